Source: an optimization exercise on an open RTL-to-GDS flow (aim: small area). Production flows keep margins and buffers that such runs may drop. The RTL was checked by simulation tests, not by an equivalence proof against the original design. Runs are listed by start time; runs that overlapped did not see each other's results, and the first one shown may already differ from the original design. Some runs may be left out. An edit can pass the tests and still lose a function that they never use.

<file path="flow/config.mk">
export PLATFORM = sky130hd
export DESIGN_NAME = processor
export DESIGN_NICKNAME = processor
export VERILOG_FILES = /design/flow/design.v
export SDC_FILE = /design/flow/constraint.sdc
export NUM_CORES = 4
export LEC_CHECK = 0
export CAP_MARGIN = 20
export CORE_MARGIN = 2
export CORE_UTILIZATION = 40
export SETUP_SLACK_MARGIN = 0.5
export SLEW_MARGIN = 20
</file>
<file path="flow/constraint.sdc">
create_clock -name core_clock -period 14.0 [get_ports {clk}]
set_input_delay 2.8000 -clock core_clock [delete_from_list [all_inputs] [get_ports {clk}]]
set_output_delay 2.8000 -clock core_clock [all_outputs]
set_load 0.01 [all_outputs]
</file>
<file path="flow/run.sh">
#!/bin/bash
# synth_recipe.tcl (not shown) runs the flow's synth.tcl, then flattens the netlist and writes it again
# the make line also repeats each setting of config.mk as NAME=value (left out here)
make -C /OpenROAD-flow-scripts/flow DESIGN_CONFIG=/design/flow/config.mk WORK_HOME=/design/flow/orfs CLKGATE_MAP_FILE= SYNTH_SCRIPT=/design/flow/synth_recipe.tcl finish
</file>
<file path="flow/design.v">
module processor( input         clk, reset,
                  output [31:0] PC,
                  input  [31:0] instruction,
                  output        WE,
                  output [31:0] address_to_mem,
                  output [31:0] data_to_mem,
                  input  [31:0] data_from_mem
                );
	wire reg_write, alu_src_a, alu_src_b, mem_to_reg, branch_beq, branch_jal, branch_jalr, zero;
	wire [2:0] alu_control, imm_control;
	wire [31:0]	rs1, rs2, imm_out, mux0_out, mux1_out, mux2_out, mux3_out, alu0_out, alu1_out, alu2_out, mux_2_0_out, mux_2_1_out;
	wire xxx1, xxx2; 
	wire [1:0] mux_2_1_control;
	reg [31:0] my_PC;
			controller ctr(	instruction[6:0], 
						instruction[14:12],
						instruction[31:25],
						reg_write,
						alu_control,
						WE,
						imm_control,
						alu_src_a,
						alu_src_b,
						mem_to_reg,
						branch_beq,
						branch_jal,
						branch_jalr,
						mux_2_1_control);
		gpr_set gpr(	instruction[19:15],
						instruction[24:20],
						instruction[11:7],
						reg_write,
						mux1_out,
						clk,
						rs1, 
						rs2,
						reset);
		imm_decoder imm(instruction[31:7],
						imm_control,
						imm_out);
		mux mux0(mux_2_1_out, alu2_out, branch_jal | branch_jalr, mux0_out);
		mux mux1(mux0_out, data_from_mem, mem_to_reg, mux1_out);
		mux mux2(rs1, my_PC, alu_src_a, mux2_out);
		mux mux3(rs2, imm_out, alu_src_b, mux3_out);
		alu alu0(	mux2_out,
					mux3_out,
					alu_control,
					alu0_out,
					zero);
		alu alu1(	imm_out,
					my_PC,
					3'b000,
					alu1_out,
					xxx1);
		alu alu2(	{{29{1'b0}},3'b100},
					my_PC,
					3'b000,
					alu2_out,
					xxx2);
		mux2 mux_2_0(	alu2_out,
						alu0_out,
						alu1_out,
						my_PC,
						{(zero & branch_beq) | branch_jal, branch_jalr},
						mux_2_0_out);
		mux2 mux_2_1(	alu0_out,
						imm_out,
						alu1_out,
						{32{1'b0}},
						mux_2_1_control,
						mux_2_1_out);				
	always @(posedge clk)
	begin
		if (reset)
		begin
			my_PC <= 0;
		end
		else
		begin
			my_PC <= mux_2_0_out;
		end
	end
	assign PC = my_PC;
	assign address_to_mem = mux_2_1_out;
	assign data_to_mem = rs2;
endmodule
module alu(	input	signed	[31:0]	src_a,
			input	signed	[31:0]	src_b,
			input			[2:0]	alu_control,
			output	reg		[31:0]	alu_out,
			output	reg				zero); 
	always @(*)
	begin
		case (alu_control)
			3'b000:  
				alu_out <= src_a + src_b;
			3'b001:  
				alu_out <= src_a & src_b;
			3'b010:  
				alu_out <= src_a - src_b;
			3'b011:  
				alu_out <= src_a < src_b;
			3'b100:  
				alu_out <= {src_a[31:24] + src_b[31:24], src_a[23:16] + src_b[23:16], src_a[15:8] + src_b[15:8], src_a[7:0] + src_b[7:0]};
			3'b101:  
				alu_out <= src_a << src_b;
			3'b110:  
				alu_out <= src_a >> src_b;
			3'b111:  
				alu_out <= src_a >>> src_b;
		endcase
		zero <= alu_out == {32{1'b0}} ? 1 : 0;
	end
endmodule
module mux(	input		[31:0]	in1,
			input		[31:0]	in2,
			input				control,
			output	reg	[31:0]	out);
	always @(*)
		if (control)
			out <= in2;
		else
			out <= in1;
endmodule
module mux2(input		[31:0]	in1,
			input		[31:0]	in2,
			input		[31:0]	in3,
			input		[31:0]	in4,
			input		[1:0]	control,
			output	reg	[31:0]	out);
	always @(*)
		case (control)
			0: out <= in1;
			1: out <= in2;
			2: out <= in3;
			3: out <= in4;
			default: out <= in1;
		endcase
endmodule
module gpr_set(	input		[4:0]	a1,
				input		[4:0]	a2,
				input		[4:0]	a3,
				input				we3,
				input		[31:0]	wd3,
				input				clk,
				output		[31:0]	rd1,
				output		[31:0]	rd2,
				input				reset);
	reg[31:0] regs [31:0];
	always @(posedge clk)
	begin
		if (reset)
		begin
			regs[0] <= {32{1'b0}};
			regs[1] <= {32{1'b0}};
			regs[2] <= {32{1'b0}};
			regs[3] <= {32{1'b0}};
			regs[4] <= {32{1'b0}};
			regs[5] <= {32{1'b0}};
			regs[6] <= {32{1'b0}};
			regs[7] <= {32{1'b0}};
			regs[8] <= {32{1'b0}};
			regs[9] <= {32{1'b0}};
			regs[10] <= {32{1'b0}};
			regs[11] <= {32{1'b0}};
			regs[12] <= {32{1'b0}};
			regs[13] <= {32{1'b0}};
			regs[14] <= {32{1'b0}};
			regs[15] <= {32{1'b0}};
			regs[16] <= {32{1'b0}};
			regs[17] <= {32{1'b0}};
			regs[18] <= {32{1'b0}};
			regs[19] <= {32{1'b0}};
			regs[20] <= {32{1'b0}};
			regs[21] <= {32{1'b0}};
			regs[22] <= {32{1'b0}};
			regs[23] <= {32{1'b0}};
			regs[24] <= {32{1'b0}};
			regs[25] <= {32{1'b0}};
			regs[26] <= {32{1'b0}};
			regs[27] <= {32{1'b0}};
			regs[28] <= {32{1'b0}};
			regs[29] <= {32{1'b0}};
			regs[30] <= {32{1'b0}};
			regs[31] <= {32{1'b0}};
		end
		else
		begin
			if (a3 != 5'b00000)
			begin
				if (we3)
				begin
					regs[a3] <= wd3;
				end
			end
		end
	end
	assign rd1 = regs[a1];
	assign rd2 = regs[a2];
endmodule
module imm_decoder(	input		[24:0]	imm_in,
					input		[2:0]	imm_control,
					output	reg	[31:0]	imm_out);
	always @(*)
		case (imm_control)
			3'b000:  
				imm_out <= {{21{imm_in[24]}}, imm_in[23:18], imm_in[17:14], imm_in[13]};
			3'b001:  
				imm_out <= {{21{imm_in[24]}}, imm_in[23:18], imm_in[4:1], imm_in[0]};
			3'b010:  
				imm_out <= {32{1'b0}};
			3'b011:  
				imm_out <= {{20{imm_in[24]}}, imm_in[0], imm_in[23:18], imm_in[4:1], 1'b0};
			3'b100:  
				imm_out <= {{12{imm_in[24]}}, imm_in[12:5], imm_in[13], imm_in[23:18], imm_in[17:14], 1'b0};
			3'b101:  
				imm_out <= {imm_in[24], imm_in[23:13], imm_in[12:5], {12{1'b0}}};
			default:
				imm_out <= {32{1'b0}};
		endcase
endmodule
module controller(	input 		[6:0] 	opcode, 
					input		[2:0]	funct3,
					input		[6:0]	funct7,
					output reg			reg_write,
					output reg	[2:0]	alu_control,
					output reg			mem_write,
					output reg	[2:0]	imm_control,
					output reg			alu_src_a,
					output reg			alu_src_b,
					output reg			mem_to_reg,
					output reg			branch_beq,
					output reg			branch_jal,
					output reg			branch_jalr,
					output reg	[1:0]	mux_2_1_control);
	always @(*)
		case (opcode)
			7'b0110011:	 
			begin
				case (funct7)
					7'b0000000:  
					begin
						case (funct3)
							3'b000:  
								alu_control <= 000;
							3'b111:  
								alu_control <= 001;
							3'b010:  
								alu_control <= 011;
							3'b001:  
								alu_control <= 101;
							3'b101:  
								alu_control <= 110;
							default:  
								alu_control <= 000;
						endcase
					end
					7'b0100000:  
					begin
						case (funct3)
							3'b000:  
								alu_control <= 010;
							3'b101:  
								alu_control <= 111;
							default:  
								alu_control <= 010;
						endcase
					end
					default:  
						alu_control <= 000;
				endcase
				{reg_write, mem_write, imm_control, alu_src_a, alu_src_b, mem_to_reg, branch_beq, branch_jal, branch_jalr, mux_2_1_control} <= {1'b1, 1'b0, 3'b000, 1'b0, 1'b0, 1'b0, 1'b0, 1'b0, 1'b0, 2'b00};
			end
			7'b0010011:  
				{reg_write, alu_control, mem_write, imm_control, alu_src_a, alu_src_b, mem_to_reg, branch_beq, branch_jal, branch_jalr, mux_2_1_control} <= {1'b1, 3'b000, 1'b0, 3'b000, 1'b0, 1'b1, 1'b0, 1'b0, 1'b0, 1'b0, 2'b00};
			7'b0001011:  
				{reg_write, alu_control, mem_write, imm_control, alu_src_a, alu_src_b, mem_to_reg, branch_beq, branch_jal, branch_jalr, mux_2_1_control} <= {1'b1, 3'b100, 1'b0, 3'b010, 1'b0, 1'b0, 1'b0, 1'b0, 1'b0, 1'b0, 2'b00};
			7'b0000011:  
				{reg_write, alu_control, mem_write, imm_control, alu_src_a, alu_src_b, mem_to_reg, branch_beq, branch_jal, branch_jalr, mux_2_1_control} <= {1'b1, 3'b000, 1'b0, 3'b000, 1'b0, 1'b1, 1'b1, 1'b0, 1'b0, 1'b0, 2'b00};
			7'b0100011:  
				{reg_write, alu_control, mem_write, imm_control, alu_src_a, alu_src_b, mem_to_reg, branch_beq, branch_jal, branch_jalr, mux_2_1_control} <= {1'b0, 3'b000, 1'b1, 3'b001, 1'b0, 1'b1, 1'b1, 1'b0, 1'b0, 1'b0, 2'b00};
			7'b1100011:  
				{reg_write, alu_control, mem_write, imm_control, alu_src_a, alu_src_b, mem_to_reg, branch_beq, branch_jal, branch_jalr, mux_2_1_control} <= {1'b0, 3'b010, 1'b0, 3'b011, 1'b0, 1'b0, 1'b0, 1'b1, 1'b0, 1'b0, 2'b00};
			7'b1101111:  
				{reg_write, alu_control, mem_write, imm_control, alu_src_a, alu_src_b, mem_to_reg, branch_beq, branch_jal, branch_jalr, mux_2_1_control} <= {1'b1, 3'b000, 1'b0, 3'b100, 1'b0, 1'b0, 1'b0, 1'b0, 1'b1, 1'b0, 2'b00};
			7'b1100111:  
				{reg_write, alu_control, mem_write, imm_control, alu_src_a, alu_src_b, mem_to_reg, branch_beq, branch_jal, branch_jalr, mux_2_1_control} <= {1'b1, 3'b000, 1'b0, 3'b000, 1'b0, 1'b1, 1'b0, 1'b0, 1'b0, 1'b1, 2'b00};
			7'b0010111:  
				{reg_write, alu_control, mem_write, imm_control, alu_src_a, alu_src_b, mem_to_reg, branch_beq, branch_jal, branch_jalr, mux_2_1_control} <= {1'b1, 3'b000, 1'b0, 3'b101, 1'b1, 1'b1, 1'b0, 1'b0, 1'b0, 1'b0, 2'b10};
			7'b0110111:  
				{reg_write, alu_control, mem_write, imm_control, alu_src_a, alu_src_b, mem_to_reg, branch_beq, branch_jal, branch_jalr, mux_2_1_control} <= {1'b1, 3'b000, 1'b0, 3'b101, 1'b0, 1'b1, 1'b0, 1'b0, 1'b0, 1'b0, 2'b01};
			default:  
				{reg_write, alu_control, mem_write, imm_control, alu_src_a, alu_src_b, mem_to_reg, branch_beq, branch_jal, branch_jalr, mux_2_1_control} <= {1'b0, 3'b000, 1'b0, 3'b000, 1'b0, 1'b0, 1'b0, 1'b0, 1'b1, 1'b1, 2'b00};
		endcase			
endmodule
</file>
==> flow_metrics.py, run 1 <==
metrics = {
    "timing": {
        "fin_skew_ns": 0.0639,
        "fin_crit_sh_pct": 96.9,
        "worst_pin_slew_ns": 1.35,
        "setup_ws_ns": 0.438,
        "slew_violations": 0,
        "tns_ns": 0,
        "maxSlewHeadroom_pct": 9.38,
        "setup_viol": 0,
        "hold_viol_final": 0,
        "max_freq_ghz": 0.0737,
        "fin_crit_ns": 13.56,
        "rsz0062_at_grt": "no",
    },
    "logic_synthesis": {
        "synth_seq_cells": 1056,
        "ys_async_sr_fraction_pct": 0,
        "syn_inst": 6325,
        "synth-simple-area-share_pct": 14.0,
        "synth-edff-count": 1024,
        "synth_top_family_by_area": "multiplexers",
        "synth.cell_area_sq_um": 68000,
        "synth_mux_area_share_pct": 18.8,
        "synth_cell_type_count": 108,
        "synth_xor_xnor_area_share_pct": 1.15,
        "syn_area_per_cell_sq_um": 10.8,
        "synth_compound_area_share_pct": 13.5,
        "synthAdderAreaFrac_pct": 1.97,
        "yosys_most_used_dff": "edfxtp_1",
        "yosysWarnings": 7,
        "yosysSeqAreaShare_pct": 46.1,
    },
    "floorplanning": {
        "chipWidth_um": 416,
        "dieArea_sq_um": 173000,
        "placementRows": 151,
        "start_util_pct": 40.2,
        "die_h_um": 416,
        "fp.coreArea_sq_um": 169000,
        "io_pins": 163,
    },
    "global_routing": {
        "grt_max_degree": 60,
        "grt.total_usage_pct": 40.6,
        "grt_pass1_vias": 58100,
        "grt_overflow": 0,
        "antenna_found_initial": 26,
        "grt_first_pass_wirelength_mm": 488,
    },
    "detailed_routing": {
        "first_iter_violations": 9666,
        "ant_nets": 0,
        "post_drt_wl_per_cell_um": 40.9,
        "routed_wl_mm": 360,
        "drt-pass1-iter-count": 6,
        "drc": 0,
        "num_vias": 61100,
        "viasPerCell": 6.94,
    },
    "clock_tree": {
        "root_buffer": "clkbuf_16",
        "clkLatencyLatePin_ns": 0.79,
        "clock_sinks": 1056,
        "cts_max_path_buffers": 3,
        "cts_setup_buffers": 0,
        "cts_tree": "done",
        "clkTransAtPathRegs_ns": 0.07,
        "htree_levels": 3,
        "numCtsBuffers": 108,
    },
    "placed_design": {
        "port-buffer-count": 162,
        "pre_cts_ws_ns": 0.549,
        "hpwl_mm": 252,
        "gp_congestion": 1.07,
    },
    "setup_path": {
        "crit_family": "compound AO/OA/AOI/OAI gates",
        "crit_start": "instruction[17]",
        "cp.arrival_ns": 10.76,
        "worst_path_most_repeated_cell": "a21oi_1",
        "crit_buf_inv": 4,
        "required_ns": 11.20,
        "worstSetupPathType": "input pin to primary output",
        "path_max_fanout": 27,
        "max_stage_delay_ns": 0.88,
        "reg2reg_depth": 28,
        "crit_chain": "buf_4, inv_2, nor2_1, a221o_1, nor3_2, a21oi_1, ha_1, a21oi_1, nor2b_1, a21oi_1, o21ai_1, a41oi_1, a211oi_2, buf_4, o21ai_0, a22o_1, xnor2_1, a21oi_1, o22ai_1, buf_4",
        "slowest_stage": "a21oi_1",
        "rr_startpoint": "gpr.regs[31][14]",
        "end_kind": "primary output",
        "timing.rr.end": "my_PC[3]",
        "rrSetupSlack_ns": 4.21,
        "startpoint_type": "input pin",
    },
    "cells_and_area": {
        "area_growth_pct": 14.3,
        "drive_above_1_share_pct": 17.7,
        "fillers": 15600,
        "final_cell_mix": "nor2_1, edfxtp_1, mux2i_1, buf_4, mux4_2",
        "multi_input_area_sq_um": 34400,
        "mostFrequentLayoutCell": "nor2_1",
        "nets": 6647,
        "seq_area_sq_um": 31400,
    },
    "hold_path": {
        "hold_start": "my_PC[10]",
        "hold-path-cell-count": 2,
        "min_to": "my_PC[10]",
        "min_path_type": "register to register",
    },
    "status": {
        "status": "timing/DRC/antenna clean",
    },
    "run": {
        "cap_violations": 0,
    },
}
[routing by layer]
layer | global-route usage [%] | share of wire (%)
met3 | 10.4 | 12
met2 | 62.3 | 44
met5 | 0 | 0.029
met4 | 33.8 | 10
met1 | 48.1 | 33
[worst max path at each step]
stage / to / slack (ns) / depth (start not counted)
6_report: address_to_mem[25] / 0.44 / 20
5_1_grt: address_to_mem[31] / 0.51 / 26
4_1_cts: address_to_mem[28] / 0.51 / 23
3_5_place_dp: address_to_mem[28] / 0.55 / 23
3_3_place_gp: address_to_mem[31] / 0.49 / 26
2_1_floorplan: address_to_mem[31] / 1.80 / 33
[metrics by stage]
step	util, %	cell area (sq um)	std cells	hold slack, ns
global route	46.0	77700	8788	0.668
global placement	43.8	74000	8584	0.613
CTS	45.9	77600	8782	0.640
detailed placement	43.8	74100	8584	0.628
finish	46.0	77700	8801	0.662
floorplan	-	68100	6356	0.539
[worst min-delay path, stage by stage (launching register included)]
cell and delay [ns]:
dfxtp_1 0.42, o21ai_0 0.12, a21oi_1 0.07
[timing repair]
action / 4_1_cts / 5_1_grt
resized for setup: 0 / 8
hold buffers: 0 / 0
setup endpoints to repair: 0 / 8
[synth_stat cells, drive strengths merged (44+ instances only)]
cell | instances | share of area, %
nor2 | 1348 | 7.5
clkbuf | 326 | 1.8
edfxtp | 1024 | 45
nand2b | 60 | 0.55
a22oi | 212 | 2.3
a221oi | 52 | 0.68
and3 | 46 | 0.42
mux4 | 347 | 11
nor4 | 44 | 0.42
buf | 255 | 2.0
xnor2 | 71 | 0.91
o22ai | 68 | 0.63
nand2 | 319 | 1.8
a21oi | 304 | 2.3
o21ai | 199 | 1.5
nand3 | 119 | 0.88
mux2i | 471 | 6.9
a211oi | 51 | 0.57
nor3 | 70 | 0.53
a22o | 53 | 0.68
o211ai | 67 | 0.75
ha | 99 | 1.8
inv | 109 | 0.60
[sequential cells by signal, indices dropped and copies added, names as in the netlist]
| register | flops |
|---|---|
| gpr.regs | 1024 |
| my_PC | 32 |
[final cells by class]
type | instances | area share [%]
clock buffers | 125 | 3.61
repair buffers | 592 | 6.63
flip-flops and latches | 1056 | 40.4
inverters | 111 | 0.536
diodes | 18 | 0.0579
well taps | 2218 | 3.57
clock inverters | 73 | 0.995
multi-input cells | 4608 | 44.2
[cells by family (layout without fill, tap and decap cells)]
family / Yosys count / count (layout)
compound gates: 1342 / 1342
xor+xnor: 89 / 89
fa+ha+maj: 104 / 104
buf+inv: 692 / 901
flops: 1056 / 1056
mux: 842 / 842
other cells: 1 / 50
simple gates: 2199 / 2199
Power of run 1 is not shown: the default activity estimate is doubtful for this run.
==> inputs of run 2 (changes only) <==
==> flow/design.v (replaced) <==
module processor( input         clk, reset,
                  output [31:0] PC,
                  input  [31:0] instruction,
                  output        WE,
                  output [31:0] address_to_mem,
                  output [31:0] data_to_mem,
                  input  [31:0] data_from_mem
                );
    wire [6:0] opcode = instruction[6:0];
    wire [2:0] f3     = instruction[14:12];
    wire [6:0] f7     = instruction[31:25];
    wire [4:0] a1     = instruction[19:15];
    wire [4:0] a2     = instruction[24:20];
    wire [4:0] a3     = instruction[11:7];
    wire is_op    = opcode == 7'b0110011;
    wire is_addi  = opcode == 7'b0010011;
    wire is_qb    = opcode == 7'b0001011;
    wire is_lw    = opcode == 7'b0000011;
    wire is_sw    = opcode == 7'b0100011;
    wire is_beq   = opcode == 7'b1100011;
    wire is_jal   = opcode == 7'b1101111;
    wire is_jalr  = opcode == 7'b1100111;
    wire is_auipc = opcode == 7'b0010111;
    wire is_lui   = opcode == 7'b0110111;
    wire stop     = ~(is_op | is_addi | is_qb | is_lw | is_sw | is_beq |
                      is_jal | is_jalr | is_auipc | is_lui);
    wire f7_zero = f7 == 7'b0000000;
    wire f7_sub  = f7 == 7'b0100000;
    wire op_and  = is_op & f7_zero & (f3 == 3'b111);
    wire op_slt  = is_op & f7_zero & (f3 == 3'b010);
    wire op_sll  = is_op & f7_zero & (f3 == 3'b001);
    wire op_srl  = is_op & f7_zero & (f3 == 3'b101);
    wire op_sra  = is_op & f7_sub  & (f3 == 3'b101);
    wire op_sub  = is_op & f7_sub  & (f3 != 3'b101);
    wire op_shift = op_sll | op_srl | op_sra;
    wire reg_write = is_op | is_addi | is_qb | is_lw | is_jal | is_jalr |
                     is_auipc | is_lui;
    reg  [31:0] my_PC;
    wire [31:0] rs1, rs2, wd;
    reg  [31:1] valid;
    wire [31:0] r [0:31];
    assign r[0] = 32'b0;
    wire [31:1] sel1, sel2, wen;
    genvar gi;
    generate
        for (gi = 1; gi < 32; gi = gi + 1) begin : g_reg
            reg [31:0] q;
            always @(posedge clk)
                if (wen[gi]) q <= wd;
            assign r[gi]    = q;
            assign wen[gi]  = reg_write & (a3 == gi);
            assign sel1[gi] = valid[gi] & (a1 == gi);
            assign sel2[gi] = valid[gi] & (a2 == gi);
        end
    endgenerate
    always @(posedge clk)
        if (reset) valid <= 31'b0;
        else       valid <= valid | wen;
    wire [32*31-1:0] rflat;
    generate
        for (gi = 1; gi < 32; gi = gi + 1) begin : g_flat
            assign rflat[32*(gi-1) +: 32] = r[gi];
        end
    endgenerate
    rdport p1(.sel(sel1), .d(rflat), .y(rs1));
    rdport p2(.sel(sel2), .d(rflat), .y(rs2));
    wire [31:0] immI = {{21{instruction[31]}}, instruction[30:20]};
    wire [31:0] immS = {{21{instruction[31]}}, instruction[30:25], instruction[11:7]};
    wire [31:0] immB = {{20{instruction[31]}}, instruction[7], instruction[30:25], instruction[11:8], 1'b0};
    wire [31:0] immJ = {{12{instruction[31]}}, instruction[19:12], instruction[20], instruction[30:21], 1'b0};
    wire [31:0] immU = {instruction[31:12], 12'b0};
    wire use_pc  = is_auipc | is_jal | is_beq;
    wire negb    = op_sub | op_slt;
    wire [31:0] opa = is_lui ? 32'b0 : (use_pc ? my_PC : rs1);
    reg  [31:0] imm;
    always @(*) begin
        case (1'b1)
            is_sw:              imm = immS;
            is_beq:             imm = immB;
            is_jal:             imm = immJ;
            is_auipc | is_lui:  imm = immU;
            default:            imm = immI;
        endcase
    end
    wire [31:0] opb = (is_op | is_qb) ? (rs2 ^ {32{negb}}) : imm;
    wire [8:0] s0 = {1'b0, opa[7:0]}   + {1'b0, opb[7:0]}   + {8'b0, negb};
    wire [8:0] s1 = {1'b0, opa[15:8]}  + {1'b0, opb[15:8]}  + {8'b0, s0[8] & ~is_qb};
    wire [8:0] s2 = {1'b0, opa[23:16]} + {1'b0, opb[23:16]} + {8'b0, s1[8] & ~is_qb};
    wire [7:0] s3 = opa[31:24] + opb[31:24] + {7'b0, s2[8] & ~is_qb};
    wire [31:0] sum = {s3, s2[7:0], s1[7:0], s0[7:0]};
    wire slt = (rs1[31] ^ rs2[31]) ? rs1[31] : sum[31];
    function [31:0] rev32(input [31:0] x);
        integer k;
        for (k = 0; k < 32; k = k + 1) rev32[k] = x[31 - k];
    endfunction
    wire fill = op_sra & rs1[31];
    wire [31:0] sh_in  = op_sll ? rev32(rs1) : rs1;
    wire [31:0] st1 = rs2[0] ? {fill,        sh_in[31:1]} : sh_in;
    wire [31:0] st2 = rs2[1] ? {{2{fill}},   st1[31:2]}   : st1;
    wire [31:0] st3 = rs2[2] ? {{4{fill}},   st2[31:4]}   : st2;
    wire [31:0] st4 = rs2[3] ? {{8{fill}},   st3[31:8]}   : st3;
    wire [31:0] sh_r = rs2[4] ? {{16{fill}}, st4[31:16]}  : st4;
    wire big = |rs2[31:5];
    wire [31:0] sh_o   = big ? {32{fill}} : sh_r;
    wire [31:0] shres  = op_sll ? rev32(sh_o) : sh_o;
    wire [31:0] pc4 = my_PC + 32'd4;
    reg  [31:0] wdr;
    always @(*) begin
        if (is_lw)                 wdr = data_from_mem;
        else if (is_jal | is_jalr) wdr = pc4;
        else if (op_and)           wdr = rs1 & rs2;
        else if (op_slt)           wdr = {31'b0, slt};
        else if (op_shift)         wdr = shres;
        else                       wdr = sum;
    end
    assign wd = wdr;
    wire taken = is_jal | is_jalr | (is_beq & (rs1 == rs2));
    always @(posedge clk)
        if (reset)      my_PC <= 32'b0;
        else if (stop)  my_PC <= my_PC;
        else if (taken) my_PC <= sum;
        else            my_PC <= pc4;
    assign PC = my_PC;
    assign WE = is_sw;
    assign address_to_mem = sum;
    assign data_to_mem = rs2;
endmodule
module rdport(input [31:1] sel, input [32*31-1:0] d, output [31:0] y);
    genvar b;
    generate
        for (b = 0; b < 32; b = b + 1) begin : g_bit
            wire [31:1] t;
            wire [9:0]  g;
            genvar k;
            for (k = 1; k < 32; k = k + 1) begin : g_t
                assign t[k] = d[32*(k-1) + b];
            end
            for (k = 0; k < 10; k = k + 1) begin : g_g
                aoi222 u(.a1(sel[3*k+1]), .a2(t[3*k+1]), .b1(sel[3*k+2]), .b2(t[3*k+2]),
                         .c1(sel[3*k+3]), .c2(t[3*k+3]), .y(g[k]));
            end
            wire n31, o0, o1, o2;
            nand2g u31(.a(sel[31]), .b(t[31]), .y(n31));
            nand4g u0(.a(g[0]), .b(g[1]), .c(g[2]), .d(g[3]), .y(o0));
            nand4g u1(.a(g[4]), .b(g[5]), .c(g[6]), .d(g[7]), .y(o1));
            nand3g u2(.a(g[8]), .b(g[9]), .c(n31), .y(o2));
            or3g   uo(.a(o0), .b(o1), .c(o2), .y(y[b]));
        end
    endgenerate
endmodule
module aoi222(input a1, a2, b1, b2, c1, c2, output y);
    assign y = ~((a1 & a2) | (b1 & b2) | (c1 & c2));
endmodule
module nand2g(input a, b, output y);
    assign y = ~(a & b);
endmodule
module nand3g(input a, b, c, output y);
    assign y = ~(a & b & c);
endmodule
module nand4g(input a, b, c, d, output y);
    assign y = ~(a & b & c & d);
endmodule
module or3g(input a, b, c, output y);
    assign y = a | b | c;
endmodule
--- a/flow/config.mk
+++ b/flow/config.mk
@@ -11,2 +11,3 @@
 export SETUP_SLACK_MARGIN = 0.5
 export SLEW_MARGIN = 20
+export SYNTH_HIERARCHICAL = 1
==> run 2 against run 1 <==
The layout now fails its checks (setup timing); register-to-register slack better by 0.15 ns; critical path depth up 25; routed wire length down 37%; fmax down 3.6%; cell count down 32%; worst hold slack worse by 0.17 ns; synthesized cell count down 44%; global-route usage down 5.6 points; critical endpoint is now address_to_mem[30]; largest cell class is now sequential cells.
==> flow_metrics.py, run 2 <==
metrics = {
    "status": {
        "status": "failed layout checks",
        "so_faults": "setup timing",
    },
    "floorplanning": {
        "fp.coreArea_sq_um": 122000,
        "placementRows": 128,
        "chipWidth_um": 353,
        "io_pins": 163,
        "die_h_um": 353,
        "dieArea_sq_um": 125000,
        "start_util_pct": 40.2,
    },
    "timing": {
        "rsz0062_at_grt": "yes",
        "fin_skew_ns": 0.0686,
        "fin_crit_sh_pct": 100,
        "setup_viol": 2,
        "slew_violations": 0,
        "fin_crit_ns": 14.06,
        "maxSlewHeadroom_pct": 22.1,
        "hold_viol_final": 0,
        "worst_pin_slew_ns": 1.16,
        "setup_ws_ns": -0.0638,
        "max_freq_ghz": 0.0711,
    },
    "detailed_routing": {
        "num_vias": 42800,
        "drc": 0,
        "drt-pass1-iter-count": 14,
        "viasPerCell": 7.20,
        "first_iter_violations": 8905,
        "post_drt_wl_per_cell_um": 38.1,
        "ant_nets": 0,
        "routed_wl_mm": 227,
    },
    "global_routing": {
        "grt_first_pass_wirelength_mm": 312,
        "grt_overflow": 0,
        "use_met1_pct": 45.2,
        "antenna_found_initial": 11,
        "use_met3_pct": 9.51,
        "grt_max_degree": 64,
        "grt.total_usage_pct": 35.1,
        "grt.met2_usage_pct": 53.0,
        "grt_pass1_vias": 39800,
        "top_usage_layer": "met2",
    },
    "placed_design": {
        "gp_congestion": 1.02,
        "hpwl_mm": 158,
        "dp.cells": 5698,
        "port-buffer-count": 162,
    },
    "logic_synthesis": {
        "syn_inst": 3548,
        "synth-edff-count": 992,
        "synth_seq_cells": 1055,
        "synth_top_area_share_pct": 61.0,
        "yosys.area.top_type": "edfxtp_1",
        "synth.most_common_cell": "edfxtp_1",
        "yosysSeqAreaShare_pct": 63.6,
        "yosys_most_used_dff": "edfxtp_1",
        "synth.area.top_cells": "edfxtp_1, a222oi_1, dfxtp_1, nand2_1, nand4_1",
        "ys_async_sr_fraction_pct": 0,
        "yosysWarnings": 7,
        "ys_top_cells_by_count": "edfxtp_1, a222oi_1, nand2_1",
        "synth_cell_type_count": 82,
        "syn_area_per_cell_sq_um": 13.8,
        "synth.cell_area_sq_um": 48900,
    },
    "clock_tree": {
        "clkLatencyLatePin_ns": 0.78,
        "cts_hold_buf": 0,
        "clock_sinks": 1055,
        "cts_max_path_buffers": 3,
        "root_buffer": "clkbuf_16",
        "clkTransAtPathRegs_ns": 0.06,
        "cts_tree": "done",
        "htree_levels": 3,
        "numCtsBuffers": 109,
    },
    "cells_and_area": {
        "fin_cells": 5948,
        "fillers": 10400,
        "reg.largest.list": "g.q: 992 flops, my_PC: 32 flops, valid: 31 flops",
        "area_growth_pct": 24.3,
        "nets": 4357,
        "top_register": "g.q",
        "drive_above_1_share_pct": 21.3,
        "largest_reg_flops": 992,
        "mostFrequentLayoutCell": "edfxtp_1",
        "final_cell_mix": "edfxtp_1, a222oi_1, buf_4, nand2_1, nor2_1",
    },
    "setup_path": {
        "startpoint_type": "input pin",
        "end_kind": "primary output",
        "cp.arrival_ns": 11.26,
        "worst_path_most_repeated_cell": "a21oi_2",
        "slowest_stage": "or3_1",
        "worstSetupPathType": "input pin to primary output",
        "path_max_fanout": 8,
        "crit_family": "compound AO/OA/AOI/OAI gates",
        "crit_buf_inv": 5,
        "required_ns": 11.20,
        "max_stage_delay_ns": 0.55,
    },
    "hold_path": {
        "min_path_type": "register to register",
    },
    "run": {
        "cap_violations": 0,
    },
}
==> run 2: worst register-to-register path, delay by kind of cell, from the launching register on <==
kind,cells,cell delay [ns]
AND/OR/NAND/NOR,14,2.23
flip-flops,1,0.34
buffers and inverters,4,0.93
adder cells (fa/ha/maj),6,2.20
XOR/XNOR,2,0.40
AO/OA/AOI/OAI,20,3.27
==> run 2: worst paths after layout <==
path	start	end	slack, ns	depth (start not counted)
worst min register to register	valid[31]	valid[31]	0.49	2
worst max register to register	valid[22]	g_reg[8].q[31]	4.36	46
worst max-delay path	instruction[21]	address_to_mem[30]	-0.06	45
worst min-delay path	valid[31]	valid[31]	0.49	2
==> run 2: cell type report <==
cell class                 count  area, sq um  share of cell area (%)
multi-input combinational   2347        18200                    30.0
clock inverter                60          659                    1.09
timing repair buffer         679         5760                    9.48
tap                         1625         2030                    3.35
sequential                  1055        31000                    51.1
antenna                        8         20.0                  0.0330
inverter                      31          119                   0.196
clock buffer                 143         2900                    4.77
==> run 2: timing repair <==
action | 4_1_cts | 5_1_grt
endpoints found under the setup margin | 9 | 10
gates cloned | 1 | 0
endpoints found under the hold margin | 0 | 0
setup buffers | 29 | 7
resized for setup | 150 | 23
pin swaps | 49 | 15
==> run 2: per-layer routing <==
layer  routed length (um)  vias to the layer above
met5                   57                        -
met4                16500                        8
met3                30100                      648
met2                98400                     3568
met1                81700                    21300
li1                     -                    17300
==> run 2: cell families (layout without fill, tap and decap cells) <==
group / Yosys count / in the layout / share of synthesized area [%]
buf+inv: 146 / 913 / 1.19
simple gates: 989 / 989 / 10.4
mux: 51 / 51 / 1.39
xor+xnor: 80 / 80 / 1.43
fa+ha+maj: 68 / 68 / 1.86
other cells: 0 / 8 / 0
compound gates: 1159 / 1159 / 20.2
flops: 1055 / 1055 / 63.6
==> run 2: Yosys stat by module, one instance, submodules excluded, a selection <==
| module | flops+latches | cell area [sq um] | copies in the design |
|---|---|---|---|
| nand2g | 0 | 3.75 | 64 |
| aoi222 | 0 | 10.0 | 640 |
| processor | 1055 | 40700 | 1 |
| or3g | 0 | 6.26 | 64 |
| nand3g | 0 | 5.00 | 64 |
| nand4g | 0 | 6.26 | 128 |
==> run 2: per-stage QoR <==
step	instance area, sq um	TNS, ns	utilization (%)	hold slack (ns)	worst slack (ns)
global route	60700	-1.76	50.0	0.522	-0.453
CTS	60500	0	49.8	0.491	0.00102
global placement	56400	-4.59	46.4	0.465	-0.929
detailed placement	56400	-4.41	46.4	0.475	-0.923
finish	60700	-0.0712	50.0	0.489	-0.0638
floorplan	49200	0	-	0.446	0.485
Power of run 2 is not shown: the default activity estimate is doubtful for this run.
==> inputs of run 3 (changes only) <==
--- a/flow/design.v
+++ b/flow/design.v
@@ -70,50 +70,37 @@
     wire [31:0] immJ = {{12{instruction[31]}}, instruction[19:12], instruction[20], instruction[30:21], 1'b0};
     wire [31:0] immU = {instruction[31:12], 12'b0};
-    wire use_pc  = is_auipc | is_jal | is_beq;
-    wire negb    = op_sub | op_slt;
-    wire [31:0] opa = is_lui ? 32'b0 : (use_pc ? my_PC : rs1);
-    reg  [31:0] imm;
-    always @(*) begin
-        case (1'b1)
-            is_sw:              imm = immS;
-            is_beq:             imm = immB;
-            is_jal:             imm = immJ;
-            is_auipc | is_lui:  imm = immU;
-            default:            imm = immI;
-        endcase
-    end
-    wire [31:0] opb = (is_op | is_qb) ? (rs2 ^ {32{negb}}) : imm;
-    wire [8:0] s0 = {1'b0, opa[7:0]}   + {1'b0, opb[7:0]}   + {8'b0, negb};
-    wire [8:0] s1 = {1'b0, opa[15:8]}  + {1'b0, opb[15:8]}  + {8'b0, s0[8] & ~is_qb};
-    wire [8:0] s2 = {1'b0, opa[23:16]} + {1'b0, opb[23:16]} + {8'b0, s1[8] & ~is_qb};
-    wire [7:0] s3 = opa[31:24] + opb[31:24] + {7'b0, s2[8] & ~is_qb};
-    wire [31:0] sum = {s3, s2[7:0], s1[7:0], s0[7:0]};
+    wire use_pc = is_auipc | is_jal | is_beq;
+    wire negb   = op_sub | op_slt;
+    wire useR   = is_op | is_qb;
+    wire selA_r = ~(use_pc | is_lui);
+    wire selI   = is_addi | is_lw | is_jalr;
+    wire selS   = is_sw;
+    wire selB   = is_beq;
+    wire selJ   = is_jal;
+    wire selU   = is_auipc | is_lui;
+    wire [31:0] sum;
+    addsec u_add(.rs1(rs1), .rs2(rs2), .pc(my_PC), .ins(instruction[31:7]),
+                 .selA_r(selA_r), .selA_pc(use_pc), .useR(useR), .negb(negb), .qb(is_qb),
+                 .selI(selI), .selS(selS), .selB(selB), .selJ(selJ), .selU(selU),
+                 .sum(sum));
     wire slt = (rs1[31] ^ rs2[31]) ? rs1[31] : sum[31];
-    function [31:0] rev32(input [31:0] x);
-        integer k;
-        for (k = 0; k < 32; k = k + 1) rev32[k] = x[31 - k];
-    endfunction
+    wire [31:0] shr, shl;
+    wire big  = |rs2[31:5];
     wire fill = op_sra & rs1[31];
-    wire [31:0] sh_in  = op_sll ? rev32(rs1) : rs1;
-    wire [31:0] st1 = rs2[0] ? {fill,        sh_in[31:1]} : sh_in;
-    wire [31:0] st2 = rs2[1] ? {{2{fill}},   st1[31:2]}   : st1;
-    wire [31:0] st3 = rs2[2] ? {{4{fill}},   st2[31:4]}   : st2;
-    wire [31:0] st4 = rs2[3] ? {{8{fill}},   st3[31:8]}   : st3;
-    wire [31:0] sh_r = rs2[4] ? {{16{fill}}, st4[31:16]}  : st4;
-    wire big = |rs2[31:5];
-    wire [31:0] sh_o   = big ? {32{fill}} : sh_r;
-    wire [31:0] shres  = op_sll ? rev32(sh_o) : sh_o;
-    wire [31:0] pc4 = my_PC + 32'd4;
-    reg  [31:0] wdr;
-    always @(*) begin
-        if (is_lw)                 wdr = data_from_mem;
-        else if (is_jal | is_jalr) wdr = pc4;
-        else if (op_and)           wdr = rs1 & rs2;
-        else if (op_slt)           wdr = {31'b0, slt};
-        else if (op_shift)         wdr = shres;
-        else                       wdr = sum;
-    end
-    assign wd = wdr;
-    wire taken = is_jal | is_jalr | (is_beq & (rs1 == rs2));
+    shifter u_sh(.x(rs1), .amt(rs2[4:0]), .left(op_sll), .fill(fill), .r(shr), .l(shl));
+    wire [31:0] pc4;
+    inc30 u_inc(.pc(my_PC[31:2]), .y(pc4[31:2]));
+    assign pc4[1:0] = my_PC[1:0];
+    wire sh_r = (op_srl | op_sra) & ~big;
+    wire sh_l = op_sll & ~big;
+    wire sh_f = op_sra & big & rs1[31];
+    wire s_sum = ~(is_lw | is_jal | is_jalr | op_and | op_slt | op_shift);
+    wbmux u_wb(.s_mem(is_lw), .s_pc4(is_jal | is_jalr), .s_and(op_and), .s_slt(op_slt),
+               .s_shr(sh_r), .s_shl(sh_l), .s_sum(s_sum), .fillall(sh_f),
+               .mem(data_from_mem), .pc4(pc4), .rs1(rs1), .rs2(rs2), .slt(slt),
+               .shr(shr), .shl(shl), .sum(sum), .y(wd));
+    wire eqv;
+    eqm u_eq(.a(rs1), .b(rs2), .eq(eqv));
+    wire taken = is_jal | is_jalr | (is_beq & eqv);
     always @(posedge clk)
         if (reset)      my_PC <= 32'b0;
@@ -140,10 +127,10 @@
                          .c1(sel[3*k+3]), .c2(t[3*k+3]), .y(g[k]));
             end
-            wire n31, o0, o1, o2;
+            wire n31, o0, o1, z;
             nand2g u31(.a(sel[31]), .b(t[31]), .y(n31));
             nand4g u0(.a(g[0]), .b(g[1]), .c(g[2]), .d(g[3]), .y(o0));
             nand4g u1(.a(g[4]), .b(g[5]), .c(g[6]), .d(g[7]), .y(o1));
-            nand3g u2(.a(g[8]), .b(g[9]), .c(n31), .y(o2));
-            or3g   uo(.a(o0), .b(o1), .c(o2), .y(y[b]));
+            nor2g  u2(.a(o0), .b(o1), .y(z));
+            nand4g uo(.a(z), .b(g[8]), .c(g[9]), .d(n31), .y(y[b]));
         end
     endgenerate
@@ -164,2 +151,200 @@
     assign y = a | b | c;
 endmodule
+module mux2i(input a0, a1, s, output y);
+    assign y = ~(s ? a1 : a0);
+endmodule
+module shifter(input [31:0] x, input [4:0] amt, input left, input fill,
+               output [31:0] r, output [31:0] l);
+    wire [31:0] s0, s1, s2, s3, s4, s5;
+    wire nfill = ~fill;
+    genvar i;
+    generate
+        for (i = 0; i < 32; i = i + 1) begin : g_s
+            mux2i u0(.a0(x[i]),  .a1(x[31-i]), .s(left), .y(s0[i]));
+            mux2i u1(.a0(s0[i]), .a1(i + 1  < 32 ? s0[(i+1)  % 32] : nfill), .s(amt[0]), .y(s1[i]));
+            mux2i u2(.a0(s1[i]), .a1(i + 2  < 32 ? s1[(i+2)  % 32] :  fill), .s(amt[1]), .y(s2[i]));
+            mux2i u3(.a0(s2[i]), .a1(i + 4  < 32 ? s2[(i+4)  % 32] : nfill), .s(amt[2]), .y(s3[i]));
+            mux2i u4(.a0(s3[i]), .a1(i + 8  < 32 ? s3[(i+8)  % 32] :  fill), .s(amt[3]), .y(s4[i]));
+            mux2i u5(.a0(s4[i]), .a1(i + 16 < 32 ? s4[(i+16) % 32] : nfill), .s(amt[4]), .y(s5[i]));
+            assign r[i] = s5[i];
+            assign l[i] = s5[31-i];
+        end
+    endgenerate
+endmodule
+module wbmux(input s_mem, s_pc4, s_and, s_slt, s_shr, s_shl, s_sum, fillall,
+             input [31:0] mem, pc4, rs1, rs2, input slt,
+             input [31:0] shr, shl, sum, output [31:0] y);
+    genvar i;
+    generate
+        for (i = 0; i < 32; i = i + 1) begin : g_b
+            wire n1, n2, np;
+            a32oi  u1(.a1(rs1[i]), .a2(rs2[i]), .a3(s_and), .b1(s_mem), .b2(mem[i]), .y(n1));
+            nand2g up(.a(s_pc4), .b(pc4[i]), .y(np));
+            aoi222 u2(.a1(s_shr), .a2(shr[i]), .b1(s_shl), .b2(shl[i]), .c1(s_sum), .c2(sum[i]), .y(n2));
+            if (i == 0) begin : g_0
+                wire n3 = ~((s_slt & slt) | fillall);
+                nand4g u3(.a(n1), .b(n2), .c(n3), .d(np), .y(y[i]));
+            end else begin : g_n
+                wire nf = ~fillall;
+                nand4g u3(.a(n1), .b(n2), .c(nf), .d(np), .y(y[i]));
+            end
+        end
+    endgenerate
+endmodule
+module inc30(input [29:0] pc, output [29:0] y);
+    wire [30:0] c;
+    assign c[0] = 1'b1;
+    genvar i;
+    generate
+        for (i = 0; i < 30; i = i + 1) begin : g_i
+            hadd u(.a(pc[i]), .b(c[i]), .s(y[i]), .c(c[i+1]));
+        end
+    endgenerate
+endmodule
+module eqm(input [31:0] a, b, output eq);
+    assign eq = a == b;
+endmodule
+module addsec(input [31:0] rs1, rs2, pc, input [31:7] ins,
+              input selA_r, selA_pc, useR, negb, qb,
+              input selI, selS, selB, selJ, selU,
+              output [31:0] sum);
+    wire [31:0] na, nb, x, g, p, gq, pq;
+    wire selIJ   = selI | selJ;
+    wire selSB   = selS | selB;
+    wire selIS   = selI | selS;
+    wire selISB  = selI | selS | selB;
+    wire selJU   = selJ | selU;
+    wire selIm   = selISB | selJ;
+    wire selAll  = selIm | selU;
+    genvar i;
+    generate
+        for (i = 0; i < 32; i = i + 1) begin : g_op
+            a22oi ua(.a1(rs1[i]), .a2(selA_r), .b1(pc[i]), .b2(selA_pc), .y(na[i]));
+            xor2g ux(.a(rs2[i]), .b(negb), .y(x[i]));
+            if (i == 0) begin : b0
+                aoi222 ub(.a1(useR), .a2(x[i]), .b1(selI), .b2(ins[20]), .c1(selS), .c2(ins[7]), .y(nb[i]));
+            end else if (i < 5) begin : b4
+                aoi222 ub(.a1(useR), .a2(x[i]), .b1(selIJ), .b2(ins[20+i]), .c1(selSB), .c2(ins[7+i]), .y(nb[i]));
+            end else if (i < 11) begin : b10
+                a22oi  ub(.a1(useR), .a2(x[i]), .b1(selIm), .b2(ins[20+i]), .y(nb[i]));
+            end else if (i == 11) begin : b11
+                assign nb[i] = ~((useR & x[i]) | (selIS & ins[31]) | (selB & ins[7]) | (selJ & ins[20]));
+            end else if (i < 20) begin : b19
+                aoi222 ub(.a1(useR), .a2(x[i]), .b1(selISB), .b2(ins[31]), .c1(selJU), .c2(ins[i]), .y(nb[i]));
+            end else if (i < 31) begin : b30
+                aoi222 ub(.a1(useR), .a2(x[i]), .b1(selIm), .b2(ins[31]), .c1(selU), .c2(ins[i]), .y(nb[i]));
+            end else begin : b31
+                a22oi  ub(.a1(useR), .a2(x[i]), .b1(selAll), .b2(ins[31]), .y(nb[i]));
+            end
+            xor2g up(.a(na[i]), .b(nb[i]), .y(p[i]));
+            if (i % 8 == 7) begin : q
+                nor3g ug(.a(na[i]), .b(nb[i]), .c(qb), .y(g[i]));
+                nor2bg uq(.a(qb), .bn(p[i]), .y(pq[i]));
+            end else begin : nq
+                nor2g ug(.a(na[i]), .b(nb[i]), .y(g[i]));
+                assign pq[i] = p[i];
+            end
+        end
+    endgenerate
+    assign gq[0] = 1'b0;
+    wire g0c;
+    a21og u0(.a1(p[0]), .a2(negb), .b1(g[0]), .y(g0c));
+    wire [31:0] G0 = {g[31:1], g0c};
+    wire [31:0] P0 = pq;
+    wire [31:0] G1, P1, G2, P2, G3, P3, G4, P4, G5;
+    generate
+        for (i = 0; i < 32; i = i + 1) begin : g_up
+            if (i % 2 == 1) begin : l1
+                a21og ug(.a1(P0[i]), .a2(G0[i-1]), .b1(G0[i]), .y(G1[i]));
+                if (i >= 2) begin : pp and2g up(.a(P0[i]), .b(P0[i-1]), .y(P1[i])); end
+                else begin : np assign P1[i] = 1'b0; end
+            end else begin : k1
+                assign G1[i] = G0[i]; assign P1[i] = P0[i];
+            end
+            if (i % 4 == 3) begin : l2
+                a21og ug(.a1(P1[i]), .a2(G1[i-2]), .b1(G1[i]), .y(G2[i]));
+                if (i >= 4) begin : pp and2g up(.a(P1[i]), .b(P1[i-2]), .y(P2[i])); end
+                else begin : np assign P2[i] = 1'b0; end
+            end else begin : k2
+                assign G2[i] = G1[i]; assign P2[i] = P1[i];
+            end
+            if (i % 8 == 7) begin : l3
+                a21og ug(.a1(P2[i]), .a2(G2[i-4]), .b1(G2[i]), .y(G3[i]));
+                if (i >= 8) begin : pp and2g up(.a(P2[i]), .b(P2[i-4]), .y(P3[i])); end
+                else begin : np assign P3[i] = 1'b0; end
+            end else begin : k3
+                assign G3[i] = G2[i]; assign P3[i] = P2[i];
+            end
+            if (i % 16 == 15) begin : l4
+                a21og ug(.a1(P3[i]), .a2(G3[i-8]), .b1(G3[i]), .y(G4[i]));
+                if (i >= 16) begin : pp and2g up(.a(P3[i]), .b(P3[i-8]), .y(P4[i])); end
+                else begin : np assign P4[i] = 1'b0; end
+            end else begin : k4
+                assign G4[i] = G3[i]; assign P4[i] = P3[i];
+            end
+        end
+    endgenerate
+    assign G5 = G4;
+    wire [31:0] C3, C2, C1, C0;
+    generate
+        for (i = 0; i < 32; i = i + 1) begin : g_dn
+            if (i == 23) begin : d3
+                a21og u(.a1(P3[i]), .a2(G5[15]), .b1(G5[i]), .y(C3[i]));
+            end else begin : e3
+                assign C3[i] = G5[i];
+            end
+            if (i % 8 == 3 && i >= 8) begin : d2
+                a21og u(.a1(P2[i]), .a2(C3[i-4]), .b1(C3[i]), .y(C2[i]));
+            end else begin : e2
+                assign C2[i] = C3[i];
+            end
+            if (i % 4 == 1 && i >= 4) begin : d1
+                a21og u(.a1(P1[i]), .a2(C2[i-2]), .b1(C2[i]), .y(C1[i]));
+            end else begin : e1
+                assign C1[i] = C2[i];
+            end
+            if (i % 2 == 0 && i >= 2) begin : d0
+                a21og u(.a1(P0[i]), .a2(C1[i-1]), .b1(C1[i]), .y(C0[i]));
+            end else begin : e0
+                assign C0[i] = C1[i];
+            end
+        end
+    endgenerate
+    generate
+        for (i = 0; i < 32; i = i + 1) begin : g_s
+            if (i == 0) begin : s0
+                xor2g u(.a(p[i]), .b(negb), .y(sum[i]));
+            end else begin : sn
+                xor2g u(.a(p[i]), .b(C0[i-1]), .y(sum[i]));
+            end
+        end
+    endgenerate
+endmodule
+module hadd(input a, b, output s, c);
+    assign s = a ^ b;
+    assign c = a & b;
+endmodule
+module a22oi(input a1, a2, b1, b2, output y);
+    assign y = ~((a1 & a2) | (b1 & b2));
+endmodule
+module a21og(input a1, a2, b1, output y);
+    assign y = (a1 & a2) | b1;
+endmodule
+module and2g(input a, b, output y);
+    assign y = a & b;
+endmodule
+module xor2g(input a, b, output y);
+    assign y = a ^ b;
+endmodule
+module nor2g(input a, b, output y);
+    assign y = ~(a | b);
+endmodule
+module nor3g(input a, b, c, output y);
+    assign y = ~(a | b | c);
+endmodule
+module nor2bg(input a, bn, output y);
+    assign y = ~(a | ~bn);
+endmodule
+module a32oi(input a1, a2, a3, b1, b2, output y);
+    assign y = ~((a1 & a2 & a3) | (b1 & b2));
+endmodule
==> flow/flow/run.sh (new file) <==
#!/bin/bash
# Standard ORFS layout with two changes: ports are buffered with the smallest
# buffer, and clock tree synthesis inserts no dummy loads.
set -euo pipefail
export BUFFER_PORTS_ARGS="-buffer_cell sky130_fd_sc_hd__buf_1"
export CTS_ARGS="-sink_clustering_enable -repair_clock_nets -dont_use_dummy_load -buf_list sky130_fd_sc_hd__clkbuf_16 -sink_clustering_size 25 -sink_clustering_max_diameter 80"
bash standard.sh finish > standard_flow.log 2>&1
==> flow/standard.sh (new file) <==
#!/bin/bash
# synth_recipe.tcl (not shown) runs the flow's synth.tcl, then flattens the netlist and writes it again
# the make line also repeats each setting of config.mk as NAME=value (left out here)
make -C /OpenROAD-flow-scripts/flow DESIGN_CONFIG=/design/flow/config.mk WORK_HOME=/design/flow/orfs CLKGATE_MAP_FILE= SYNTH_SCRIPT=/design/flow/synth_recipe.tcl "${@:-finish}"
--- a/flow/config.mk
+++ b/flow/config.mk
@@ -6,8 +6,11 @@
 export NUM_CORES = 4
 export LEC_CHECK = 0
-export CAP_MARGIN = 20
+export CAP_MARGIN = 10
 export CORE_MARGIN = 2
-export CORE_UTILIZATION = 40
-export SETUP_SLACK_MARGIN = 0.5
-export SLEW_MARGIN = 20
+export CORE_UTILIZATION = 58
+export CTS_BUF_LIST = sky130_fd_sc_hd__clkbuf_16
+export CTS_CLUSTER_DIAMETER = 80
+export CTS_CLUSTER_SIZE = 25
+export SETUP_SLACK_MARGIN = 0
+export SLEW_MARGIN = 10
 export SYNTH_HIERARCHICAL = 1
removed: flow/run.sh
==> run 3 against run 2 <==
Area after synthesis shrank 2.0%; the run now finishes clean; count of clock-buffer cells in the layout shrank 91; worst hold slack gained 0.0031 ns; utilization grew 14 points; cell count shrank 24%; critical endpoint is now address_to_mem[31]; cell area shrank 14%; global-route usage grew 10 points.
==> flow_metrics.py, run 3 <==
metrics = {
    "logic_synthesis": {
        "yosysWarnings": 7,
        "synth_seq_cells": 1055,
        "synth.cell_area_sq_um": 47900,
        "synth.area.top_cells": "edfxtp_1, a222oi_1, mux2i_1, nand4_1, dfxtp_1",
        "synth_cell_type_count": 65,
        "ys_async_sr_fraction_pct": 0,
        "ys_top_cells_by_count": "edfxtp_1, a222oi_1, nand4_1",
        "yosys.area.top_type": "edfxtp_1",
        "synth_top_area_share_pct": 62.2,
        "yosys_most_used_dff": "edfxtp_1",
        "synth-edff-count": 992,
        "syn_inst": 3130,
        "syn_area_per_cell_sq_um": 15.3,
        "synth.most_common_cell": "edfxtp_1",
        "yosysSeqAreaShare_pct": 64.9,
    },
    "timing": {
        "hold_viol_final": 0,
        "worst_pin_slew_ns": 1.27,
        "rsz0062_at_grt": "no",
        "tns_ns": 0,
        "setup_viol": 0,
        "maxSlewHeadroom_pct": 14.9,
        "fin_crit_ns": 12.70,
        "fin_skew_ns": 0.110,
        "max_freq_ghz": 0.0788,
        "slew_violations": 0,
        "fin_crit_sh_pct": 90.7,
    },
    "setup_path": {
        "rr_startpoint": "my_PC[2]",
        "crit_family": "simple AND/OR/NAND/NOR gates",
        "crit_buf_inv": 3,
        "crit_start": "instruction[21]",
        "startpoint_type": "input pin",
        "worst_path_most_repeated_cell": "a21o_1",
        "timing.rr.end": "g_reg[29].q[31]",
        "worstSetupPathType": "input pin to primary output",
        "max_stage_delay_ns": 0.74,
        "required_ns": 11.20,
        "cp.arrival_ns": 9.90,
        "reg2reg_depth": 33,
        "crit_chain": "buf_1, nor3_1, and3_1, buf_4, a222oi_1, nand4_1, nor2_1, nand4_1, xor2_1, a222oi_1, xor2_1, and2_1, and2_1, and2_1, a21o_1, a21o_1, a21o_1, a21o_1, xor2_1, buf_1",
        "rrSetupSlack_ns": 6.29,
        "end_kind": "primary output",
        "slowest_stage": "nand4_1",
        "path_max_fanout": 17,
    },
    "cells_and_area": {
        "mostFrequentLayoutCell": "edfxtp_1",
        "top_register": "g.q",
        "drive_above_1_share_pct": 10.3,
        "area_growth_pct": 9.54,
        "utilization_pct": 64.1,
        "final_cell_mix": "edfxtp_1, a222oi_1, nand4_1, mux2i_1, buf_4",
        "largest_reg_flops": 992,
        "reg.largest.list": "g.q: 992 flops, my_PC: 32 flops, valid: 31 flops",
        "nets": 3562,
    },
    "hold_path": {
        "min_to": "valid[14]",
        "hold_start": "valid[14]",
        "min_path_type": "register to register",
        "hold-path-cell-count": 2,
    },
    "placed_design": {
        "hpwl_mm": 127,
        "port-buffer-count": 162,
        "gp_congestion": 1.05,
    },
    "clock_tree": {
        "cts_setup_buffers": 0,
        "htree_levels": 2,
        "cts_hold_buf": 0,
        "clkTransAtPathRegs_ns": 0.10,
        "ctsResizeCount": 0,
        "cts_max_path_buffers": 3,
        "root_buffer": "clkbuf_16",
        "clock_sinks": 1055,
        "cts_tree": "done",
        "clkLatencyLatePin_ns": 0.68,
        "numCtsBuffers": 52,
    },
    "floorplanning": {
        "dieArea_sq_um": 84800,
        "die_h_um": 291,
        "io_pins": 163,
        "chipWidth_um": 291,
        "fp.coreArea_sq_um": 81800,
        "start_util_pct": 58.5,
        "placementRows": 105,
    },
    "global_routing": {
        "grt_overflow": 0,
        "antenna_found_initial": 7,
        "grt_first_pass_wirelength_mm": 275,
        "grt_max_degree": 65,
        "grt.total_usage_pct": 45.4,
        "grt_pass1_vias": 36300,
    },
    "detailed_routing": {
        "num_vias": 39400,
        "ant_nets": 0,
        "routed_wl_mm": 198,
        "drc": 0,
        "post_drt_wl_per_cell_um": 43.8,
        "viasPerCell": 8.68,
        "first_iter_violations": 10800,
        "drt-pass1-iter-count": 21,
    },
    "run": {
        "cap_violations": 0,
    },
    "status": {
        "status": "timing/DRC/antenna clean",
    },
}
[run 3: cell types whose count changed after synthesis, sizes merged, moves of 68 or more]
| cell | previous run | this run |
|---|---|---|
| nand3 | 101 | 11 |
| mux2i | 33 | 224 |
| or3 | 74 | 3 |
| nand2 | 253 | 106 |
| nand4 | 144 | 228 |
| clkbuf | 89 | 21 |
| xor2 | 28 | 128 |
| o21ai | 84 | 4 |
| a21oi | 145 | 19 |
[run 3: worst reg2reg max path, delay by kind of cell, from the launching register on]
kind	cells	cell delay, ns
fa+ha+maj	30	6.50
simple gates	2	0.20
flops	1	0.40
buf+inv	1	0.39
[run 3: per-module statistics from Yosys (local to each module, per instance), excerpt]
module	area (sq um)	flops+latches	cells
inc30	3.75	0	1
nor2bg	13.8	0	1
addsec	63.8	0	9
nor3g	10.0	0	1
hadd	12.5	0	1
a32oi	8.76	0	1
a21og	7.51	0	1
and2g	6.26	0	1
processor	33600	1055	1464
wbmux	12.5	0	2
eqm	347	0	43
shifter	244	0	33
[run 3: layer usage]
metal / vias to the layer above / track usage, % / wire (um)
li1: 15100 / - / -
met5: - / 0 / 35
met3: 770 / 12.3 / 34200
met1: 19100 / 60.9 / 64800
met2: 4364 / 66.8 / 83200
met4: 6 / 26.8 / 16200
[run 3: worst max-delay path by stage]
stage,end,cells after the start
after floorplan,address_to_mem[31],18
after global placement,address_to_mem[31],20
after detailed placement,address_to_mem[31],20
after CTS,address_to_mem[31],21
after global routing,address_to_mem[31],20
final,address_to_mem[31],20
[run 3: area by class of cell]
type | count | area (sq um)
Multi-Input combinational cell | 2000 | 16700
Clock buffer | 52 | 1300
Antenna cell | 2 | 5.00
Inverter | 8 | 30.0
Fill cell | 5975 | 29400
Sequential cell | 1055 | 31000
Timing Repair Buffer | 349 | 2010
Tap cell | 1070 | 1340
[run 3: cells by family (layout without fill, tap and decap cells)]
kind of cell | count (synthesis) | count (layout) | synth area share [%]
muxes | 224 | 224 | 4.68
buffers and inverters | 75 | 409 | 0.931
and+or+nand+nor | 715 | 715 | 8.03
xor gates and xnor gates | 129 | 129 | 2.36
DFF | 1055 | 1055 | 64.9
AOI/OAI and AO/OA | 899 | 899 | 18.3
adders and majority gates | 32 | 32 | 0.826
other | 1 | 3 | 0.00783
[run 3: metrics by stage]
step | hold WS [ns] | area [sq um] | instances | setup WS (ns)
2_1_floorplan | 0.442 | 47900 | 3130 | 2.12
3_3_place_gp | 0.464 | 51100 | 4482 | 1.88
3_5_place_dp | 0.466 | 51100 | 4482 | 1.93
4_1_cts | 0.492 | 52400 | 4534 | 1.90
5_1_grt | 0.510 | 52400 | 4534 | 1.47
6_report | 0.492 | 52400 | 4536 | 1.30
Power of run 3 is not shown: the default activity estimate is doubtful for this run.
==> inputs of run 4 (changes only) <==
==> flow/flow/run.sh (replaced) <==
#!/bin/bash
# Standard ORFS layout with two changes: ports are buffered with the smallest
# buffer, and clock tree synthesis inserts no dummy loads.
set -euo pipefail
export BUFFER_PORTS_ARGS="-buffer_cell sky130_fd_sc_hd__buf_1"
export CTS_ARGS="-sink_clustering_enable -repair_clock_nets -dont_use_dummy_load -buf_list sky130_fd_sc_hd__clkbuf_16 -sink_clustering_size 30 -sink_clustering_max_diameter 80"
bash standard.sh finish > standard_flow.log 2>&1
--- a/flow/config.mk
+++ b/flow/config.mk
@@ -8,8 +8,8 @@
 export CAP_MARGIN = 10
 export CORE_MARGIN = 2
-export CORE_UTILIZATION = 58
+export CORE_UTILIZATION = 63
 export CTS_BUF_LIST = sky130_fd_sc_hd__clkbuf_16
 export CTS_CLUSTER_DIAMETER = 80
-export CTS_CLUSTER_SIZE = 25
+export CTS_CLUSTER_SIZE = 30
 export SETUP_SLACK_MARGIN = 0
 export SLEW_MARGIN = 10
==> run 4 against run 3 <==
Still clean; utilization up 4.8 points; non-clock buffer count fell by 19; cell count down 2.5%; die area fell by 7.8%; critical path type unchanged; largest cell class unchanged.
==> flow_metrics.py, run 4 <==
metrics = {
    "setup_path": {
        "end_kind": "primary output",
        "cp.arrival_ns": 9.72,
        "slowest_stage": "nand4_1",
        "worst_path_most_repeated_cell": "a21o_1",
        "crit_chain": "buf_1, nor2b_1, and3_1, buf_4, a222oi_1, nand4_1, nor2_1, nand4_1, a22oi_2, xor2_1, a21o_1, a21o_1, a21o_1, a21o_1, a21o_1, a21o_1, a21o_1, a21o_1, a21o_1, xor2_1, buf_1",
        "path_max_fanout": 17,
        "startpoint_type": "input pin",
        "rr_startpoint": "valid[6]",
        "max_stage_delay_ns": 0.77,
        "crit_start": "instruction[18]",
        "worstSetupPathType": "input pin to primary output",
        "rrSetupSlack_ns": 6.44,
        "timing.rr.end": "g_reg[27].q[0]",
        "reg2reg_depth": 22,
        "required_ns": 11.20,
    },
    "placed_design": {
        "hpwl_mm": 122,
        "port-buffer-count": 162,
        "gp_congestion": 1.06,
    },
    "logic_synthesis": {
        "synth-edff-count": 992,
        "ys_async_sr_fraction_pct": 0,
        "yosys.area.top_type": "edfxtp_1",
        "synth_top_area_share_pct": 62.2,
        "ys_top_cells_by_count": "edfxtp_1, a222oi_1, nand4_1",
        "syn_area_per_cell_sq_um": 15.3,
        "synth.cell_area_sq_um": 47900,
        "yosysWarnings": 7,
        "synth.area.top_cells": "edfxtp_1, a222oi_1, mux2i_1, nand4_1, dfxtp_1",
        "syn_inst": 3130,
        "yosysSeqAreaShare_pct": 64.9,
        "yosys_most_used_dff": "edfxtp_1",
        "synth_seq_cells": 1055,
        "synth.most_common_cell": "edfxtp_1",
        "synth_cell_type_count": 65,
    },
    "cells_and_area": {
        "largest_reg_flops": 992,
        "mostFrequentLayoutCell": "edfxtp_1",
        "multi_input_area_sq_um": 16700,
        "seq_area_sq_um": 31000,
        "area_growth_pct": 8.77,
        "fillers": 5169,
        "drive_above_1_share_pct": 9.83,
        "final_cell_mix": "edfxtp_1, a222oi_1, nand4_1, mux2i_1, buf_4",
        "top_register": "g.q",
        "nets": 3538,
        "reg.largest.list": "g.q: 992 flops, my_PC: 32 flops, valid: 31 flops",
    },
    "timing": {
        "hold_viol_final": 0,
        "max_freq_ghz": 0.0799,
        "fin_skew_ns": 0.135,
        "setup_viol": 0,
        "fin_crit_ns": 12.52,
        "slew_violations": 0,
        "worst_pin_slew_ns": 1.41,
        "rsz0062_at_grt": "no",
        "tns_ns": 0,
        "fin_crit_sh_pct": 89.4,
        "maxSlewHeadroom_pct": 5.92,
    },
    "detailed_routing": {
        "post_drt_wl_per_cell_um": 44.2,
        "drc": 0,
        "ant_nets": 0,
        "drt-pass1-iter-count": 14,
        "viasPerCell": 8.95,
        "routed_wl_mm": 195,
        "num_vias": 39600,
        "first_iter_violations": 11100,
    },
    "clock_tree": {
        "clkLatencyLatePin_ns": 0.69,
        "ctsResizeCount": 0,
        "cts_hold_buf": 0,
        "cts_tree": "done",
        "clkTransAtPathRegs_ns": 0.06,
        "clock_sinks": 1055,
        "cts_max_path_buffers": 3,
        "root_buffer": "clkbuf_16",
        "numCtsBuffers": 47,
        "htree_levels": 2,
        "cts_setup_buffers": 0,
    },
    "global_routing": {
        "grt.total_usage_pct": 48.5,
        "antenna_found_initial": 4,
        "grt_first_pass_wirelength_mm": 268,
        "grt_max_degree": 65,
        "grt_pass1_vias": 36400,
        "grt_overflow": 0,
    },
    "hold_path": {
        "hold-path-cell-count": 1,
        "hold_start": "valid[27]",
        "min_path_type": "register to register",
        "min_to": "valid[27]",
    },
    "floorplanning": {
        "fp.coreArea_sq_um": 75600,
        "placementRows": 101,
        "dieArea_sq_um": 78200,
        "start_util_pct": 63.3,
        "io_pins": 163,
        "die_h_um": 280,
        "chipWidth_um": 280,
    },
    "run": {
        "cap_violations": 0,
    },
    "status": {
        "status": "timing/DRC/antenna clean",
    },
}
[run 4: cell counts after synthesis]
Identical to the previous run, type by type.
[run 4: how the worst max path moves through the flow]
stage	endpoint	slack [ns]	cells past startpoint
CTS	address_to_mem[31]	2.05	23
global route	address_to_mem[31]	1.60	21
global placement	address_to_mem[31]	2.10	23
finish	address_to_mem[31]	1.48	21
floorplan	address_to_mem[31]	2.12	18
detailed placement	address_to_mem[31]	2.10	23
[run 4: cell families (layout without fill, tap and decap cells)]
logic type	after synthesis	in the layout	synth area share (%)
AO/OA/AOI/OAI	899	899	18.3
XOR/XNOR	129	129	2.36
adder cells (fa/ha/maj)	32	32	0.826
buffers and inverters	75	385	0.931
flip-flops	1055	1055	64.9
multiplexers	224	224	4.68
other	1	6	0.00783
AND/OR/NAND/NOR	715	715	8.03
[run 4: modules after synthesis (local to each module, per instance), a selection]
module | area (sq um) | flip-flops and latches | copies in the design | cells inside
hadd | 12.5 | 0 | 30 | 1
shifter | 244 | 0 | 1 | 33
nor3g | 10.0 | 0 | 3 | 1
eqm | 347 | 0 | 1 | 43
wbmux | 12.5 | 0 | 1 | 2
a21og | 7.51 | 0 | 53 | 1
a22oi | 12.5 | 0 | 39 | 1
nor2bg | 13.8 | 0 | 3 | 1
xor2g | 8.76 | 0 | 96 | 1
addsec | 63.8 | 0 | 1 | 9
[run 4: worst max-delay path: cells and delay by family]
family                    cells  cell delay, ns
and+or+nand+nor               5            2.29
xor gates and xnor gates      2            0.59
buffers and inverters         3            1.09
AOI/OAI and AO/OA            11            2.91
[run 4: stage by stage]
stage | cell area, sq um | instances | util [%] | setup WS (ns) | hold WS [ns]
3_5_place_dp | 50900 | 4371 | 67.3 | 2.10 | 0.478
6_report | 52100 | 4423 | 68.9 | 1.48 | 0.493
4_1_cts | 52100 | 4418 | 68.9 | 2.05 | 0.492
3_3_place_gp | 50900 | 4371 | 67.3 | 2.10 | 0.474
5_1_grt | 52100 | 4418 | 68.9 | 1.60 | 0.512
2_1_floorplan | 47900 | 3130 | - | 2.12 | 0.442
[run 4: final cells by class]
cell class	instances	area share (%)
inverters	8	0.0577
repair buffers	330	3.59
flip-flops and latches	1055	59.6
clock buffers	47	2.26
diodes	5	0.0240
multi-input cells	2000	32.1
well taps	978	2.35
[run 4: per-layer routing]
layer	up-vias	wire [um]	global-route usage (%)
met2	4643	81000	70.1
met5	-	17	0
met3	879	36700	16.2
li1	15100	-	-
met4	4	16900	30.5
met1	19000	60700	63.3
Power of run 4 is not shown: the default activity estimate is doubtful for this run.
==> inputs of run 5 (changes only) <==
--- a/flow/design.v
+++ b/flow/design.v
@@ -38,5 +38,4 @@
     reg  [31:0] my_PC;
     wire [31:0] rs1, rs2, wd;
-    reg  [31:1] valid;
     wire [31:0] r [0:31];
     assign r[0] = 32'b0;
@@ -49,12 +48,9 @@
                 if (wen[gi]) q <= wd;
             assign r[gi]    = q;
-            assign wen[gi]  = reg_write & (a3 == gi);
-            assign sel1[gi] = valid[gi] & (a1 == gi);
-            assign sel2[gi] = valid[gi] & (a2 == gi);
+            assign wen[gi]  = (reg_write & (a3 == gi)) | reset;
+            assign sel1[gi] = a1 == gi;
+            assign sel2[gi] = a2 == gi;
         end
     endgenerate
-    always @(posedge clk)
-        if (reset) valid <= 31'b0;
-        else       valid <= valid | wen;
     wire [32*31-1:0] rflat;
     generate
@@ -94,8 +90,10 @@
     wire sh_r = (op_srl | op_sra) & ~big;
     wire sh_l = op_sll & ~big;
-    wire sh_f = op_sra & big & rs1[31];
-    wire s_sum = ~(is_lw | is_jal | is_jalr | op_and | op_slt | op_shift);
-    wbmux u_wb(.s_mem(is_lw), .s_pc4(is_jal | is_jalr), .s_and(op_and), .s_slt(op_slt),
-               .s_shr(sh_r), .s_shl(sh_l), .s_sum(s_sum), .fillall(sh_f),
+    wire nrst = ~reset;
+    wire sh_f = op_sra & big & rs1[31] & nrst;
+    wire s_sum = ~(is_lw | is_jal | is_jalr | op_and | op_slt | op_shift) & nrst;
+    wbmux u_wb(.s_mem(is_lw & nrst), .s_pc4((is_jal | is_jalr) & nrst), .s_and(op_and & nrst),
+               .s_slt(op_slt & nrst), .s_shr(sh_r & nrst), .s_shl(sh_l & nrst), .s_sum(s_sum),
+               .fillall(sh_f),
                .mem(data_from_mem), .pc4(pc4), .rs1(rs1), .rs2(rs2), .slt(slt),
                .shr(shr), .shl(shl), .sum(sum), .y(wd));
==> flow/flow/run.sh (replaced) <==
#!/bin/bash
# Standard ORFS layout with two changes: ports are buffered with the smallest
# buffer, and clock tree synthesis inserts no dummy loads.
set -euo pipefail
export BUFFER_PORTS_ARGS="-buffer_cell sky130_fd_sc_hd__buf_1"
export CTS_ARGS="-sink_clustering_enable -repair_clock_nets -dont_use_dummy_load -buf_list sky130_fd_sc_hd__clkbuf_16 -sink_clustering_size 25 -sink_clustering_max_diameter 80"
bash standard.sh finish > standard_flow.log 2>&1
--- a/flow/config.mk
+++ b/flow/config.mk
@@ -8,8 +8,8 @@
 export CAP_MARGIN = 10
 export CORE_MARGIN = 2
-export CORE_UTILIZATION = 63
+export CORE_UTILIZATION = 58
 export CTS_BUF_LIST = sky130_fd_sc_hd__clkbuf_16
 export CTS_CLUSTER_DIAMETER = 80
-export CTS_CLUSTER_SIZE = 30
+export CTS_CLUSTER_SIZE = 25
 export SETUP_SLACK_MARGIN = 0
 export SLEW_MARGIN = 10
==> run 5 against run 4 <==
Fmax shrank 0.83%; routed wire length decreased by 1.7%; sequential share of layout area is 0.81 points lower; count of clock-buffer cells in the layout up 5; sequential cell count is 31 lower; largest cell class unchanged.
==> flow_metrics.py, run 5 <==
metrics = {
    "logic_synthesis": {
        "synth_top_family_by_area": "compound AO/OA/AOI/OAI gates",
        "synth_cell_type_count": 57,
        "synth_xor_xnor_area_share_pct": 2.39,
        "synth_seq_cells": 1024,
        "yosysWarnings": 7,
        "synth_mux_area_share_pct": 4.74,
        "syn_area_per_cell_sq_um": 15.4,
        "synth-edff-count": 992,
        "syn_inst": 3081,
        "yosys_most_used_dff": "edfxtp_1",
        "ys_top_cells_by_count": "edfxtp_1, a222oi_1, nand4_1",
        "yosysSeqAreaShare_pct": 64.3,
        "synth.cell_area_sq_um": 47300,
        "yosys.area.top_type": "edfxtp_1",
        "synth_top_area_share_pct": 62.9,
        "synth-simple-area-share_pct": 7.53,
        "synth_compound_area_share_pct": 19.1,
        "ys_async_sr_fraction_pct": 0,
        "synthAdderAreaFrac_pct": 0.835,
        "synth.most_common_cell": "edfxtp_1",
        "synth.area.top_cells": "edfxtp_1, a222oi_1, mux2i_1, nand4_1, xor2_1",
    },
    "setup_path": {
        "end_kind": "primary output",
        "crit_family": "simple AND/OR/NAND/NOR gates",
        "crit_buf_inv": 4,
        "path_max_fanout": 32,
        "required_ns": 11.20,
        "cp.arrival_ns": 9.83,
        "worst_path_most_repeated_cell": "a21o_1",
        "slowest_stage": "buf_1",
        "max_stage_delay_ns": 0.83,
        "worstSetupPathType": "input pin to primary output",
        "startpoint_type": "input pin",
        "crit_chain": "buf_1, buf_4, or3_1, nor2_4, buf_4, a222oi_1, nand4_1, nor2_1, nand4_1, xor2_1, a222oi_1, xor2_1, nor2b_4, and2_1, and2_1, and2_1, a21o_1, a21o_1, a21o_1, a21o_1, xor2_1, buf_1",
    },
    "floorplanning": {
        "fp.coreArea_sq_um": 80700,
        "io_pins": 163,
        "start_util_pct": 58.7,
        "chipWidth_um": 290,
        "dieArea_sq_um": 83900,
        "die_h_um": 290,
        "placementRows": 104,
    },
    "global_routing": {
        "grt_max_degree": 70,
        "grt_first_pass_wirelength_mm": 263,
        "grt_overflow": 0,
        "antenna_found_initial": 16,
        "grt.total_usage_pct": 44.4,
        "grt_pass1_vias": 35500,
    },
    "cells_and_area": {
        "mostFrequentLayoutCell": "edfxtp_1",
        "final_cell_mix": "edfxtp_1, a222oi_1, nand4_1, mux2i_1, buf_1",
        "reg.largest.list": "g.q: 992 flops, my_PC: 32 flops",
        "area_growth_pct": 9.29,
        "drive_above_1_share_pct": 11.4,
        "largest_reg_flops": 992,
        "nets": 3469,
        "top_register": "g.q",
    },
    "placed_design": {
        "gp_congestion": 1.03,
        "hpwl_mm": 120,
        "pre_cts_ws_ns": 1.84,
        "port-buffer-count": 162,
    },
    "clock_tree": {
        "clock_sinks": 1024,
        "cts_max_path_buffers": 3,
        "cts_tree": "done",
        "clkTransAtPathRegs_ns": 0.07,
        "cts_setup_buffers": 0,
        "clkLatencyLatePin_ns": 0.69,
        "numCtsBuffers": 52,
        "root_buffer": "clkbuf_16",
        "cts_hold_buf": 0,
        "ctsResizeCount": 0,
        "htree_levels": 2,
    },
    "detailed_routing": {
        "ant_nets": 0,
        "num_vias": 38700,
        "routed_wl_mm": 192,
        "first_iter_violations": 10600,
        "viasPerCell": 8.70,
        "post_drt_wl_per_cell_um": 43.2,
        "drc": 0,
        "drt-pass1-iter-count": 16,
    },
    "timing": {
        "setup_ws_ns": 1.37,
        "slew_violations": 0,
        "worst_pin_slew_ns": 1.38,
        "hold_slack_ns": 0.607,
        "fin_skew_ns": 0.145,
        "fin_crit_sh_pct": 90.2,
        "maxSlewHeadroom_pct": 7.89,
        "tns_ns": 0,
        "hold_viol_final": 0,
        "max_freq_ghz": 0.0792,
        "rsz0062_at_grt": "no",
        "fin_crit_ns": 12.63,
        "setup_viol": 0,
    },
    "run": {
        "cap_violations": 0,
    },
    "status": {
        "status": "timing/DRC/antenna clean",
    },
    "hold_path": {
        "min_path_type": "register to register",
    },
}
run 5: cell types whose count changed after synthesis, moves of 12 or more:
cell / before / now
a221oi_1: 30 / 0
a2111oi_1: 0 / 18
a21oi_1: 18 / 36
dfxtp_1: 63 / 32
a31o_2: 0 / 31
nor2_1: 173 / 156
a2111oi_2: 0 / 12
and3_1: 61 / 4
nor4b_1: 1 / 30
run 5: Yosys stat by module, one instance, submodules excluded, excerpt:
module,cells inside,times used
a21og,1,53
a22oi,1,39
aoi222,1,696
inc30,1,1
nand4g,1,224
nor2bg,1,3
nor2g,1,92
run 5: final cells by class:
type,count,area [sq um]
Sequential cell,1024,30400
Fill cell,5928,29000
Multi-Input combinational cell,1971,16800
Timing Repair Buffer,319,1790
Tap cell,1060,1330
Clock buffer,52,1300
Antenna cell,10,25.0
Inverter,5,18.8
run 5: routing by layer:
metal | global-route usage (%) | part of all wire (%) | vias up
met1 | 58.4 | 33 | 18900
met5 | 0 | 0.033 | -
met2 | 65.3 | 43 | 4027
li1 | - | - | 14900
met4 | 22.4 | 6.9 | 8
met3 | 16.2 | 17 | 786
run 5: cells by family after synthesis:
kind of cell,after synthesis
buf+inv,86
simple gates,657
mux,224
other cells,1
compound gates,928
fa+ha+maj,32
xor+xnor,129
flops,1024
run 5: worst register-to-register path, delay by kind of cell (launching register included):
kind | cells | cell delay (ns)
fa+ha+maj | 30 | 6.27
flops | 1 | 0.40
buf+inv | 1 | 0.36
simple gates | 2 | 0.30
run 5: path summary, 6_finish.rpt:
kind,startpoint,end,slack (ns),cells after the start
setup / recovery,instruction[20],address_to_mem[31],1.37,22
hold / removal,my_PC[29],my_PC[29],0.61,2
setup reg to reg,my_PC[2],g_reg[29].q[31],6.41,33
hold reg to reg,my_PC[29],my_PC[29],0.61,2
run 5: through the flow:
step           instance area (sq um)  std cells  util, %
5_1_grt                        51700       4433     64.1
6_report                       51700       4441     64.1
3_3_place_gp                   50400       4379     62.5
3_5_place_dp                   50400       4379     62.5
4_1_cts                        51700       4431     64.1
2_1_floorplan                  47300       3081        -
Power of run 5 is not shown: the default activity estimate is doubtful for this run.
==> inputs of run 6 (changes only) <==
==> flow/flow/run.sh (replaced) <==
#!/bin/bash
# Standard ORFS layout with three changes: ports are buffered with the
# smallest buffer, clock tree synthesis inserts no dummy loads, and global
# routing downsizes gates off the critical paths (power recovery).
set -euo pipefail
export BUFFER_PORTS_ARGS="-buffer_cell sky130_fd_sc_hd__buf_1"
export CTS_ARGS="-sink_clustering_enable -repair_clock_nets -dont_use_dummy_load -buf_list sky130_fd_sc_hd__clkbuf_16 -sink_clustering_size 30 -sink_clustering_max_diameter 80"
export RECOVER_POWER=100
bash standard.sh finish > standard_flow.log 2>&1
--- a/flow/config.mk
+++ b/flow/config.mk
@@ -6,11 +6,11 @@
 export NUM_CORES = 4
 export LEC_CHECK = 0
-export CAP_MARGIN = 10
+export CAP_MARGIN = 25
 export CORE_MARGIN = 2
-export CORE_UTILIZATION = 58
+export CORE_UTILIZATION = 63
 export CTS_BUF_LIST = sky130_fd_sc_hd__clkbuf_16
 export CTS_CLUSTER_DIAMETER = 80
-export CTS_CLUSTER_SIZE = 25
+export CTS_CLUSTER_SIZE = 30
 export SETUP_SLACK_MARGIN = 0
-export SLEW_MARGIN = 10
+export SLEW_MARGIN = 15
 export SYNTH_HIERARCHICAL = 1
==> run 6 against run 5 <==
Now fails the layout checks on capacitance limit, slew limit; die area down 7.8%; cell area down 0.99%; register-to-register slack worse by 0.99 ns; clock skew down 0.046 ns; fmax down 5.4%; sequential share of layout area up 0.59 points; non-clock buffer count up 24; worst hold slack worse by 0.011 ns; cell count down 1.5%; critical path type unchanged.
==> flow_metrics.py, run 6 <==
metrics = {
    "timing": {
        "hold_slack_ns": 0.595,
        "tns_ns": 0,
        "rsz0062_at_grt": "no",
        "worst_pin_slew_ns": 3.06,
        "hold_viol_final": 0,
        "fin_skew_ns": 0.0996,
        "maxSlewHeadroom_pct": -104,
        "max_freq_ghz": 0.0749,
        "fin_crit_sh_pct": 95.4,
        "fin_crit_ns": 13.35,
        "slew_violations": 1958,
        "setup_viol": 0,
    },
    "logic_synthesis": {
        "ys_async_sr_fraction_pct": 0,
        "synth_cell_type_count": 57,
        "synth.area.top_cells": "edfxtp_1, a222oi_1, mux2i_1, nand4_1, xor2_1",
        "synth.most_common_cell": "edfxtp_1",
        "synth_top_area_share_pct": 62.9,
        "syn_area_per_cell_sq_um": 15.4,
        "synth_seq_cells": 1024,
        "synth-edff-count": 992,
        "yosysWarnings": 7,
        "ys_top_cells_by_count": "edfxtp_1, a222oi_1, nand4_1",
        "yosysSeqAreaShare_pct": 64.3,
        "syn_inst": 3081,
        "synth.cell_area_sq_um": 47300,
        "yosys.area.top_type": "edfxtp_1",
        "yosys_most_used_dff": "edfxtp_1",
    },
    "cells_and_area": {
        "final_cell_mix": "edfxtp_1, a222oi_1, nand4_1, mux2i_1, buf_1",
        "reg.largest.list": "g.q: 992 flops, my_PC: 32 flops",
        "top_register": "g.q",
        "largest_reg_flops": 992,
        "nets": 3485,
        "area_growth_pct": 8.20,
        "mostFrequentLayoutCell": "edfxtp_1",
        "fillers": 5115,
        "drive_above_1_share_pct": 8.50,
    },
    "clock_tree": {
        "cts_tree": "done",
        "cts_setup_buffers": 0,
        "htree_levels": 2,
        "cts_hold_buf": 0,
        "numCtsBuffers": 44,
        "root_buffer": "clkbuf_16",
        "clkTransAtPathRegs_ns": 0.07,
        "ctsResizeCount": 0,
        "clock_sinks": 1024,
        "cts_max_path_buffers": 3,
        "clkLatencyLatePin_ns": 0.66,
    },
    "setup_path": {
        "cp.arrival_ns": 10.55,
        "path_max_fanout": 32,
        "required_ns": 11.20,
        "worstSetupPathType": "input pin to primary output",
        "end_kind": "primary output",
        "startpoint_type": "input pin",
    },
    "floorplanning": {
        "start_util_pct": 63.6,
        "die_h_um": 278,
        "placementRows": 100,
        "chipWidth_um": 278,
        "io_pins": 163,
        "fp.coreArea_sq_um": 74400,
        "dieArea_sq_um": 77300,
    },
    "placed_design": {
        "hpwl_mm": 119,
        "gp_congestion": 1.04,
        "port-buffer-count": 162,
    },
    "detailed_routing": {
        "num_vias": 39100,
        "drc": 0,
        "drt-pass1-iter-count": 14,
        "routed_wl_mm": 188,
        "ant_nets": 0,
        "post_drt_wl_per_cell_um": 43.0,
        "viasPerCell": 8.94,
        "first_iter_violations": 10700,
    },
    "global_routing": {
        "grt.total_usage_pct": 47.1,
        "grt_max_degree": 70,
        "grt_overflow": 0,
        "antenna_found_initial": 15,
        "grt_pass1_vias": 36700,
        "grt_first_pass_wirelength_mm": 261,
    },
    "run": {
        "cap_violations": 65,
    },
    "hold_path": {
        "min_path_type": "register to register",
    },
    "status": {
        "so_faults": "capacitance limit, slew limit",
        "status": "failed layout checks",
    },
}
[run 6: cell counts after synthesis]
Identical to the previous run, type by type.
[run 6: critical path: stages]
cell      delay (ns)
clkbuf_1        0.65
nand2b_1        0.42
nor3_2          0.27
clkbuf_1        1.68
a222oi_1        0.30
nand4_1         0.39
nor2_1          0.08
nand4_1         0.17
xor2_1          0.10
a222oi_1        0.92
xor2_1          0.32
and2_0          0.21
and2_1          0.13
a21o_1          0.32
a21o_1          0.37
a21o_1          0.34
a21o_1          0.23
a21o_1          0.17
a21o_1          0.14
xor2_1          0.30
buf_1           0.20
[run 6: path summary, 6_finish.rpt]
kind	slack [ns]	depth (start not counted)	start	endpoint
worst max-delay path	0.65	21	instruction[21]	address_to_mem[31]
worst max register to register	5.42	33	my_PC[2]	g_reg[27].q[31]
worst min register to register	0.60	2	my_PC[31]	my_PC[31]
worst min-delay path	0.60	2	my_PC[31]	my_PC[31]
[run 6: modules after synthesis, one instance, submodules excluded, excerpt]
module	cells	cell area, sq um
mux2i	1	10.0
nand2g	1	3.75
hadd	1	12.5
eqm	43	347
nand4g	1	6.26
inc30	1	3.75
processor	1415	33100
shifter	33	244
a22oi	1	12.5
a21og	1	7.51
a32oi	1	8.76
nor3g	1	10.0
[run 6: cell families (layout without fill, tap and decap cells)]
logic type / Yosys count / after routing / share of synthesized area [%]
AO/OA/AOI/OAI: 928 / 928 / 19.1
XOR/XNOR: 129 / 129 / 2.39
adder cells (fa/ha/maj): 32 / 32 / 0.835
buffers and inverters: 86 / 392 / 1.10
flip-flops: 1024 / 1024 / 64.3
multiplexers: 224 / 224 / 4.74
other: 1 / 18 / 0.00792
AND/OR/NAND/NOR: 657 / 657 / 7.53
[run 6: cell type report]
type / instances / area (sq um) / share of cell area [%]
Multi-Input combinational cell: 1971 / 16700 / 32.6
Inverter: 5 / 18.8 / 0.0366
Timing Repair Buffer: 343 / 1690 / 3.31
Clock buffer: 44 / 1100 / 2.15
Tap cell: 969 / 1210 / 2.37
Sequential cell: 1024 / 30400 / 59.4
Antenna cell: 17 / 42.5 / 0.0831
[run 6: through the flow]
| step | util, % | worst slack (ns) | area [sq um] | std cells |
|---|---|---|---|---|
| after global placement | 67.6 | 2.22 | 50300 | 4292 |
| after detailed placement | 68.0 | 2.09 | 50600 | 4308 |
| after global routing | 68.7 | 0.811 | 51200 | 4360 |
| final | 68.8 | 0.647 | 51200 | 4373 |
| after CTS | 69.5 | 2.07 | 51700 | 4352 |
| after floorplan | - | 1.68 | 47300 | 3081 |
[run 6: per-layer routing]
layer  vias up  track usage, %  share of wire, %
met3       956            17.9                17
met5         -          0.0625              0.13
li1      15000               -                 -
met2      4357            69.9                43
met4        10            27.9               8.1
met1     18800            59.2                31
Power of run 6 is not shown: the default activity estimate is doubtful for this run.
==> inputs of run 7 (changes only) <==
--- a/flow/design.v
+++ b/flow/design.v
@@ -48,7 +48,4 @@
                 if (wen[gi]) q <= wd;
             assign r[gi]    = q;
-            assign wen[gi]  = (reg_write & (a3 == gi)) | reset;
-            assign sel1[gi] = a1 == gi;
-            assign sel2[gi] = a2 == gi;
         end
     endgenerate
@@ -59,4 +56,7 @@
         end
     endgenerate
+    seldec d1(.a(a1), .y(sel1));
+    seldec d2(.a(a2), .y(sel2));
+    wendec d3(.a(a3), .en(reg_write), .force1(reset), .y(wen));
     rdport p1(.sel(sel1), .d(rflat), .y(rs1));
     rdport p2(.sel(sel2), .d(rflat), .y(rs2));
@@ -347,2 +347,34 @@
     assign y = ~((a1 & a2 & a3) | (b1 & b2));
 endmodule
+module seldec(input [4:0] a, output [31:1] y);
+    wire [3:0] lo;
+    wire [7:0] hi;
+    genvar i;
+    generate
+        for (i = 0; i < 4; i = i + 1) begin : g_lo
+            assign lo[i] = a[1:0] == i;
+        end
+        for (i = 0; i < 8; i = i + 1) begin : g_hi
+            assign hi[i] = a[4:2] == i;
+        end
+        for (i = 1; i < 32; i = i + 1) begin : g_y
+            and2g u(.a(lo[i % 4]), .b(hi[i / 4]), .y(y[i]));
+        end
+    endgenerate
+endmodule
+module wendec(input [4:0] a, input en, force1, output [31:1] y);
+    wire [3:0] lo;
+    wire [7:0] hi;
+    genvar i;
+    generate
+        for (i = 0; i < 4; i = i + 1) begin : g_lo
+            assign lo[i] = (a[1:0] == i) & en;
+        end
+        for (i = 0; i < 8; i = i + 1) begin : g_hi
+            assign hi[i] = a[4:2] == i;
+        end
+        for (i = 1; i < 32; i = i + 1) begin : g_y
+            a21og u(.a1(lo[i % 4]), .a2(hi[i / 4]), .b1(force1), .y(y[i]));
+        end
+    endgenerate
+endmodule
==> run 7 against run 6 <==
Still fails the layout checks on capacitance limit, slew limit; utilization shrank 0.26 points; fmax hardly changed; via count rose by 1.2%; sequential cell count unchanged; clock skew rose by 0.0087 ns; die area is 0.70% higher; cell area barely moved; largest cell class unchanged; count of clock-buffer cells in the layout is 1 lower; critical path depth rose by 1; cell count is 0.25% higher.
==> flow_metrics.py, run 7 <==
metrics = {
    "status": {
        "status": "failed layout checks",
        "so_faults": "capacitance limit, slew limit",
    },
    "clock_tree": {
        "clock_sinks": 1024,
        "cts_tree": "done",
        "clkLatencyLatePin_ns": 0.67,
        "ctsResizeCount": 0,
        "htree_levels": 2,
        "cts_max_path_buffers": 3,
        "cts_hold_buf": 0,
        "cts_setup_buffers": 0,
        "numCtsBuffers": 43,
        "clkTransAtPathRegs_ns": 0.07,
        "root_buffer": "clkbuf_16",
    },
    "setup_path": {
        "path_max_fanout": 17,
        "worst_path_most_repeated_cell": "a21o_1",
        "cp.arrival_ns": 10.55,
        "end_kind": "primary output",
        "required_ns": 11.20,
        "max_stage_delay_ns": 1.03,
        "worstSetupPathType": "input pin to primary output",
        "startpoint_type": "input pin",
        "reg2reg_depth": 32,
        "rr_startpoint": "my_PC[2]",
        "timing.rr.end": "g_reg[30].q[30]",
        "rrSetupSlack_ns": 5.55,
        "slowest_stage": "and2_0",
        "crit_chain": "clkbuf_1, nor3b_1, and2_0, clkbuf_1, a222oi_1, nand4_1, nor2_1, nand4_1, xor2_1, a222oi_1, and2_0, xor2_1, and2_1, and2_1, and2_1, a21o_1, a21o_1, a21o_1, a21o_1, a21o_1, xor2_1, buf_1",
    },
    "floorplanning": {
        "dieArea_sq_um": 77900,
        "io_pins": 163,
        "chipWidth_um": 279,
        "start_util_pct": 63.8,
        "die_h_um": 279,
        "fp.coreArea_sq_um": 74700,
        "placementRows": 100,
    },
    "cells_and_area": {
        "final_cell_area_sq_um": 51200,
        "final_cell_mix": "edfxtp_1, a222oi_1, nand4_1, mux2i_1, buf_1",
        "fin_cells": 4384,
        "nets": 3505,
        "reg.largest.list": "g.q: 992 flops, my_PC: 32 flops",
        "largest_reg_flops": 992,
        "drive_above_1_share_pct": 6.69,
        "fillers": 5176,
        "top_register": "g.q",
        "mostFrequentLayoutCell": "edfxtp_1",
        "area_growth_pct": 7.40,
    },
    "detailed_routing": {
        "first_iter_violations": 11800,
        "drc": 0,
        "ant_nets": 0,
        "num_vias": 39600,
        "post_drt_wl_per_cell_um": 44.1,
        "routed_wl_mm": 193,
        "viasPerCell": 9.03,
        "drt-pass1-iter-count": 17,
    },
    "timing": {
        "rsz0062_at_grt": "no",
        "setup_ws_ns": 0.647,
        "slew_violations": 2013,
        "fin_skew_ns": 0.108,
        "tns_ns": 0,
        "maxSlewHeadroom_pct": -79.8,
        "worst_pin_slew_ns": 2.70,
        "setup_viol": 0,
        "hold_viol_final": 0,
        "fin_crit_sh_pct": 95.4,
        "max_freq_ghz": 0.0749,
        "fin_crit_ns": 13.35,
    },
    "logic_synthesis": {
        "ys_top_cells_by_count": "edfxtp_1, a222oi_1, nand4_1",
        "syn_inst": 3098,
        "synth.most_common_cell": "edfxtp_1",
        "yosysSeqAreaShare_pct": 63.8,
        "synth.cell_area_sq_um": 47700,
        "ys_async_sr_fraction_pct": 0,
        "yosys_most_used_dff": "edfxtp_1",
        "yosysWarnings": 7,
        "synth_seq_cells": 1024,
        "synth_cell_type_count": 58,
        "synth.area.top_cells": "edfxtp_1, a222oi_1, mux2i_1, nand4_1, xor2_1",
        "synth_top_area_share_pct": 62.5,
        "synth-edff-count": 992,
        "syn_area_per_cell_sq_um": 15.4,
        "yosys.area.top_type": "edfxtp_1",
    },
    "global_routing": {
        "antenna_found_initial": 12,
        "grt_pass1_vias": 36300,
        "grt_max_degree": 70,
        "grt_overflow": 0,
        "grt.total_usage_pct": 48.1,
        "grt_first_pass_wirelength_mm": 267,
    },
    "run": {
        "cap_violations": 64,
    },
    "hold_path": {
        "hold-path-cell-count": 2,
        "min_to": "my_PC[1]",
        "min_path_type": "register to register",
        "hold_start": "my_PC[1]",
    },
    "placed_design": {
        "gp_congestion": 1.05,
        "hpwl_mm": 125,
        "pre_cts_ws_ns": 1.86,
        "dp.cells": 4326,
        "port-buffer-count": 162,
        "place_area_sq_um": 50400,
    },
}
-- run 7: cells by family after synthesis --
family / after synthesis / share of synthesized area [%]
flip-flops: 1024 / 63.8
AO/OA/AOI/OAI: 937 / 19.2
AND/OR/NAND/NOR: 676 / 8.10
multiplexers: 224 / 4.70
XOR/XNOR: 129 / 2.37
buffers and inverters: 75 / 0.982
adder cells (fa/ha/maj): 32 / 0.829
other: 1 / 0.00787
-- run 7: metal layers --
layer	part of all wire, %	global-route usage [%]	up-vias
met3	19	18.8	997
li1	-	-	15000
met2	41	70.2	4492
met5	0.069	0.625	-
met1	31	61.7	19100
met4	8.7	26.8	14
-- run 7: per-stage QoR --
stage / util, % / hold WS, ns
after floorplan: - / 0.531
after global placement: 67.5 / 0.624
after detailed placement: 67.5 / 0.644
after CTS: 69.0 / 0.654
after global routing: 68.5 / 0.701
final: 68.5 / 0.669
-- run 7: cell type report --
cell class | instances | area [sq um] | area share, %
inverters | 7 | 26.3 | 0.0513
diodes | 8 | 20.0 | 0.0391
flip-flops and latches | 1024 | 30400 | 59.4
multi-input cells | 1999 | 16800 | 32.7
clock buffers | 43 | 1080 | 2.10
repair buffers | 334 | 1670 | 3.27
well taps | 969 | 1210 | 2.37
-- run 7: Yosys stat by module, one instance, submodules excluded, excerpt --
module	area, sq um	times used
nor3g	10.0	3
wbmux	12.5	1
xor2g	8.76	96
seldec	87.6	2
nand4g	6.26	224
a32oi	8.76	32
nor2bg	13.8	3
hadd	12.5	30
wendec	96.3	1
addsec	63.8	1
processor	32500	1
and2g	6.26	84
shifter	244	1
nor2g	3.75	92
inc30	3.75	1
a21og	7.51	84
-- run 7: worst max path at each step --
stage / from / to / slack (ns)
floorplan: instruction[4] / address_to_mem[31] / 2.32
global placement: instruction[21] / address_to_mem[31] / 1.96
detailed placement: instruction[21] / address_to_mem[31] / 1.86
CTS: instruction[21] / address_to_mem[31] / 1.82
global route: instruction[22] / address_to_mem[31] / 0.73
finish: instruction[22] / address_to_mem[31] / 0.65
-- run 7: critical path: cells and delay by family --
family,cells,cell delay [ns]
AND/OR/NAND/NOR,9,3.19
AO/OA/AOI/OAI,7,1.81
XOR/XNOR,3,0.80
buffers and inverters,3,1.91
Power of run 7 is not shown: the default activity estimate is doubtful for this run.
==> inputs of run 8 (changes only) <==
==> flow/flow/run.sh (replaced) <==
#!/bin/bash
# Standard ORFS layout with two changes: ports are buffered with the smallest
# buffer, and clock tree synthesis inserts no dummy loads.
set -euo pipefail
export BUFFER_PORTS_ARGS="-buffer_cell sky130_fd_sc_hd__buf_1"
export CTS_ARGS="-sink_clustering_enable -repair_clock_nets -dont_use_dummy_load -buf_list sky130_fd_sc_hd__clkbuf_16 -sink_clustering_size 25 -sink_clustering_max_diameter 80"
bash standard.sh finish > standard_flow.log 2>&1
--- a/flow/config.mk
+++ b/flow/config.mk
@@ -6,10 +6,10 @@
 export NUM_CORES = 4
 export LEC_CHECK = 0
-export CAP_MARGIN = 25
+export CAP_MARGIN = 15
 export CORE_MARGIN = 2
-export CORE_UTILIZATION = 63
+export CORE_UTILIZATION = 58
 export CTS_BUF_LIST = sky130_fd_sc_hd__clkbuf_16
 export CTS_CLUSTER_DIAMETER = 80
-export CTS_CLUSTER_SIZE = 30
+export CTS_CLUSTER_SIZE = 25
 export SETUP_SLACK_MARGIN = 0
 export SLEW_MARGIN = 15
==> run 8 against run 7 <==
Now clean on timing, DRC and antenna; area after synthesis did not move; sequential cell count unchanged; critical path depth did not move; synthesized cell count is the same; cell area rose by 0.99%; count of clock-buffer cells in the layout is 7 higher; sequential share of layout area shrank 0.58 points; utilization shrank 5.3 points; critical path type unchanged; critical endpoint unchanged; largest cell class unchanged.
==> flow_metrics.py, run 8 <==
metrics = {
    "detailed_routing": {
        "routed_wl_mm": 194,
        "post_drt_wl_per_cell_um": 43.3,
        "ant_nets": 0,
        "num_vias": 38700,
        "drc": 0,
        "drt-pass1-iter-count": 17,
        "first_iter_violations": 10300,
        "viasPerCell": 8.67,
    },
    "timing": {
        "slew_violations": 0,
        "hold_slack_ns": 0.643,
        "max_freq_ghz": 0.0785,
        "maxSlewHeadroom_pct": 17.5,
        "fin_crit_sh_pct": 91.0,
        "setup_viol": 0,
        "hold_viol_final": 0,
        "rsz0062_at_grt": "no",
        "fin_crit_ns": 12.74,
        "tns_ns": 0,
        "fin_skew_ns": 0.129,
        "worst_pin_slew_ns": 1.24,
    },
    "cells_and_area": {
        "drive_above_1_share_pct": 9.58,
        "final_cell_area_sq_um": 51700,
        "fillers": 6047,
        "final_cell_mix": "edfxtp_1, a222oi_1, nand4_1, mux2i_1, buf_1",
        "utilization_pct": 63.3,
        "multi_input_area_sq_um": 16900,
        "reg.largest.list": "g.q: 992 flops, my_PC: 32 flops",
        "largest_reg_flops": 992,
        "mostFrequentLayoutCell": "edfxtp_1",
        "seq_area_sq_um": 30400,
        "nets": 3492,
        "area_growth_pct": 8.46,
        "top_register": "g.q",
    },
    "setup_path": {
        "cp.arrival_ns": 9.94,
        "rr_startpoint": "my_PC[2]",
        "required_ns": 11.20,
        "path_max_fanout": 21,
        "timing.rr.end": "g_reg[31].q[31]",
        "startpoint_type": "input pin",
        "end_kind": "primary output",
        "reg2reg_depth": 33,
        "rrSetupSlack_ns": 6.65,
        "worstSetupPathType": "input pin to primary output",
    },
    "global_routing": {
        "grt_overflow": 0,
        "grt.total_usage_pct": 44.3,
        "grt_first_pass_wirelength_mm": 268,
        "grt_max_degree": 71,
        "antenna_found_initial": 14,
        "grt_pass1_vias": 35700,
    },
    "hold_path": {
        "hold-path-cell-count": 2,
        "min_path_type": "register to register",
        "min_to": "my_PC[0]",
        "hold_start": "my_PC[0]",
    },
    "logic_synthesis": {
        "synth.cell_area_sq_um": 47700,
        "synth.area.top_cells": "edfxtp_1, a222oi_1, mux2i_1, nand4_1, xor2_1",
        "yosysSeqAreaShare_pct": 63.8,
        "synth_top_area_share_pct": 62.5,
        "ys_top_cells_by_count": "edfxtp_1, a222oi_1, nand4_1",
        "synth_cell_type_count": 58,
        "yosys.area.top_type": "edfxtp_1",
        "ys_async_sr_fraction_pct": 0,
        "synth-edff-count": 992,
        "syn_area_per_cell_sq_um": 15.4,
        "yosys_most_used_dff": "edfxtp_1",
        "syn_inst": 3098,
        "synth_seq_cells": 1024,
        "synth.most_common_cell": "edfxtp_1",
        "yosysWarnings": 7,
    },
    "clock_tree": {
        "clkLatencyLatePin_ns": 0.69,
        "clkTransAtPathRegs_ns": 0.05,
        "ctsResizeCount": 0,
        "clock_sinks": 1024,
        "htree_levels": 2,
        "cts_max_path_buffers": 3,
        "root_buffer": "clkbuf_16",
        "cts_tree": "done",
        "cts_hold_buf": 0,
        "cts_setup_buffers": 0,
        "numCtsBuffers": 50,
    },
    "floorplanning": {
        "start_util_pct": 58.3,
        "io_pins": 163,
        "die_h_um": 291,
        "dieArea_sq_um": 84500,
        "fp.coreArea_sq_um": 81700,
        "chipWidth_um": 291,
        "placementRows": 105,
    },
    "placed_design": {
        "hpwl_mm": 123,
        "gp_congestion": 1.03,
        "place_area_sq_um": 50400,
        "port-buffer-count": 162,
    },
    "run": {
        "cap_violations": 0,
    },
    "status": {
        "status": "timing/DRC/antenna clean",
    },
}
[run 8: cell types whose count changed in the layout (fill, tap and decap cells not counted), sizes merged]
cell,change
clkbuf,-67
buf,+54
diode,-2
[run 8: kinds of logic (layout without fill, tap and decap cells)]
| logic type | count (synthesis) | count (layout) | synth area share, % |
|---|---|---|---|
| AOI/OAI and AO/OA | 937 | 937 | 19.2 |
| xor gates and xnor gates | 129 | 129 | 2.37 |
| adders and majority gates | 32 | 32 | 0.829 |
| buffers and inverters | 75 | 371 | 0.982 |
| DFF | 1024 | 1024 | 63.8 |
| muxes | 224 | 224 | 4.70 |
| other | 1 | 7 | 0.00787 |
| and+or+nand+nor | 676 | 676 | 8.10 |
[run 8: per-module statistics from Yosys (local to each module, per instance), excerpt]
module	cell area, sq um	times used	cells inside
a22oi	12.5	39	1
mux2i	10.0	192	1
nor2g	3.75	92	1
wendec	96.3	1	12
and2g	6.26	84	1
aoi222	10.0	696	1
nor2bg	13.8	3	1
nand4g	6.26	224	1
[run 8: worst max path at each step]
stage                               start                  to  slack (ns)  depth (start not counted)
final                     instruction[24]  address_to_mem[31]        1.26                         22
after global placement    instruction[21]  address_to_mem[31]        1.89                         22
after CTS                 instruction[21]  address_to_mem[31]        1.78                         22
after global routing      instruction[21]  address_to_mem[31]        1.29                         22
after detailed placement  instruction[21]  address_to_mem[31]        1.80                         22
after floorplan            instruction[4]  address_to_mem[31]        2.32                         18
[run 8: cell type report]
class | instances | share of cell area, %
antenna | 6 | 0.0290
clock buffer | 50 | 2.42
inverter | 7 | 0.0508
multi-input combinational | 1999 | 32.7
sequential | 1024 | 58.9
tap | 1070 | 2.59
timing repair buffer | 314 | 3.39
[run 8: stage by stage]
step	instances	setup slack (ns)
final	4470	1.26
after global routing	4465	1.29
after CTS	4464	1.78
after detailed placement	4414	1.80
after global placement	4414	1.89
after floorplan	3098	2.32
[run 8: layer usage]
layer	vias to the layer above	wire length, um	GRT usage (%)
met1	19000	64100	58.2
met5	-	68	0
met3	770	32900	14.5
met4	8	14700	25.4
met2	3977	81900	65.0
li1	15000	-	-
[run 8: critical path, cell delays in order]
cell and delay (ns):
buf_1 0.88, nor3_1 0.20, and2_1 0.46, buf_4 0.39, a222oi_1 0.65, nand4_1 0.23, nor2_1 0.29, nand4_1 0.32
xor2_1 0.23, a222oi_1 0.55, xor2_1 0.28, a21o_1 0.21, a21o_1 0.18, a21o_1 0.21, a21o_1 0.29, a21o_1 0.32
a21o_1 0.29, a21o_1 0.20, a21o_1 0.16, a21o_1 0.19, xor2_1 0.36, buf_1 0.20
Power of run 8 is not shown: the default activity estimate is doubtful for this run.

-- what the ideal ports hide --
How much do the figures lean on ideal ports? The routed layouts below were timed once more, with nothing changed but the port constraints. Step 1: set_driving_cell puts a clkbuf_16 on clk and a buf_2 on each other input, an assumption about the parent block. Step 2 times the ports against the registers' clock, not the clock port: input delays grow and output delays shrink by t, the midpoint of the rising clock arrivals with the driver on. a / b / c = ideal / step 1 / step 2; a / b = the first two.
run | t, ns | setup slack, ns | hold WS [ns] | worst setup path at the end
run 1 | 0.835 | 0.438 / 0.409 / 0.409 | 0.662 / 0.662 / 0.662 | input to output
run 2 | 0.830 | -0.064 / -0.096 / -0.096 | 0.489 / 0.489 / 0.489 | input to output
run 3 | 0.704 | 1.303 / 1.224 / 1.224 | 0.492 / 0.492 / 0.492 | input to output
run 4 | 0.696 | 1.477 / 1.444 / 1.444 | 0.493 / 0.493 / 0.493 | input to output
run 5 | 0.688 | 1.372 / 1.336 / 1.336 | 0.607 / 0.607 / 0.607 | input to output
run 6 | 0.684 | 0.647 / 0.620 / 0.620 | 0.595 / 0.595 / 0.595 | input to output
run 7 | 0.690 | 0.647 / 0.622 / 0.622 | 0.669 / 0.669 / 0.669 | input to output
run 8 | 0.697 | 1.262 / 1.230 / 1.230 | 0.643 / 0.643 / 0.643 | input to output
For run 3, which loses most, drivers alone change the setup slack by -0.079 ns; drivers and shift together by -0.079 ns.
